Context: an optimization exercise on an open-source flow, tuned for small area, a short achievable clock period and few clock cycles. The choices shown serve that exercise and are no tape-out recipe.
Where RTL was checked, it was by simulation tests only, not by an equivalence proof against the original.
Runs are listed by start time; runs that overlapped did not see each other's results, and the first one shown may already differ from the original design.
The series may have gaps, and a smaller design here may also do less where the tests do not look.
No functional check of the RTL was part of run 2.
No activity file was given, so power comes from the tool's default toggle rates.

## design/flow/design.v

```verilog
module singleCycle
(
	input 			clk_i ,
	input 			rst_ni,
	input  [16:0]	io_sw_i  ,
	output [31:0]	imem_addr_o,
	input  [31:0]	imem_data_i,
	output [8:0]	dmem_addr_o,
	output 			dmem_we_o,
	output [31:0]	dmem_wdata_o,
	input  [31:0]	dmem_rdata_i,
	output [31:0]	io_lcd_o ,
	output [7:0]	io_ledg_o,
	output [16:0]	io_ledr_o,
	output [6:0]  	io_hex7_o, io_hex6_o, io_hex5_o, io_hex4_o, io_hex3_o, io_hex2_o, io_hex1_o, io_hex0_o
);
logic [12:2] pc;                  
logic [31:0] e_a, e_b;
logic [11:0] e_imm;               
logic [12:2] e_alt;               
logic [4:0]  e_rd;
logic        e_wen, e_load, e_store, e_br, e_jalr;
logic        e_pred, e_beq, e_bltu;
logic        e_sub, e_s_sum, e_s_slt, e_s_sltu, e_s_xor, e_s_or, e_s_and;
logic        e_s_sll, e_s_srl, e_s_sra, e_s_b, e_m8, e_m16;
logic [2:0]  e_f3;
logic [31:0] m_res;
logic [10:2] m_addr;
logic [4:0]  m_rd;
logic        m_wen, m_load, m_we, m_iost;
logic        m_ld_mem, m_ld_sw, m_ld_io;
logic [2:0]  m_f3;
logic [31:0] rf [1:31];
logic [31:0] r_lcd;
logic [16:0] r_ledr;
logic [7:0]  r_ledg;
logic [6:0]  r_hex0, r_hex1, r_hex2, r_hex3, r_hex4, r_hex5, r_hex6, r_hex7;
wire [31:0] ir = imem_data_i;
assign imem_addr_o = {19'd0, pc, 2'b00};
wire [4:0] op  = ir[6:2];
wire [2:0] f3  = ir[14:12];
wire       b30 = ir[30];
wire [4:0] rs1 = ir[19:15];
wire [4:0] rs2 = ir[24:20];
wire [4:0] rd  = ir[11:7];
wire op_r     = (op == 5'b01100);
wire op_i     = (op == 5'b00100);
wire op_load  = (op == 5'b00000);
wire op_store = (op == 5'b01000);
wire op_br    = (op == 5'b11000);
wire op_jalr  = (op == 5'b11001);
wire op_jal   = (op == 5'b11011);
wire op_auipc = (op == 5'b00101);
wire r_ok    = op_r & ((f3 == 3'b000) | (f3 == 3'b101) | ~b30);
wire i_ok    = op_i & ((f3 != 3'b001) | ~b30);
wire ld_ok   = op_load & ((f3 == 3'b000) | (f3 == 3'b001) | (f3 == 3'b010) | (f3 == 3'b100) | (f3 == 3'b101));
wire st_ok   = op_store & ((f3 == 3'b000) | (f3 == 3'b001) | (f3 == 3'b010));
wire br_ok   = op_br & ((f3 == 3'b000) | (f3 == 3'b100) | (f3 == 3'b110));
wire jalr_ok = op_jalr & (f3 == 3'b000);
wire alu_ok  = r_ok | i_ok;
wire writes  = (alu_ok | ld_ok | jalr_ok | op_jal | op_auipc) & (rd != 5'd0);
wire [31:0] rv1 = (rs1 == 5'd0) ? 32'd0 : rf[rs1];
wire [31:0] rv2 = (rs2 == 5'd0) ? 32'd0 : rf[rs2];
wire use1 = ~(op_jal | op_auipc);
wire use2 = op_r | op_store | op_br;
wire haz  = (use1 & ((e_wen & (e_rd == rs1)) | (m_wen & (m_rd == rs1)))) |
            (use2 & ((e_wen & (e_rd == rs2)) | (m_wen & (m_rd == rs2))));
wire [31:0] imm_i = {{20{ir[31]}}, ir[31:20]};
wire [31:0] imm_u = {ir[31:12], 12'd0};
wire [12:2] imm_b = {ir[31], ir[7], ir[30:25], ir[11:9]};
wire [12:2] imm_j = {ir[12], ir[20], ir[30:22]};
wire [12:2] pc_1  = pc + 11'd1;
wire [12:2] pc_4  = pc + 11'd4;
wire [12:2] pc_b  = pc + imm_b;
wire [12:2] pc_j  = pc + imm_j;
wire        pred  = ir[31];       
logic        redirect;
logic [12:2] redirect_pc;
wire         stall = haz & ~redirect;
wire         issue = ~haz & ~redirect;
logic [12:2] pc_nxt;
always_comb begin
	if (redirect)            pc_nxt = redirect_pc;
	else if (haz)            pc_nxt = pc;
	else if (op_jal)         pc_nxt = pc_j;
	else if (br_ok)          pc_nxt = pred ? pc_b : pc_4;
	else                     pc_nxt = pc_1;
end
always_ff @(posedge clk_i, negedge rst_ni) begin
	if (!rst_ni) pc <= 11'd0;
	else         pc <= pc_nxt;
end
wire [31:0] link  = {19'd0, pc_1, 2'b00};
wire [31:0] a_nxt = op_auipc ? {19'd0, pc, 2'b00} : rv1;
logic [31:0] b_nxt;
always_comb begin
	if (op_r | op_store | op_br) b_nxt = rv2;
	else if (op_jal | op_jalr)   b_nxt = link;
	else if (op_auipc)           b_nxt = imm_u;
	else                         b_nxt = imm_i;
end
always_ff @(posedge clk_i, negedge rst_ni) begin
	if (!rst_ni) begin
		e_wen <= 1'b0; e_load <= 1'b0; e_store <= 1'b0; e_br <= 1'b0; e_jalr <= 1'b0;
	end else begin
		e_wen   <= issue & writes;
		e_load  <= issue & ld_ok;
		e_store <= issue & st_ok;
		e_br    <= issue & br_ok;
		e_jalr  <= issue & jalr_ok;
	end
end
always_ff @(posedge clk_i) begin
	e_a    <= a_nxt;
	e_b    <= b_nxt;
	e_imm  <= op_store ? {ir[31:25], ir[11:7]} : ir[31:20];
	e_alt  <= pred ? pc_4 : pc_b;
	e_rd   <= rd;
	e_f3   <= f3;
	e_pred <= pred;
	e_beq  <= ~f3[2];
	e_bltu <= f3[1];
	e_sub    <= (op_r & b30 & (f3 == 3'b000)) | ((op_r | op_i) & (f3[2:1] == 2'b01)) | op_br;
	e_s_sum  <= ((op_r | op_i) & (f3 == 3'b000)) | op_auipc;
	e_s_slt  <= (op_r | op_i) & (f3 == 3'b010);
	e_s_sltu <= (op_r | op_i) & (f3 == 3'b011);
	e_s_xor  <= (op_r | op_i) & (f3 == 3'b100);
	e_s_or   <= (op_r | op_i) & (f3 == 3'b110);
	e_s_and  <= (op_r | op_i) & (f3 == 3'b111);
	e_s_sll  <= (op_r | op_i) & (f3 == 3'b001);
	e_s_srl  <= (op_r | op_i) & (f3 == 3'b101) & ~b30;
	e_s_sra  <= (op_r | op_i) & (f3 == 3'b101) & b30;
	e_s_b    <= op_jal | op_jalr | op_store;
	e_m8     <= op_store & (f3[1:0] == 2'b00);
	e_m16    <= op_store & (f3[1:0] != 2'b10);
end
wire [31:0] bx  = e_b ^ {32{e_sub}};
wire [32:0] sum = {1'b0, e_a} + {1'b0, bx} + {32'd0, e_sub};
wire        lt_u = ~sum[32];
wire        lt_s = (e_a[31] ^ e_b[31]) ? e_a[31] : sum[31];
wire        eq   = (e_a == e_b);
wire [31:0] sll = e_a << e_b[4:0];
wire [31:0] srl = e_a >> e_b[4:0];
wire [31:0] sra = $signed(e_a) >>> e_b[4:0];
wire [31:0] bmask = {{16{~e_m16}}, {8{~e_m8}}, 8'hFF};
wire [31:0] res =
	({32{e_s_sum}}  & sum[31:0]) |
	({32{e_s_slt}}  & {31'd0, lt_s}) |
	({32{e_s_sltu}} & {31'd0, lt_u}) |
	({32{e_s_xor}}  & (e_a ^ e_b)) |
	({32{e_s_or}}   & (e_a | e_b)) |
	({32{e_s_and}}  & (e_a & e_b)) |
	({32{e_s_sll}}  & sll) |
	({32{e_s_srl}}  & srl) |
	({32{e_s_sra}}  & sra) |
	({32{e_s_b}}    & (e_b & bmask));
wire [12:0] ea = e_a[12:0] + {e_imm[11], e_imm};
wire taken = e_beq ? eq : (e_bltu ? lt_u : lt_s);
assign redirect    = e_jalr | (e_br & (taken ^ e_pred));
assign redirect_pc = e_jalr ? ea[12:2] : e_alt;
wire ea_io  = ea[11];
wire io_out = ea[11] & (ea[10:8] == 3'b000) & (ea[3:0] == 4'd0) & (ea[7:4] <= 4'hA);
wire io_sw  = (ea[11:0] == 12'h900);
always_ff @(posedge clk_i, negedge rst_ni) begin
	if (!rst_ni) begin
		m_wen <= 1'b0; m_load <= 1'b0; m_we <= 1'b0; m_iost <= 1'b0;
	end else begin
		m_wen  <= e_wen;
		m_load <= e_load;
		m_we   <= e_store & ~ea_io;
		m_iost <= e_store & io_out;
	end
end
always_ff @(posedge clk_i) begin
	m_res    <= res;
	m_addr   <= ea[10:2];
	m_rd     <= e_rd;
	m_f3     <= e_f3;
	m_ld_mem <= ~ea_io;
	m_ld_sw  <= io_sw;
	m_ld_io  <= io_out;
end
assign dmem_addr_o  = m_addr;
assign dmem_we_o    = m_we;
assign dmem_wdata_o = m_res;
logic [31:0] io_rd;
always_comb begin
	case (m_addr[7:4])
		4'h0: io_rd = {25'd0, r_hex0};
		4'h1: io_rd = {25'd0, r_hex1};
		4'h2: io_rd = {25'd0, r_hex2};
		4'h3: io_rd = {25'd0, r_hex3};
		4'h4: io_rd = {25'd0, r_hex4};
		4'h5: io_rd = {25'd0, r_hex5};
		4'h6: io_rd = {25'd0, r_hex6};
		4'h7: io_rd = {25'd0, r_hex7};
		4'h8: io_rd = {15'd0, r_ledr};
		4'h9: io_rd = {24'd0, r_ledg};
		4'hA: io_rd = r_lcd;
		default: io_rd = 32'd0;
	endcase
end
wire [31:0] ld_raw = ({32{m_ld_mem}} & dmem_rdata_i) |
                     ({32{m_ld_sw}}  & {15'd0, io_sw_i}) |
                     ({32{m_ld_io}}  & io_rd);
logic [31:0] ld_val;
always_comb begin
	case (m_f3)
		3'b000:  ld_val = {{24{ld_raw[7]}},  ld_raw[7:0]};
		3'b001:  ld_val = {{16{ld_raw[15]}}, ld_raw[15:0]};
		3'b100:  ld_val = {24'd0, ld_raw[7:0]};
		3'b101:  ld_val = {16'd0, ld_raw[15:0]};
		default: ld_val = ld_raw;
	endcase
end
wire [31:0] wb = m_load ? ld_val : m_res;
always_ff @(posedge clk_i) begin
	for (int i = 1; i < 32; i++)
		if (m_wen && m_rd == i[4:0]) rf[i] <= wb;
end
always_ff @(posedge clk_i, negedge rst_ni) begin
	if (!rst_ni) begin
		r_lcd  <= 32'd0;
		r_ledr <= 17'd0;
		r_ledg <= 8'd0;
		r_hex0 <= 7'd0; r_hex1 <= 7'd0; r_hex2 <= 7'd0; r_hex3 <= 7'd0;
		r_hex4 <= 7'd0; r_hex5 <= 7'd0; r_hex6 <= 7'd0; r_hex7 <= 7'd0;
	end else if (m_iost) begin
		case (m_addr[7:4])
			4'h8: r_ledr <= m_res[16:0];
			4'h9: r_ledg <= m_res[7:0];
			4'hA: r_lcd  <= m_res;
			4'h0: r_hex0 <= m_res[6:0];
			4'h1: r_hex1 <= m_res[6:0];
			4'h2: r_hex2 <= m_res[6:0];
			4'h3: r_hex3 <= m_res[6:0];
			4'h4: r_hex4 <= m_res[6:0];
			4'h5: r_hex5 <= m_res[6:0];
			4'h6: r_hex6 <= m_res[6:0];
			4'h7: r_hex7 <= m_res[6:0];
			default: ;
		endcase
	end
end
assign io_lcd_o  = r_lcd;
assign io_ledr_o = r_ledr;
assign io_ledg_o = r_ledg;
assign io_hex0_o = r_hex0;
assign io_hex1_o = r_hex1;
assign io_hex2_o = r_hex2;
assign io_hex3_o = r_hex3;
assign io_hex4_o = r_hex4;
assign io_hex5_o = r_hex5;
assign io_hex6_o = r_hex6;
assign io_hex7_o = r_hex7;
endmodule
```

## design/flow/run.sh

```bash
#!/bin/bash
# synth_recipe.tcl (not shown) runs the flow's synth.tcl, then flattens the netlist and writes it again
# the make line also repeats each setting of config.mk as NAME=value (left out here)
make -C /OpenROAD-flow-scripts/flow DESIGN_CONFIG=/design/flow/config.mk WORK_HOME=/design/flow/orfs CLKGATE_MAP_FILE= SYNTH_SCRIPT=/design/flow/synth_recipe.tcl finish
```

## design/flow/config.mk

```make
export PLATFORM = sky130hd
export DESIGN_NAME = singleCycle
export DESIGN_NICKNAME = singleCycle
export VERILOG_FILES = /design/flow/design.v
export SDC_FILE = /design/flow/constraint.sdc
export NUM_CORES = 4
export LEC_CHECK = 0
export CAP_MARGIN = 20
export CORE_MARGIN = 2
export CORE_UTILIZATION = 30
export PLACE_DENSITY = 0.5
export SLEW_MARGIN = 20
```

## design/flow/constraint.sdc

```tcl
create_clock -name core_clock -period 7.0 [get_ports {clk_i}]
set_input_delay 1.4000 -clock core_clock [delete_from_list [all_inputs] [get_ports {clk_i}]]
set_output_delay 1.4000 -clock core_clock [all_outputs]
set_load 0.01 [all_outputs]
```

==> results of run 1 <==
[synthesized netlist by cell type (29+ instances only)]
library cell,instances
edfxtp_1,992
a22oi_1,410
clkbuf_1,313
nor2_1,311
o21ai_0,290
nand2_1,263
a22o_1,246
a221oi_1,244
a21oi_1,230
dfxtp_1,161
nand4_1,138
dfrtp_1,133
nand3_1,131
ha_1,127
mux2_2,121
mux2i_1,119
inv_1,99
nor3_1,83
a222oi_1,82
xor2_1,70
buf_1,52
xnor2_1,49
a21o_1,29
o211ai_1,29
[per-layer routing]
| metal | share of wire (%) | GRT usage (%) |
|---|---|---|
| met2 | 43 | 43.7 |
| met3 | 15 | 10.8 |
| met5 | 0.017 | 0.0918 |
| met1 | 37 | 37.2 |
| met4 | 5.8 | 13.7 |
[logic make-up after synthesis]
family                   count (synthesis)  share of synthesized area, %
XOR/XNOR                               119                          1.69
other                                    1                       0.00610
multiplexers                           246                          4.37
buffers and inverters                  498                          3.20
adder cells (fa/ha/maj)                131                          2.71
AO/OA/AOI/OAI                         1734                          20.6
AND/OR/NAND/NOR                       1081                          8.38
flip-flops                            1286                          59.1
[power groups by stage]
| stage | logic (mW) | registers, mW | clock network (mW) |
|---|---|---|---|
| floorplan | 2.20 | 8.85 | 0 |
| global placement | 3.70 | 9.02 | 0 |
| detailed placement | 3.70 | 9.02 | 0 |
| CTS | 3.71 | 8.86 | 7.77 |
| global route | 4.06 | 8.89 | 8.08 |
| finish | 3.83 | 8.87 | 7.73 |
[registers in the layout (all words and copies together), names as in the netlist, 5 cells and up]
| signal | count |
|---|---|
| e_a | 32 |
| r_hex6 | 7 |
| m_res | 32 |
| e_b | 32 |
| r_hex2 | 7 |
| r_hex1 | 7 |
| pc | 11 |
| r_hex7 | 7 |
| r_hex0 | 7 |
| r_ledg | 8 |
| e_rd | 5 |
| r_hex3 | 7 |
| r_hex4 | 7 |
| e_imm | 12 |
| m_addr | 9 |
| r_lcd | 32 |
| rf | 992 |
| e_alt | 11 |
| m_rd | 5 |
| r_ledr | 17 |
| r_hex5 | 7 |
[worst max path at each step]
stage / end
6_report: e_b[16]
5_1_grt: e_load
4_1_cts: e_load
3_5_place_dp: e_b[16]
3_3_place_gp: e_b[16]
2_1_floorplan: pc[12]
[through the flow]
stage | hold WS [ns] | setup slack [ns] | power (mW) | cells | cell area [sq um]
CTS | 0.327 | 1.94 | 20.3 | 8151 | 73500
detailed placement | 0.312 | 1.43 | 12.7 | 7896 | 68700
global placement | 0.312 | 1.46 | 12.7 | 7893 | 68600
global route | 0.352 | 1.67 | 21.0 | 8154 | 73600
floorplan | 0.310 | 2.88 | 11.0 | 5116 | 61600
finish | 0.326 | 1.91 | 20.4 | 8163 | 73600
[critical path: cells and delay by family]
family	cells	cell delay, ns
simple gates	4	2.07
buf+inv	5	1.56
compound gates	2	0.63
[cell type report]
type | count | area (sq um)
Inverter | 103 | 387
Clock buffer | 172 | 3630
Sequential cell | 1286 | 36300
Tap cell | 2688 | 3360
Fill cell | 19856 | 131000
Clock inverter | 83 | 1110
Timing Repair Buffer | 489 | 4560
Antenna cell | 10 | 25.0
Multi-Input combinational cell | 3332 | 24200
==> flow_metrics.env, run 1 <==
export IMPL_run_status="timing/DRC/antenna clean"
export IMPL_via_count=53925
export IMPL_nets=5564
export IMPL_cp_arrival_ns=5.72
export IMPL_crit_top_cell="buf_4"
export IMPL_end_kind="flop"
export IMPL_portBuffers=246
export IMPL_die_w_microns=457
export IMPL_fmax_mhz=196
export IMPL_post_route_min_period_ns=5.09
export IMPL_gp_congestion=0.969
export IMPL_cts_setup_buffers=0
export IMPL_firstDrtPassIters=9
export IMPL_cts_root_buffer="clkbuf_16"
export IMPL_hold_class="flop to flop"
export IMPL_final_util_pct=36.0
export IMPL_dieArea_sq_um=209000
export IMPL_p_sw_mw=6.33
export IMPL_clock_sinks=1286
export IMPL_finClkSkew_ns=0.0731
export IMPL_wl_per_cell_microns=38.8
export IMPL_clk_pin_slew_ns=0.06
export IMPL_synth_seq_cells=1286
export IMPL_p_seq_share_pct=43.4
export IMPL_r2r_start="e_sub"
export IMPL_grt_pass1_vias=50595
export IMPL_cts_resized=0
export IMPL_slew_headroom_pct=9.41
export IMPL_final_common_cell="edfxtp_1"
export IMPL_yosysWarnings=34
export IMPL_crit_path_start_kind="input port"
export IMPL_netlist_area_sq_um=61500
export IMPL_grt_max_degree=92
export IMPL_drc=0
export IMPL_worstHoldStart="e_f3[2]"
export IMPL_setup_viol=0
export IMPL_post_dp_hpwl_mm=199
export IMPL_syn_area_per_cell_sq_um=12.1
export IMPL_finalHoldViolations=0
export IMPL_clkLatencyLatePin_ns=0.85
export IMPL_startpoint="imem_data_i[23]"
export IMPL_wirelength_mm=317
export IMPL_yosysSeqAreaShare_pct=59.1
export IMPL_area_growth_syn_to_layout_pct=19.6
export IMPL_layout_drive_gt1_share_pct=13.7
export IMPL_pwr_share_clk_pct=37.8
export IMPL_ir_worst_vdd_mv=0.279
export IMPL_start_util_pct=30.1
export IMPL_worst_ep_required_time_ns=7.63
export IMPL_cts_buffers_inserted=138
export IMPL_synth_area_leader_cell="edfxtp_1"
export IMPL_die_h_microns=457
export IMPL_grt_pass1_wl_mm=426
export IMPL_swShare_pct=31.0
export IMPL_final_cell_mix="edfxtp_1, a22oi_1, o21ai_0"
export IMPL_r2r_cells=13
export IMPL_synth_edf_count=992
export IMPL_cts_tree="done"
export IMPL_synth_area_leaders="edfxtp_1, dfrtp_1, dfxtp_1"
export IMPL_slowest_stage="nor3_1"
export IMPL_hold_path_depth=0
export IMPL_clockBufferDepth=3
export IMPL_p_comb_share_pct=18.8
export IMPL_track_usage_pct=29.2
export IMPL_via_per_inst=6.61
export IMPL_holdBufCountCts=0
export IMPL_crit_path_max_incr_delay_ns=0.91
export IMPL_tightest_slew_ns=1.36
export IMPL_pin_count=270
export IMPL_rsz0062_at_grt="no"
export IMPL_h_tree_depth=4
export IMPL_synth_cells=5096
export IMPL_grt_overflow=0
export IMPL_async_reset_ff_share_pct=10.3
export IMPL_coreArea_sq_um=204000
export IMPL_worstSetupPathType="input port to flop"
export IMPL_tns_ns=0
export IMPL_crit_fanout=12
export IMPL_cap_viol_max_count=0
export IMPL_r2r_end="e_load"
export IMPL_drt_iter0_drc=11570
export IMPL_power_internal_mw=14.1
export IMPL_slew_violations=0
export IMPL_worst_r2r_setup_slack_ns=1.94
export IMPL_synth_cell_types=84
export IMPL_p_leak_nw=25.7
export IMPL_p_per_area_nw_per_um2=278
export IMPL_path_cells="clkdlybuf4s50_1 > buf_4 > inv_1 > nand2_1 > nor2_4 > buf_16 > buf_4 > a222oi_1 > nand4_1 > nor3_1 > o21ai_0"
export IMPL_antenna_left=0
export IMPL_yosysTopAreaCellShare_pct=48.4
export IMPL_hold_path_endpoint="m_f3[2]"
export IMPL_synth_main_ff_cell="edfxtp_1"
export IMPL_period_share_pct=72.7
export IMPL_antenna_found_initial=19
export IMPL_fp_row_count=166
Testbench counts, summed over its fixed seeds: cycles 61,608.
==> inputs of run 2 (changes only) <==
--- a/design/flow/design.v
+++ b/design/flow/design.v
@@ -21,4 +21,5 @@
 logic [4:0]  e_rd;
 logic        e_wen, e_load, e_store, e_br, e_jalr;
+logic        e_kill;              
 logic        e_pred, e_beq, e_bltu;
 logic        e_sub, e_s_sum, e_s_slt, e_s_sltu, e_s_xor, e_s_or, e_s_and;
@@ -64,6 +65,7 @@
 wire use1 = ~(op_jal | op_auipc);
 wire use2 = op_r | op_store | op_br;
-wire haz  = (use1 & ((e_wen & (e_rd == rs1)) | (m_wen & (m_rd == rs1)))) |
-            (use2 & ((e_wen & (e_rd == rs2)) | (m_wen & (m_rd == rs2))));
+wire ew   = e_wen & ~e_kill;
+wire haz  = (use1 & ((ew & (e_rd == rs1)) | (m_wen & (m_rd == rs1)))) |
+            (use2 & ((ew & (e_rd == rs2)) | (m_wen & (m_rd == rs2))));
 wire [31:0] imm_i = {{20{ir[31]}}, ir[31:20]};
 wire [31:0] imm_u = {ir[31:12], 12'd0};
@@ -74,9 +76,8 @@
 wire [12:2] pc_b  = pc + imm_b;
 wire [12:2] pc_j  = pc + imm_j;
-wire        pred  = ir[31];       
+wire        same  = (rs1 == rs2);
+wire        pred  = same ? ~f3[2] : (ir[31] | ((f3 == 3'b110) & (rs1 == 5'd0)));
 logic        redirect;
 logic [12:2] redirect_pc;
-wire         stall = haz & ~redirect;
-wire         issue = ~haz & ~redirect;
 logic [12:2] pc_nxt;
 always_comb begin
@@ -103,10 +104,12 @@
 	if (!rst_ni) begin
 		e_wen <= 1'b0; e_load <= 1'b0; e_store <= 1'b0; e_br <= 1'b0; e_jalr <= 1'b0;
+		e_kill <= 1'b0;
 	end else begin
-		e_wen   <= issue & writes;
-		e_load  <= issue & ld_ok;
-		e_store <= issue & st_ok;
-		e_br    <= issue & br_ok;
-		e_jalr  <= issue & jalr_ok;
+		e_wen   <= ~haz & writes;
+		e_load  <= ~haz & ld_ok;
+		e_store <= ~haz & st_ok;
+		e_br    <= ~haz & br_ok;
+		e_jalr  <= ~haz & jalr_ok;
+		e_kill  <= redirect;
 	end
 end
@@ -121,5 +124,5 @@
 	e_beq  <= ~f3[2];
 	e_bltu <= f3[1];
-	e_sub    <= (op_r & b30 & (f3 == 3'b000)) | ((op_r | op_i) & (f3[2:1] == 2'b01)) | op_br;
+	e_sub    <= op_r & b30 & (f3 == 3'b000);
 	e_s_sum  <= ((op_r | op_i) & (f3 == 3'b000)) | op_auipc;
 	e_s_slt  <= (op_r | op_i) & (f3 == 3'b010);
@@ -136,7 +139,7 @@
 end
 wire [31:0] bx  = e_b ^ {32{e_sub}};
-wire [32:0] sum = {1'b0, e_a} + {1'b0, bx} + {32'd0, e_sub};
-wire        lt_u = ~sum[32];
-wire        lt_s = (e_a[31] ^ e_b[31]) ? e_a[31] : sum[31];
+wire [31:0] sum = e_a + bx + {31'd0, e_sub};
+wire        lt_u = e_a < e_b;
+wire        lt_s = $signed(e_a) < $signed(e_b);
 wire        eq   = (e_a == e_b);
 wire [31:0] sll = e_a << e_b[4:0];
@@ -157,5 +160,5 @@
 wire [12:0] ea = e_a[12:0] + {e_imm[11], e_imm};
 wire taken = e_beq ? eq : (e_bltu ? lt_u : lt_s);
-assign redirect    = e_jalr | (e_br & (taken ^ e_pred));
+assign redirect    = ~e_kill & (e_jalr | (e_br & (taken ^ e_pred)));
 assign redirect_pc = e_jalr ? ea[12:2] : e_alt;
 wire ea_io  = ea[11];
@@ -166,8 +169,8 @@
 		m_wen <= 1'b0; m_load <= 1'b0; m_we <= 1'b0; m_iost <= 1'b0;
 	end else begin
-		m_wen  <= e_wen;
+		m_wen  <= ew;
 		m_load <= e_load;
-		m_we   <= e_store & ~ea_io;
-		m_iost <= e_store & io_out;
+		m_we   <= e_store & ~e_kill & ~ea_io;
+		m_iost <= e_store & ~e_kill & io_out;
 	end
 end
--- a/design/flow/config.mk
+++ b/design/flow/config.mk
@@ -6,7 +6,9 @@
 export NUM_CORES = 4
 export LEC_CHECK = 0
+export ABC_CLOCK_PERIOD_IN_PS = 3000
 export CAP_MARGIN = 20
 export CORE_MARGIN = 2
-export CORE_UTILIZATION = 30
-export PLACE_DENSITY = 0.5
+export CORE_UTILIZATION = 35
+export PLACE_DENSITY = 0.55
+export SETUP_SLACK_MARGIN = 4.0
 export SLEW_MARGIN = 20
==> run 2 against run 1 <==
Compared with the run above:
- critical path depth is 1 higher
- sequential cell count up 2
- setup slack better by 1.7 ns
- first-iteration DRC count grew 7.8%
- synthesized cell count increased by 2.6%
- synthesized area up 2.7%
- non-clock buffer count is 463 higher
- largest cell class unchanged
- highest routed layer unchanged
==> flow_metrics.env, run 2 <==
export IMPL_grt_overflow=0
export IMPL_gp_congestion=0.971
export IMPL_fp_row_count=155
export IMPL_rsz0062_at_grt="yes"
export IMPL_fmax_mhz=298
export IMPL_worstHoldStart="e_f3[2]"
export IMPL_via_per_inst=6.96
export IMPL_r2r_start="e_sub"
export IMPL_clockBufferDepth=3
export IMPL_start_util_pct=35.3
export IMPL_synth_area_leaders="edfxtp_1, a22oi_1, dfrtp_1"
export IMPL_finalHoldViolations=0
export IMPL_synth_edf_count=992
export IMPL_hold_path_depth=0
export IMPL_antenna_found_initial=25
export IMPL_synth_cell_types=97
export IMPL_synth_area_leader_cell="edfxtp_1"
export IMPL_stdcell_area_sq_um=82200
export IMPL_ir_worst_vdd_mv=0.194
export IMPL_grt_max_degree=93
export IMPL_synth_cells=5227
export IMPL_die_h_microns=429
export IMPL_cts_buffers_inserted=144
export IMPL_finClkSkew_ns=0.0485
export IMPL_yosysSeqAreaShare_pct=57.6
export IMPL_clock_sinks=1288
export IMPL_cp_arrival_ns=4.01
export IMPL_crit_path_start_kind="flop"
export IMPL_firstDrtPassIters=11
export IMPL_async_reset_ff_share_pct=10.4
export IMPL_clk_pin_slew_ns=0.06
export IMPL_nets=6195
export IMPL_setup_viol=0
export IMPL_final_cell_mix="edfxtp_1, a22oi_1, buf_4"
export IMPL_top_register="rf"
export IMPL_crit_fanout=5
export IMPL_cap_viol_max_count=0
export IMPL_grt_pass1_wl_mm=451
export IMPL_post_dp_hpwl_mm=192
export IMPL_finalNonFillerCells=8434
export IMPL_yosys_top_cells_count="edfxtp_1, a22oi_1, nor2_1"
export IMPL_tns_ns=0
export IMPL_cts_root_buffer="clkbuf_16"
export IMPL_drt_iter0_drc=12468
export IMPL_r2r_cells=12
export IMPL_coreArea_sq_um=179000
export IMPL_syn_area_per_cell_sq_um=12.1
export IMPL_period_share_pct=48.0
export IMPL_tightest_slew_ns=1.17
export IMPL_via_count=58727
export IMPL_cts_tree="done"
export IMPL_worstSetupPathType="flop to flop"
export IMPL_largest_register_ffs=992
export IMPL_wl_per_cell_microns=40.2
export IMPL_post_synth_top_count_cell="edfxtp_1"
export IMPL_drc=0
export IMPL_dp_cells=7696
export IMPL_synth_main_ff_cell="edfxtp_1"
export IMPL_p_leak_nw=30.5
export IMPL_h_tree_depth=4
export IMPL_worst_ep_required_time_ns=7.66
export IMPL_track_usage_pct=35.0
export IMPL_wirelength_mm=339
export IMPL_worst_r2r_setup_slack_ns=3.64
export IMPL_netlist_area_sq_um=63200
export IMPL_synth_seq_cells=1288
export IMPL_run_status="timing/DRC/antenna clean"
export IMPL_clkLatencyLatePin_ns=0.83
export IMPL_post_route_min_period_ns=3.36
export IMPL_layout_drive_gt1_share_pct=27.4
export IMPL_pin_count=270
export IMPL_slew_violations=0
export IMPL_final_common_cell="edfxtp_1"
export IMPL_r2r_end="m_res[19]"
export IMPL_hold_class="flop to flop"
export IMPL_portBuffers=246
export IMPL_die_w_microns=429
export IMPL_dieArea_sq_um=184000
export IMPL_yosysWarnings=34
export IMPL_slew_headroom_pct=21.7
export IMPL_p_per_area_nw_per_um2=264
export IMPL_grt_pass1_vias=55032
export IMPL_antenna_left=0
export IMPL_area_growth_syn_to_layout_pct=30.2
export IMPL_dpl_cell_area_sq_um=70000
export IMPL_hold_path_endpoint="m_f3[2]"
export IMPL_end_kind="flop"
export IMPL_totalPowerFinal_mw=21.7
export IMPL_yosysTopAreaCellShare_pct=47.1
## run 2: per-stage QoR
stage | worst slack (ns) | util [%] | hold WS, ns
4_1_cts | 3.74 | 44.8 | 0.328
3_3_place_gp | 1.59 | 39.1 | 0.312
5_1_grt | 3.63 | 45.9 | 0.338
6_report | 3.64 | 45.9 | 0.328
3_5_place_dp | 1.44 | 39.1 | 0.315
2_1_floorplan | 3.49 | - | 0.310
## run 2: kinds of logic after synthesis
logic type / synth area share, %
AO/OA/AOI/OAI: 19.5
flip-flops: 57.6
AND/OR/NAND/NOR: 9.09
buffers and inverters: 3.41
multiplexers: 5.53
adder cells (fa/ha/maj): 3.20
XOR/XNOR: 1.68
other: 0.00594
## run 2: worst max-delay path by stage
stage | start | endpoint | slack, ns | depth (start not counted)
2_1_floorplan | imem_data_i[28] | pc[12] | 3.49 | 10
5_1_grt | e_sub | m_res[19] | 3.63 | 12
4_1_cts | e_sub | m_res[30] | 3.74 | 12
6_report | e_sub | m_res[19] | 3.64 | 12
3_3_place_gp | imem_data_i[16] | e_a[24] | 1.59 | 9
3_5_place_dp | imem_data_i[16] | e_a[24] | 1.44 | 9
## run 2: final cells by class
| cell class | instances | area [sq um] |
|---|---|---|
| tap | 2355 | 2950 |
| sequential | 1288 | 36600 |
| clock inverter | 75 | 746 |
| antenna | 13 | 32.5 |
| clock buffer | 184 | 3930 |
| fill | 15933 | 96800 |
| timing repair buffer | 952 | 9650 |
| multi-input combinational | 3455 | 27900 |
| timing repair inverter | 1 | 6.26 |
| inverter | 111 | 458 |
## run 2: per-layer routing
| layer | up-vias | global-route usage [%] | share of wire [%] |
|---|---|---|---|
| li1 | 22318 | - | - |
| met1 | 28486 | 41.9 | 34 |
| met2 | 6109 | 51.9 | 42 |
| met3 | 1784 | 14.5 | 16 |
| met4 | 30 | 22.4 | 8.3 |
| met5 | - | 0.833 | 0.16 |
## run 2: worst max-delay path, cell delays in order, from the launching register on
cell	delay, ns
dfxtp_4	0.39
buf_12	0.15
xor2_1	0.14
ha_1	0.31
a211o_1	0.33
or4_4	0.44
nor3_4	0.30
buf_6	0.15
nor4_4	0.05
a21boi_2	0.22
o21ai_2	0.10
xor2_2	0.23
a211o_1	0.40
## run 2: report_power, final
part / switching [mW] / internal [mW] / leakage (nW)
Clock: 3.32 / 4.37 / 2.27
Combinational: 3.12 / 2.09 / 15.9
Sequential: 0.278 / 8.53 / 12.4
## run 2: timing repair
item | CTS | global route
gates cloned | 26 | 6
pin swaps | 175 | 133
gates resized for setup | 773 | 252
hold buffers | 0 | 0
hold endpoints to repair | 0 | 0
endpoints found under the setup margin | 1263 | 511
setup buffers | 318 | 116
==> inputs of run 3 (changes only) <==
--- a/design/flow/design.v
+++ b/design/flow/design.v
@@ -26,5 +26,6 @@
 logic        e_s_sll, e_s_srl, e_s_sra, e_s_b, e_m8, e_m16;
 logic [2:0]  e_f3;
-logic [31:0] m_res;
+logic [31:0] m_res, m_sum;
+logic        m_is_sum;
 logic [10:2] m_addr;
 logic [4:0]  m_rd;
@@ -148,5 +149,4 @@
 wire [31:0] bmask = {{16{~e_m16}}, {8{~e_m8}}, 8'hFF};
 wire [31:0] res =
-	({32{e_s_sum}}  & sum[31:0]) |
 	({32{e_s_slt}}  & {31'd0, lt_s}) |
 	({32{e_s_sltu}} & {31'd0, lt_u}) |
@@ -177,4 +177,6 @@
 always_ff @(posedge clk_i) begin
 	m_res    <= res;
+	m_sum    <= sum;
+	m_is_sum <= e_s_sum;
 	m_addr   <= ea[10:2];
 	m_rd     <= e_rd;
@@ -217,5 +219,5 @@
 	endcase
 end
-wire [31:0] wb = m_load ? ld_val : m_res;
+wire [31:0] wb = m_load ? ld_val : (m_is_sum ? m_sum : m_res);
 always_ff @(posedge clk_i) begin
 	for (int i = 1; i < 32; i++)
--- a/design/flow/config.mk
+++ b/design/flow/config.mk
@@ -10,5 +10,8 @@
 export CORE_MARGIN = 2
 export CORE_UTILIZATION = 35
+export CTS_CLUSTER_DIAMETER = 80
+export CTS_CLUSTER_SIZE = 22
 export PLACE_DENSITY = 0.55
 export SETUP_SLACK_MARGIN = 4.0
 export SLEW_MARGIN = 20
+export TNS_END_PERCENT = 20
==> run 3 against run 2 <==
Compared with the run above:
- setup slack lost 0.0095 ns
- combinational power is 12% lower
- via count decreased by 4.0%
- synthesized cell count down 0.80%
- power is 13% lower
- clock skew increased by 0.0069 ns
- sequential power grew 3.1%
- synthesized area rose by 0.23%
- die area up 0.23%
- critical path type unchanged
==> flow_metrics.env, run 3 <==
export IMPL_post_dp_hpwl_mm=187
export IMPL_worstSetupPathType="flop to flop"
export IMPL_top_register="rf"
export IMPL_gp_congestion=0.974
export IMPL_final_cell_mix="edfxtp_1, buf_4, a22oi_1"
export IMPL_tns_ns=0
export IMPL_grt_max_degree=89
export IMPL_yosysTopAreaCellShare_pct=47.0
export IMPL_wl_per_cell_microns=39.3
export IMPL_cp_top_family="simple AND/OR/NAND/NOR gates"
export IMPL_run_status="timing/DRC/antenna clean"
export IMPL_yosys_top_cells_count="edfxtp_1, a22oi_1, nor2_1"
export IMPL_hold_class="flop to flop"
export IMPL_antenna_found_initial=20
export IMPL_final_util_pct=43.0
export IMPL_post_synth_top_count_cell="edfxtp_1"
export IMPL_fp_row_count=156
export IMPL_finalHoldViolations=0
export IMPL_layout_drive_gt1_share_pct=21.2
export IMPL_cp_arrival_ns=3.99
export IMPL_worst_ep_required_time_ns=7.62
export IMPL_slew_headroom_pct=18.0
export IMPL_via_count=56386
export IMPL_synth_area_leader_cell="edfxtp_1"
export IMPL_drc=0
export IMPL_track_usage_pct=32.8
export IMPL_pin_count=270
export IMPL_synth_area_leaders="edfxtp_1, dfxtp_1, dfrtp_1"
export IMPL_dieArea_sq_um=184000
export IMPL_h_tree_depth=3
export IMPL_cp_num_buf_inv=5
export IMPL_start_util_pct=35.1
export IMPL_tightest_slew_ns=1.23
export IMPL_via_per_inst=6.97
export IMPL_synth_cells=5185
export IMPL_clockBufferDepth=3
export IMPL_area_growth_syn_to_layout_pct=22.5
export IMPL_slew_violations=0
export IMPL_clkLatencyLatePin_ns=0.77
export IMPL_antenna_left=0
export IMPL_crit_path_start_kind="flop"
export IMPL_cts_root_buffer="clkbuf_16"
export IMPL_clock_sinks=1321
export IMPL_period_share_pct=48.1
export IMPL_worst_r2r_setup_slack_ns=3.63
export IMPL_largest_register_ffs=992
export IMPL_firstDrtPassIters=17
export IMPL_stdcell_area_sq_um=77500
export IMPL_dp_cells=7652
export IMPL_setup_viol=0
export IMPL_syn_area_per_cell_sq_um=12.2
export IMPL_rsz0062_at_grt="yes"
export IMPL_synth_main_ff_cell="edfxtp_1"
export IMPL_final_common_cell="edfxtp_1"
export IMPL_dpl_cell_area_sq_um=70100
export IMPL_cts_tree="done"
export IMPL_cts_buffers_inserted=80
export IMPL_p_per_area_nw_per_um2=244
export IMPL_grt_pass1_wl_mm=425
export IMPL_p_leak_nw=27.6
export IMPL_synth_seq_cells=1321
export IMPL_clk_pin_slew_ns=0.10
export IMPL_synth_edf_count=992
export IMPL_die_w_microns=429
export IMPL_die_h_microns=429
export IMPL_nets=5910
export IMPL_post_route_min_period_ns=3.37
export IMPL_netlist_area_sq_um=63300
export IMPL_ir_worst_vdd_mv=0.203
export IMPL_crit_path_max_incr_delay_ns=0.57
export IMPL_finClkSkew_ns=0.0554
export IMPL_async_reset_ff_share_pct=10.1
export IMPL_end_kind="flop"
export IMPL_slowest_stage="or4b_4"
export IMPL_yosysWarnings=34
export IMPL_cap_viol_max_count=0
export IMPL_grt_overflow=0
export IMPL_portBuffers=246
export IMPL_drt_iter0_drc=12014
export IMPL_path_cells="buf_12 > clkinvlp_4 > ha_4 > nor4_4 > nand4_1 > buf_6 > a21oi_4 > nor4_4 > buf_6 > or4b_4 > a21o_1 > o2111ai_4 > buf_6 > mux2i_2 > a21oi_1"
export IMPL_crit_top_cell="buf_6"
export IMPL_finalNonFillerCells=8093
export IMPL_coreArea_sq_um=180000
export IMPL_wirelength_mm=318
export IMPL_grt_pass1_vias=51701
export IMPL_synth_cell_types=89
export IMPL_fmax_mhz=297
export IMPL_yosysSeqAreaShare_pct=58.5
export IMPL_crit_fanout=7
[run 3: report_power, final]
group	switching [mW]	internal (mW)	leakage, nW
clock network	2.92	2.28	1.21
registers	0.300	8.78	12.7
logic	2.80	1.80	13.7
total	6.02	12.9	27.6
[run 3: repair_timing]
action                     in CTS  in global routing
hold buffers                    0                  0
setup endpoints to repair    1251                969
gates cloned                   15                  8
buffers inserted              207                 72
pin swaps                      87                 38
resized for setup             346                141
[run 3: cells by family after synthesis]
kind of cell | share of synthesized area (%)
other | 0.00592
adder cells (fa/ha/maj) | 3.19
flip-flops | 58.5
multiplexers | 4.72
buffers and inverters | 3.22
AND/OR/NAND/NOR | 8.08
XOR/XNOR | 1.85
AO/OA/AOI/OAI | 20.4
[run 3: final timing paths]
kind                         start         to  depth (start not counted)
min reg2reg                e_f3[2]    m_f3[2]                          0
max                        e_a[31]      pc[6]                         15
max reg2reg                e_a[31]      pc[6]                         15
max in group asynchronous   rst_ni  r_lcd[27]                          2
min in group asynchronous   rst_ni   r_lcd[1]                          1
min                        e_f3[2]    m_f3[2]                          0
[run 3: through the flow]
stage | hold WS (ns) | setup slack, ns | total power [mW]
floorplan | 0.310 | 3.59 | 11.5
detailed placement | 0.315 | 1.47 | 12.9
finish | 0.330 | 3.63 | 18.9
global route | 0.342 | 3.55 | 19.4
global placement | 0.313 | 1.50 | 12.9
CTS | 0.326 | 3.70 | 18.4
[run 3: worst register-to-register path, stage by stage, from the launching register on]
cell and delay (ns):
dfxtp_2 0.36, buf_12 0.12, clkinvlp_4 0.12, ha_4 0.26
nor4_4 0.30, nand4_1 0.15, buf_6 0.16, a21oi_4 0.18
nor4_4 0.05, buf_6 0.15, or4b_4 0.57, a21o_1 0.22
o2111ai_4 0.10, buf_6 0.19, mux2i_2 0.24, a21oi_1 0.06
[run 3: layout make-up]
type                       instances  area [sq um]
clock buffer                      92          2070
antenna                           14          35.0
fill                           16638        103000
inverter                         103           398
sequential                      1321         37200
clock inverter                    31           440
timing repair buffer             774          7790
multi-input combinational       3388         26700
tap                             2370          2970
[run 3: per-layer routing]
layer / track usage [%] / share of wire [%] / up-vias
met5: 0 / 0.098 / -
met4: 17.6 / 7.5 / 14
met3: 14.8 / 17 / 1533
met2: 47.1 / 41 / 5630
met1: 40.9 / 35 / 27572
li1: - / - / 21637
Testbench counts for the RTL of run 3, summed over its fixed seeds: cycles 61,333.
==> inputs of run 4 (changes only) <==
--- a/design/flow/design.v
+++ b/design/flow/design.v
@@ -18,13 +18,16 @@
 logic [31:0] e_a, e_b;
 logic [11:0] e_imm;               
+logic [4:0]  e_shl, e_shr;        
 logic [12:2] e_alt;               
 logic [4:0]  e_rd;
 logic        e_wen, e_load, e_store, e_br, e_jalr;
 logic        e_kill;              
-logic        e_pred, e_beq, e_bltu;
-logic        e_sub, e_s_sum, e_s_slt, e_s_sltu, e_s_xor, e_s_or, e_s_and;
-logic        e_s_sll, e_s_srl, e_s_sra, e_s_b, e_m8, e_m16;
+logic        e_pred, e_beq, e_uns;
+logic        e_sub, e_s_sum, e_s_slt, e_s_xor, e_s_or, e_s_and;
+logic        e_s_sll, e_s_sr, e_s_sra, e_s_b, e_m8, e_m16;
 logic [2:0]  e_f3;
-logic [31:0] m_res, m_sum;
+logic [31:0] m_res;
+logic [15:0] m_sum_lo;
+logic        m_c16;
 logic        m_is_sum;
 logic [10:2] m_addr;
@@ -118,4 +121,6 @@
 	e_a    <= a_nxt;
 	e_b    <= b_nxt;
+	e_shl  <= b_nxt[4:0];
+	e_shr  <= b_nxt[4:0];
 	e_imm  <= op_store ? {ir[31:25], ir[11:7]} : ir[31:20];
 	e_alt  <= pred ? pc_4 : pc_b;
@@ -124,14 +129,13 @@
 	e_pred <= pred;
 	e_beq  <= ~f3[2];
-	e_bltu <= f3[1];
+	e_uns  <= op_br ? f3[1] : f3[0];
 	e_sub    <= op_r & b30 & (f3 == 3'b000);
 	e_s_sum  <= ((op_r | op_i) & (f3 == 3'b000)) | op_auipc;
-	e_s_slt  <= (op_r | op_i) & (f3 == 3'b010);
-	e_s_sltu <= (op_r | op_i) & (f3 == 3'b011);
+	e_s_slt  <= (op_r | op_i) & (f3[2:1] == 2'b01);
 	e_s_xor  <= (op_r | op_i) & (f3 == 3'b100);
 	e_s_or   <= (op_r | op_i) & (f3 == 3'b110);
 	e_s_and  <= (op_r | op_i) & (f3 == 3'b111);
 	e_s_sll  <= (op_r | op_i) & (f3 == 3'b001);
-	e_s_srl  <= (op_r | op_i) & (f3 == 3'b101) & ~b30;
+	e_s_sr   <= (op_r | op_i) & (f3 == 3'b101);
 	e_s_sra  <= (op_r | op_i) & (f3 == 3'b101) & b30;
 	e_s_b    <= op_jal | op_jalr | op_store;
@@ -140,24 +144,22 @@
 end
 wire [31:0] bx  = e_b ^ {32{e_sub}};
-wire [31:0] sum = e_a + bx + {31'd0, e_sub};
-wire        lt_u = e_a < e_b;
-wire        lt_s = $signed(e_a) < $signed(e_b);
+wire [16:0] sum_lo = {1'b0, e_a[15:0]} + {1'b0, bx[15:0]} + {16'd0, e_sub};
+wire        lt   = {e_a[31] ^ ~e_uns, e_a[30:0]} < {e_b[31] ^ ~e_uns, e_b[30:0]};
 wire        eq   = (e_a == e_b);
-wire [31:0] sll = e_a << e_b[4:0];
-wire [31:0] srl = e_a >> e_b[4:0];
-wire [31:0] sra = $signed(e_a) >>> e_b[4:0];
+wire [31:0] sll  = e_a << e_shl;
+wire [32:0] sh_x = {e_s_sra & e_a[31], e_a};
+wire [32:0] sh_r = $signed(sh_x) >>> e_shr;
 wire [31:0] bmask = {{16{~e_m16}}, {8{~e_m8}}, 8'hFF};
 wire [31:0] res =
-	({32{e_s_slt}}  & {31'd0, lt_s}) |
-	({32{e_s_sltu}} & {31'd0, lt_u}) |
+	({32{e_s_sum}}  & {e_a[31:16] ^ bx[31:16], e_a[31:16] & bx[31:16]}) |
+	({32{e_s_slt}}  & {31'd0, lt}) |
 	({32{e_s_xor}}  & (e_a ^ e_b)) |
 	({32{e_s_or}}   & (e_a | e_b)) |
 	({32{e_s_and}}  & (e_a & e_b)) |
 	({32{e_s_sll}}  & sll) |
-	({32{e_s_srl}}  & srl) |
-	({32{e_s_sra}}  & sra) |
+	({32{e_s_sr}}   & sh_r[31:0]) |
 	({32{e_s_b}}    & (e_b & bmask));
 wire [12:0] ea = e_a[12:0] + {e_imm[11], e_imm};
-wire taken = e_beq ? eq : (e_bltu ? lt_u : lt_s);
+wire taken = e_beq ? eq : lt;
 assign redirect    = ~e_kill & (e_jalr | (e_br & (taken ^ e_pred)));
 assign redirect_pc = e_jalr ? ea[12:2] : e_alt;
@@ -177,5 +179,6 @@
 always_ff @(posedge clk_i) begin
 	m_res    <= res;
-	m_sum    <= sum;
+	m_sum_lo <= sum_lo[15:0];
+	m_c16    <= sum_lo[16];
 	m_is_sum <= e_s_sum;
 	m_addr   <= ea[10:2];
@@ -219,5 +222,22 @@
 	endcase
 end
-wire [31:0] wb = m_load ? ld_val : (m_is_sum ? m_sum : m_res);
+logic [15:0] kg [0:4];
+logic [15:0] kp [0:4];
+always_comb begin
+	kp[0] = m_res[31:16];
+	kg[0] = m_res[15:0];
+	kg[0][0] = m_res[0] | (m_res[16] & m_c16);
+	for (int l = 0; l < 4; l++)
+		for (int i = 0; i < 16; i++)
+			if (i >= (1 << l)) begin
+				kg[l+1][i] = kg[l][i] | (kp[l][i] & kg[l][i - (1 << l)]);
+				kp[l+1][i] = kp[l][i] & kp[l][i - (1 << l)];
+			end else begin
+				kg[l+1][i] = kg[l][i];
+				kp[l+1][i] = kp[l][i];
+			end
+end
+wire [15:0] sum_hi = m_res[31:16] ^ {kg[4][14:0], m_c16};
+wire [31:0] wb = m_load ? ld_val : (m_is_sum ? {sum_hi, m_sum_lo} : m_res);
 always_ff @(posedge clk_i) begin
 	for (int i = 1; i < 32; i++)
==> design/flow/flow/run.sh (new file) <==
#!/bin/bash
# The standard layout (standard.sh) with one change: the buffers that
# global placement puts on every input and output port are
# sky130_fd_sc_hd__buf_2 instead of ORFS's default pick
# (sky130_fd_sc_hd__clkdlybuf4s50_1, a slow delay cell). Synthesis is the
# standard one, unchanged. Each step's full output goes to its own log here.
set -euo pipefail
bash standard.sh synth > synth.log 2>&1
bash standard.sh "BUFFER_PORTS_ARGS=-buffer_cell sky130_fd_sc_hd__buf_2" finish > layout.log 2>&1
==> design/flow/standard.sh (new file) <==
#!/bin/bash
# synth_recipe.tcl (not shown) runs the flow's synth.tcl, then flattens the netlist and writes it again
# the make line also repeats each setting of config.mk as NAME=value (left out here)
make -C /OpenROAD-flow-scripts/flow DESIGN_CONFIG=/design/flow/config.mk WORK_HOME=/design/flow/orfs CLKGATE_MAP_FILE= SYNTH_SCRIPT=/design/flow/synth_recipe.tcl "${@:-finish}"
--- a/design/flow/config.mk
+++ b/design/flow/config.mk
@@ -6,5 +6,4 @@
 export NUM_CORES = 4
 export LEC_CHECK = 0
-export ABC_CLOCK_PERIOD_IN_PS = 3000
 export CAP_MARGIN = 20
 export CORE_MARGIN = 2
@@ -15,3 +14,3 @@
 export SETUP_SLACK_MARGIN = 4.0
 export SLEW_MARGIN = 20
-export TNS_END_PERCENT = 20
+export TNS_END_PERCENT = 100
removed: design/flow/run.sh
==> run 4 against run 3 <==
Compared with the run above:
- hold slack better by 0.0017 ns
- first-iteration DRC count is 2.4% higher
- die area is 0.98% lower
- sequential power hardly changed
- synthesized cell count is 1.4% lower
==> flow_metrics.env, run 4 <==
export IMPL_run_status="timing/DRC/antenna clean"
export IMPL_ir_worst_vdd_mv=0.155
export IMPL_synth_cell_types=84
export IMPL_syn_area_per_cell_sq_um=12.3
export IMPL_worstSetupPathType="flop to flop"
export IMPL_start_util_pct=35.2
export IMPL_drc=0
export IMPL_via_per_inst=7.02
export IMPL_crit_fanout=12
export IMPL_grt_busiest_layer="met2"
export IMPL_nets=5755
export IMPL_track_usage_pct=33.4
export IMPL_rsz0062_at_grt="yes"
export IMPL_yosysWarnings=36
export IMPL_worst_ep_required_time_ns=7.63
export IMPL_antenna_found_initial=22
export IMPL_grt_max_degree=90
export IMPL_area_growth_syn_to_layout_pct=20.1
export IMPL_cts_buffers_inserted=78
export IMPL_p_sw_mw=5.80
export IMPL_hold_class="flop to flop"
export IMPL_power_internal_mw=12.4
export IMPL_firstDrtPassIters=12
export IMPL_portBuffers=246
export IMPL_synth_cells=5112
export IMPL_synth_area_leader_cell="edfxtp_1"
export IMPL_finClkSkew_ns=0.0627
export IMPL_p_leak_nw=26.9
export IMPL_die_w_microns=427
export IMPL_h_tree_depth=3
export IMPL_yosysSeqAreaShare_pct=58.6
export IMPL_tns_ns=0
export IMPL_die_h_microns=427
export IMPL_stdcell_area_sq_um=75300
export IMPL_holdBufCountCts=0
export IMPL_slew_violations=0
export IMPL_tightest_slew_ns=1.44
export IMPL_use_met3_pct=15.3
export IMPL_synth_seq_cells=1306
export IMPL_top_register="rf"
export IMPL_pin_count=270
export IMPL_yosys_top_cells_count="edfxtp_1, a22oi_1, clkbuf_1"
export IMPL_final_cell_mix="edfxtp_1, a22oi_1, buf_4"
export IMPL_layout_drive_gt1_share_pct=24.6
export IMPL_wl_per_cell_microns=40.3
export IMPL_dpl_cell_area_sq_um=68200
export IMPL_p_comb_share_pct=22.1
export IMPL_synth_area_leaders="edfxtp_1, a22oi_1, dfxtp_1"
export IMPL_antenna_left=0
export IMPL_post_synth_top_count_cell="edfxtp_1"
export IMPL_period_share_pct=47.9
export IMPL_grt_util_met2_pct=47.5
export IMPL_yosysTopAreaCellShare_pct=47.5
export IMPL_post_dp_hpwl_mm=177
export IMPL_dieArea_sq_um=183000
export IMPL_synth_edf_count=992
export IMPL_coreArea_sq_um=178000
export IMPL_fp_row_count=155
export IMPL_setup_viol=0
export IMPL_cts_tree="done"
export IMPL_slew_headroom_pct=2.12
export IMPL_seq_area_sq_um=36900
export IMPL_via_count=55495
export IMPL_cap_viol_max_count=0
export IMPL_swShare_pct=31.9
export IMPL_end_kind="flop"
export IMPL_async_reset_ff_share_pct=10.3
export IMPL_final_common_cell="edfxtp_1"
export IMPL_grt_pass1_wl_mm=422
export IMPL_largest_register_ffs=992
export IMPL_fill_cells=16348
export IMPL_grt_pass1_vias=50490
export IMPL_synth_main_ff_cell="edfxtp_1"
export IMPL_netlist_area_sq_um=62700
export IMPL_fmax_mhz=298
export IMPL_cp_arrival_ns=3.98
export IMPL_p_per_area_nw_per_um2=241
export IMPL_grt_overflow=0
export IMPL_p_seq_share_pct=49.8
export IMPL_grtUsageMet1_pct=41.6
export IMPL_wirelength_mm=319
export IMPL_finalHoldViolations=0
export IMPL_multi_input_area_sq_um=26500
export IMPL_clockBufferDepth=3
export IMPL_cts_root_buffer="clkbuf_16"
export IMPL_pwr_share_clk_pct=28.1
export IMPL_crit_path_start_kind="flop"
export IMPL_post_route_min_period_ns=3.35
export IMPL_clock_sinks=1306
export IMPL_gp_congestion=0.961
export IMPL_clkLatencyLatePin_ns=0.78
export IMPL_clk_pin_slew_ns=0.09
export IMPL_drt_iter0_drc=12298
[run 4: cell types whose count changed in the layout (fill, tap and decap cells not counted), moves of 22 or more]
cell | before | now
nand2_1 | 203 | 235
a22oi_1 | 381 | 651
a221oi_1 | 261 | 135
clkdlybuf4s50_1 | 213 | 0
buf_2 | 0 | 236
a22o_1 | 271 | 124
buf_4 | 417 | 299
mux4_2 | 16 | 47
a21oi_1 | 202 | 152
buf_6 | 29 | 51
nand3_1 | 140 | 97
[run 4: critical path, cell delays in order (launching register included)]
cell      delay (ns)
dfxtp_4         0.38
buf_4           0.14
buf_4           0.21
ha_1            0.23
a221oi_1        0.31
o21bai_2        0.16
o41ai_2         0.40
nand4b_2        0.25
and3_4          0.25
o41ai_4         0.36
buf_6           0.20
mux2_2          0.33
[run 4: cell families after synthesis]
group | Yosys count | share of synthesized area (%)
AND/OR/NAND/NOR | 1077 | 8.51
XOR/XNOR | 127 | 1.77
buffers and inverters | 507 | 3.19
multiplexers | 268 | 5.47
AO/OA/AOI/OAI | 1665 | 19.2
other | 1 | 0.00598
adder cells (fa/ha/maj) | 161 | 3.26
flip-flops | 1306 | 58.6
[run 4: final timing paths]
check,startpoint,cells after the start,end,slack [ns]
setup / recovery,e_a[12],11,pc[10],3.65
hold / removal,e_f3[1],0,m_f3[1],0.33
setup reg to reg,e_a[12],11,pc[10],3.65
hold reg to reg,e_f3[1],0,m_f3[1],0.33
max in group asynchronous,rst_ni,2,r_hex1[2],5.06
min in group asynchronous,rst_ni,1,r_lcd[28],0.72
[run 4: what timing repair did]
item,in CTS,in global routing
gates resized for setup,317,123
pin swaps,72,59
hold endpoints to repair,0,0
endpoints found under the setup margin,1086,692
buffers inserted,186,46
gates cloned,16,8
[run 4: routing by layer]
| metal | share of wire [%] | vias to the layer above |
|---|---|---|
| li1 | - | 21172 |
| met1 | 35 | 27173 |
| met2 | 40 | 5690 |
| met3 | 17 | 1442 |
| met4 | 7.6 | 18 |
| met5 | 0.13 | - |
[run 4: area by class of cell]
class                           count  share of cell area (%)
Inverter                          102                   0.525
Sequential cell                  1306                    49.0
Timing Repair Buffer              688                    8.08
Clock buffer                       89                    2.72
Multi-Input combinational cell   3335                    35.2
Clock inverter                     26                   0.480
Antenna cell                        9                  0.0299
Tap cell                         2355                    3.91
[run 4: stage by stage]
| step | setup WS [ns] | power [mW] | hold WS [ns] | cells | utilization, % |
|---|---|---|---|---|---|
| floorplan | 3.45 | 11.2 | 0.310 | 5132 | - |
| detailed placement | 2.03 | 12.5 | 0.313 | 7529 | 38.2 |
| CTS | 3.68 | 17.8 | 0.334 | 7846 | 41.6 |
| global route | 3.63 | 18.7 | 0.338 | 7905 | 42.2 |
| finish | 3.65 | 18.2 | 0.331 | 7910 | 42.2 |
| global placement | 2.05 | 12.5 | 0.313 | 7527 | 38.2 |
[run 4: power by group through the flow]
stage	registers (mW)	clock network (mW)	logic, mW
6_report	9.05	5.10	4.01
5_1_grt	9.07	5.37	4.21
4_1_cts	9.03	5.09	3.73
3_5_place_dp	9.22	0	3.26
3_3_place_gp	9.22	0	3.24
2_1_floorplan	8.99	0	2.16
Testbench counts for the RTL of run 4, summed over its fixed seeds: cycles 61,333.
==> inputs of run 5 (changes only) <==
--- a/design/flow/design.v
+++ b/design/flow/design.v
@@ -78,6 +78,27 @@
 wire [12:2] pc_1  = pc + 11'd1;
 wire [12:2] pc_4  = pc + 11'd4;
-wire [12:2] pc_b  = pc + imm_b;
-wire [12:2] pc_j  = pc + imm_j;
+logic [10:0] bg [0:4];
+logic [10:0] bp [0:4];
+logic [10:0] jg [0:4];
+logic [10:0] jp [0:4];
+always_comb begin
+	bg[0] = pc & imm_b;  bp[0] = pc ^ imm_b;
+	jg[0] = pc & imm_j;  jp[0] = pc ^ imm_j;
+	for (int l = 0; l < 4; l++)
+		for (int i = 0; i < 11; i++)
+			if (i >= (1 << l)) begin
+				bg[l+1][i] = bg[l][i] | (bp[l][i] & bg[l][i - (1 << l)]);
+				bp[l+1][i] = bp[l][i] & bp[l][i - (1 << l)];
+				jg[l+1][i] = jg[l][i] | (jp[l][i] & jg[l][i - (1 << l)]);
+				jp[l+1][i] = jp[l][i] & jp[l][i - (1 << l)];
+			end else begin
+				bg[l+1][i] = bg[l][i];
+				bp[l+1][i] = bp[l][i];
+				jg[l+1][i] = jg[l][i];
+				jp[l+1][i] = jp[l][i];
+			end
+end
+wire [12:2] pc_b  = bp[0] ^ {bg[4][9:0], 1'b0};
+wire [12:2] pc_j  = jp[0] ^ {jg[4][9:0], 1'b0};
 wire        same  = (rs1 == rs2);
 wire        pred  = same ? ~f3[2] : (ir[31] | ((f3 == 3'b110) & (rs1 == 5'd0)));
@@ -121,6 +142,6 @@
 	e_a    <= a_nxt;
 	e_b    <= b_nxt;
-	e_shl  <= b_nxt[4:0];
-	e_shr  <= b_nxt[4:0];
+	e_shl  <= b_nxt[4:0] & {5{(op_r | op_i) & (f3 == 3'b001)}};
+	e_shr  <= b_nxt[4:0] & {5{(op_r | op_i) & (f3 == 3'b101)}};
 	e_imm  <= op_store ? {ir[31:25], ir[11:7]} : ir[31:20];
 	e_alt  <= pred ? pc_4 : pc_b;
@@ -145,6 +166,22 @@
 wire [31:0] bx  = e_b ^ {32{e_sub}};
 wire [16:0] sum_lo = {1'b0, e_a[15:0]} + {1'b0, bx[15:0]} + {16'd0, e_sub};
-wire        lt   = {e_a[31] ^ ~e_uns, e_a[30:0]} < {e_b[31] ^ ~e_uns, e_b[30:0]};
-wire        eq   = (e_a == e_b);
+wire [31:0] ca = {e_a[31] ^ ~e_uns, e_a[30:0]};
+wire [31:0] cb = {e_b[31] ^ ~e_uns, e_b[30:0]};
+logic [31:0] clt [0:5];
+logic [31:0] ceq [0:5];
+always_comb begin
+	clt[0] = ~ca & cb;
+	ceq[0] = ~(ca ^ cb);
+	for (int l = 1; l <= 5; l++) begin
+		clt[l] = 32'd0;
+		ceq[l] = 32'd0;
+		for (int i = 0; i < (32 >> l); i++) begin
+			clt[l][i] = clt[l-1][2*i+1] | (ceq[l-1][2*i+1] & clt[l-1][2*i]);
+			ceq[l][i] = ceq[l-1][2*i+1] & ceq[l-1][2*i];
+		end
+	end
+end
+wire        lt   = clt[5][0];
+wire        eq   = ceq[5][0];
 wire [31:0] sll  = e_a << e_shl;
 wire [32:0] sh_x = {e_s_sra & e_a[31], e_a};
==> run 5 against run 4 <==
Compared with the run above:
- maximum frequency is 4.0% higher
- largest cell class unchanged
- non-clock buffer count grew 61
- first-iteration DRC count is 1.1% higher
- synthesized area grew 1.2%
- utilization increased by 0.23 points
- clock-buffer cell count increased by 5
- hold slack hardly changed
- largest power group unchanged
- register-to-register slack improved by 0.31 ns
- design area grew 1.8%
- still clean
==> flow_metrics.env, run 5 <==
export IMPL_slowest_stage="buf_6"
export IMPL_cp_num_buf_inv=2
export IMPL_nets=5972
export IMPL_cp_top_family="simple AND/OR/NAND/NOR gates"
export IMPL_startpoint="imem_data_i[21]"
export IMPL_timing_final_ws_setup_ns=3.78
export IMPL_yosysSeqAreaShare_pct=58.2
export IMPL_slew_violations=0
export IMPL_start_util_pct=35.2
export IMPL_dieArea_sq_um=185000
export IMPL_grt_overflow=0
export IMPL_clockBufferDepth=3
export IMPL_grt_util_met2_pct=48.2
export IMPL_path_cells="buf_16 > nand3b_4 > nor2_4 > buf_6 > a22oi_1 > nand4_1 > nor3_4 > o21ai_0"
export IMPL_coreArea_sq_um=181000
export IMPL_via_per_inst=7.02
export IMPL_tightest_slew_ns=1.25
export IMPL_grt_pass1_wl_mm=433
export IMPL_crit_fanout=25
export IMPL_cap_viol_max_count=0
export IMPL_post_synth_top_count_cell="edfxtp_1"
export IMPL_die_h_microns=430
export IMPL_fmax_mhz=310
export IMPL_grt_busiest_layer="met2"
export IMPL_crit_path_start_kind="input port"
export IMPL_syn_area_per_cell_sq_um=12.0
export IMPL_die_w_microns=430
export IMPL_largest_register_ffs=992
export IMPL_synth_area_leaders="edfxtp_1, a22oi_1, dfxtp_1"
export IMPL_hold_class="flop to flop"
export IMPL_timing_hold_ws_ns=0.331
export IMPL_via_count=57294
export IMPL_final_cell_mix="edfxtp_1, a22oi_1, buf_4"
export IMPL_clkLatencyLatePin_ns=0.77
export IMPL_cts_tree="done"
export IMPL_final_common_cell="edfxtp_1"
export IMPL_layout_drive_gt1_share_pct=25.4
export IMPL_use_met3_pct=16.4
export IMPL_yosysTopAreaCellShare_pct=46.9
export IMPL_synth_cell_types=101
export IMPL_netlist_area_sq_um=63500
export IMPL_holdBufCountCts=0
export IMPL_track_usage_pct=33.6
export IMPL_async_reset_ff_share_pct=10.2
export IMPL_h_tree_depth=3
export IMPL_top_register="rf"
export IMPL_synth_edf_count=992
export IMPL_area_growth_syn_to_layout_pct=20.8
export IMPL_synth_seq_cells=1316
export IMPL_synth_main_ff_cell="edfxtp_1"
export IMPL_antenna_found_initial=28
export IMPL_cts_buffers_inserted=79
export IMPL_end_kind="flop"
export IMPL_post_dp_hpwl_mm=184
export IMPL_r2r_start="m_c16"
export IMPL_p_leak_nw=27.5
export IMPL_ir_worst_vdd_mv=0.186
export IMPL_post_route_min_period_ns=3.22
export IMPL_run_status="timing/DRC/antenna clean"
export IMPL_worst_ep_required_time_ns=7.56
export IMPL_totalPowerFinal_mw=18.0
export IMPL_grt_max_degree=75
export IMPL_crit_path_max_incr_delay_ns=0.53
export IMPL_dpl_cell_area_sq_um=68600
export IMPL_synth_cells=5273
export IMPL_slew_headroom_pct=16.6
export IMPL_clk_pin_slew_ns=0.09
export IMPL_firstDrtPassIters=15
export IMPL_wirelength_mm=327
export IMPL_yosysWarnings=42
export IMPL_drc=0
export IMPL_yosys_top_cells_count="edfxtp_1, a22oi_1, nand2_1"
export IMPL_worstHoldStart="e_f3[1]"
export IMPL_finalHoldViolations=0
export IMPL_worstSetupPathType="input port to flop"
export IMPL_tns_ns=0
export IMPL_rsz0062_at_grt="yes"
export IMPL_antenna_left=0
export IMPL_cp_arrival_ns=3.79
export IMPL_setup_viol=0
export IMPL_finClkSkew_ns=0.0763
export IMPL_wl_per_cell_microns=40.1
export IMPL_cts_root_buffer="clkbuf_16"
export IMPL_period_share_pct=46.1
export IMPL_synth_area_leader_cell="edfxtp_1"
export IMPL_stdcell_area_sq_um=76700
export IMPL_clock_sinks=1316
export IMPL_worst_r2r_setup_slack_ns=3.96
export IMPL_dp_slack_ns=1.84
export IMPL_p_per_area_nw_per_um2=235
export IMPL_pin_count=270
export IMPL_portBuffers=246
export IMPL_drt_iter0_drc=12435
export IMPL_grt_pass1_vias=52058
export IMPL_grtUsageMet1_pct=40.4
export IMPL_fp_row_count=156
export IMPL_gp_congestion=0.957
## run 5: cell types whose count changed in the layout (fill, tap and decap cells not counted), sizes merged, moves of 13 or more
cell    previous run  this run
buf              681       736
or3               20         5
o221ai            15         2
nor2             303       245
a21oi            195       234
a221oi           142        43
a22oi            654       849
inv              118       143
o21ai            274       250
a22o             124        33
nor3              58       113
nand2            238       353
mux2             125       140
## run 5: final timing paths
kind                              to  cells past startpoint
max                          e_b[20]                      8
min                          m_f3[1]                      0
max reg2reg                rf[1][26]                     13
min reg2reg                  m_f3[1]                      0
max in group asynchronous  r_hex0[4]                      2
min in group asynchronous  r_lcd[20]                      1
## run 5: kinds of logic after synthesis
logic type / Yosys count / synth area share, %
mux: 281 / 5.50
compound gates: 1710 / 19.0
simple gates: 1140 / 8.78
other cells: 1 / 0.00591
buf+inv: 540 / 3.56
fa+ha+maj: 160 / 3.20
flops: 1316 / 58.2
xor+xnor: 125 / 1.73
## run 5: per-layer routing
layer | vias up | share of wire, % | wire, microns
met1 | 27856 | 34 | 110000
met5 | - | 0.26 | 852
met2 | 6009 | 41 | 133000
met3 | 1679 | 17 | 56600
met4 | 38 | 8.3 | 27100
li1 | 21712 | - | -
## run 5: layout make-up
class / count / area [sq um]
inverter: 130 / 503
fill: 16700 / 104000
clock inverter: 31 / 413
timing repair buffer: 749 / 6770
multi-input combinational: 3453 / 26800
antenna: 14 / 35.0
sequential: 1316 / 37100
clock buffer: 94 / 2050
tap: 2370 / 2970
## run 5: where the power goes
group | total, mW | leakage [nW] | switching (mW) | internal (mW)
clock | 5.14 | 1.19 | 2.88 | 2.26
sequential | 9.07 | 12.6 | 0.390 | 8.68
combinational | 3.79 | 13.7 | 2.34 | 1.45
total | 18.0 | 27.5 | 5.61 | 12.4
## run 5: through the flow
stage               std cells  util, %
floorplan                5293        -
global placement         7684     38.0
detailed placement       7688     38.0
CTS                      8047     41.5
global route             8148     42.5
finish                   8157     42.5
## run 5: timing repair
item                                    4_1_cts  5_1_grt
endpoints found under the setup margin      971      510
setup buffers                               214       84
gates resized for setup                     363      191
pin swaps                                    88       62
cloned                                       20       10
## run 5: worst register-to-register path: stages (launching register included)
cell and delay (ns):
dfxtp_4 0.38, ha_4 0.16, or2_4 0.23, ha_4 0.16
o211ai_1 0.24, a21oi_1 0.14, o21ai_1 0.19, a21oi_2 0.10
o21a_1 0.19, o21ai_2 0.28, xor2_2 0.24, mux2i_4 0.10
buf_12 0.21, clkbuf_16 0.23
Testbench counts for the RTL of run 5, summed over its fixed seeds: cycles 61,333.
==> inputs of run 6 (changes only) <==
==> design/flow/run.sh (new file) <==
#!/bin/bash
# synth_recipe.tcl (not shown) runs the flow's synth.tcl, then flattens the netlist and writes it again
# the make line also repeats each setting of config.mk as NAME=value (left out here)
make -C /OpenROAD-flow-scripts/flow DESIGN_CONFIG=/design/flow/config.mk WORK_HOME=/design/flow/orfs CLKGATE_MAP_FILE= SYNTH_SCRIPT=/design/flow/synth_recipe.tcl finish
removed: design/flow/flow/run.sh
removed: design/flow/standard.sh
==> run 6 against run 5 <==
Compared with the run above:
- still clean
- global-route usage rose by 1.1 points
- maximum frequency rose by 2.2%
- design area rose by 4.0%
- cell count rose by 2.0%
- synthesized area did not move
- combinational power rose by 8.2%
- clock-buffer cell count fell by 4
- critical path depth rose by 2
- synthesized cell count did not move
- critical path type unchanged
- critical endpoint is now e_a[19]
- largest power group unchanged
- highest routed layer unchanged
==> flow_metrics.env, run 6 <==
export IMPL_clk_pin_slew_ns=0.09
export IMPL_synth_edf_count=992
export IMPL_h_tree_depth=3
export IMPL_track_usage_pct=34.7
export IMPL_pin_count=270
export IMPL_worstSetupPathType="input port to flop"
export IMPL_swShare_pct=31.2
export IMPL_yosysWarnings=42
export IMPL_netlist_area_sq_um=63500
export IMPL_die_h_microns=430
export IMPL_top_register="rf"
export IMPL_rsz0062_at_grt="yes"
export IMPL_fmax_mhz=317
export IMPL_yosysSeqAreaShare_pct=58.2
export IMPL_crit_fanout=31
export IMPL_run_status="timing/DRC/antenna clean"
export IMPL_portBuffers=246
export IMPL_firstDrtPassIters=14
export IMPL_grtUsageMet1_pct=41.1
export IMPL_async_reset_ff_share_pct=10.2
export IMPL_dp_slack_ns=1.54
export IMPL_cts_buffers_inserted=79
export IMPL_layout_drive_gt1_share_pct=24.6
export IMPL_synth_area_leader_cell="edfxtp_1"
export IMPL_via_per_inst=7.00
export IMPL_clockBufferDepth=3
export IMPL_clock_sinks=1316
export IMPL_power_internal_mw=12.6
export IMPL_finalHoldViolations=0
export IMPL_ir_worst_vdd_mv=0.181
export IMPL_timing_final_ws_setup_ns=3.84
export IMPL_slew_headroom_pct=17.5
export IMPL_clkLatencyLatePin_ns=0.78
export IMPL_p_per_area_nw_per_um2=229
export IMPL_cp_arrival_ns=3.72
export IMPL_wl_per_cell_microns=40.3
export IMPL_drt_iter0_drc=13024
export IMPL_cap_viol_max_count=0
export IMPL_grt_busiest_layer="met2"
export IMPL_tns_ns=0
export IMPL_gp_congestion=0.972
export IMPL_r2r_start="e_a[31]"
export IMPL_drc=0
export IMPL_synth_seq_cells=1316
export IMPL_synth_cells=5273
export IMPL_setup_viol=0
export IMPL_worstHoldStart="e_f3[1]"
export IMPL_yosysTopAreaCellShare_pct=46.9
export IMPL_via_count=58233
export IMPL_p_comb_share_pct=22.5
export IMPL_tightest_slew_ns=1.24
export IMPL_final_cell_mix="edfxtp_1, a22oi_1, buf_4"
export IMPL_worst_ep_required_time_ns=7.56
export IMPL_p_leak_nw=29.0
export IMPL_cts_root_buffer="clkbuf_16"
export IMPL_p_sw_mw=5.70
export IMPL_synth_area_leaders="edfxtp_1, a22oi_1, dfxtp_1"
export IMPL_die_w_microns=430
export IMPL_hold_path_endpoint="m_f3[1]"
export IMPL_worst_r2r_setup_slack_ns=3.94
export IMPL_period_share_pct=45.1
export IMPL_hold_class="flop to flop"
export IMPL_finClkSkew_ns=0.0740
export IMPL_hold_path_depth=0
export IMPL_post_route_min_period_ns=3.16
export IMPL_final_common_cell="edfxtp_1"
export IMPL_fp_row_count=156
export IMPL_crit_path_start_kind="input port"
export IMPL_coreArea_sq_um=181000
export IMPL_grt_pass1_vias=53459
export IMPL_post_synth_top_count_cell="edfxtp_1"
export IMPL_end_kind="flop"
export IMPL_p_seq_share_pct=49.1
export IMPL_start_util_pct=35.2
export IMPL_grt_util_met2_pct=49.7
export IMPL_syn_area_per_cell_sq_um=12.0
export IMPL_antenna_left=0
export IMPL_slew_violations=0
export IMPL_grt_max_degree=75
export IMPL_area_growth_syn_to_layout_pct=25.6
export IMPL_synth_cell_types=101
export IMPL_post_dp_hpwl_mm=191
export IMPL_yosys_top_cells_count="edfxtp_1, a22oi_1, nand2_1"
export IMPL_totalPowerFinal_mw=18.3
export IMPL_grt_pass1_wl_mm=446
export IMPL_timing_hold_ws_ns=0.331
export IMPL_wirelength_mm=336
export IMPL_grt_overflow=0
export IMPL_r2r_end="pc[10]"
export IMPL_largest_register_ffs=992
export IMPL_pwr_share_clk_pct=28.4
export IMPL_nets=6133
export IMPL_synth_main_ff_cell="edfxtp_1"
export IMPL_dieArea_sq_um=185000
export IMPL_r2r_cells=11
export IMPL_cts_tree="done"
export IMPL_antenna_found_initial=21
export IMPL_use_met3_pct=17.1
export IMPL_startpoint="imem_data_i[17]"
run 6: per-layer routing:
| metal | share of wire (%) | up-vias |
|---|---|---|
| met1 | 33 | 28403 |
| met4 | 8.7 | 18 |
| met5 | 0.085 | - |
| met2 | 41 | 5964 |
| li1 | - | 22081 |
| met3 | 17 | 1767 |
run 6: power groups by stage:
stage | clock (mW) | combinational, mW | sequential, mW
after floorplan | 0 | 1.88 | 9.03
after global placement | 0 | 3.00 | 9.22
after detailed placement | 0 | 3.02 | 9.23
after CTS | 5.19 | 3.76 | 8.96
after global routing | 5.44 | 4.26 | 8.98
final | 5.19 | 4.10 | 8.96
run 6: cell families after synthesis:
family | share of synthesized area, %
AOI/OAI and AO/OA | 19.0
xor gates and xnor gates | 1.73
adders and majority gates | 3.20
buffers and inverters | 3.56
DFF | 58.2
muxes | 5.50
other | 0.00591
and+or+nand+nor | 8.78
run 6: final cells by class:
| cell class | count | area (sq um) |
|---|---|---|
| Antenna cell | 18 | 45.0 |
| Tap cell | 2370 | 2970 |
| Sequential cell | 1316 | 37200 |
| Fill cell | 16384 | 101000 |
| Clock inverter | 35 | 459 |
| Clock buffer | 90 | 2080 |
| Multi-Input combinational cell | 3457 | 27100 |
| Timing Repair Buffer | 906 | 9340 |
| Inverter | 130 | 498 |
run 6: through the flow:
| step | utilization [%] | instance area [sq um] | cells |
|---|---|---|---|
| 2_1_floorplan | - | 64200 | 5293 |
| 3_3_place_gp | 38.8 | 70100 | 7724 |
| 3_5_place_dp | 38.9 | 70200 | 7727 |
| 4_1_cts | 43.3 | 78200 | 8227 |
| 5_1_grt | 44.1 | 79700 | 8305 |
| 6_report | 44.1 | 79700 | 8322 |
run 6: worst max-delay path: stages:
cell      delay, ns
buf_6          0.12
buf_8          0.14
nand3b_1       0.30
buf_4          0.23
nor2_4         0.08
buf_6          0.54
a22oi_1        0.20
nand2_1        0.11
nor3_1         0.07
a21oi_2        0.45
run 6: how the worst max path moves through the flow:
stage / endpoint / slack [ns] / cells past startpoint
3_5_place_dp: e_a[12] / 1.54 / 10
5_1_grt: pc[10] / 3.91 / 11
6_report: e_a[19] / 3.84 / 10
3_3_place_gp: e_a[20] / 1.54 / 9
4_1_cts: dmem_wdata_o[25] / 3.85 / 1
2_1_floorplan: e_shl[0] / 3.72 / 10
run 6: repair_timing:
action                     in CTS  in global routing
pin swaps                      98                 60
hold buffers                    0                  0
gates cloned                   25                  4
setup endpoints to repair    1126                671
buffers inserted              350                 70
resized for setup             704                165
==> inputs of run 7 (changes only) <==
==> design/flow/flow/run.sh (new file) <==
#!/bin/bash
# The standard layout (standard.sh) with one change: the buffers that
# global placement puts on every input and output port are
# sky130_fd_sc_hd__buf_2 instead of ORFS's default pick
# (sky130_fd_sc_hd__clkdlybuf4s50_1, a slow delay cell). Synthesis is the
# standard one, unchanged. Each step's full output goes to its own log here.
set -euo pipefail
bash standard.sh synth > synth.log 2>&1
bash standard.sh "BUFFER_PORTS_ARGS=-buffer_cell sky130_fd_sc_hd__buf_2" finish > layout.log 2>&1
==> design/flow/standard.sh (new file) <==
#!/bin/bash
# synth_recipe.tcl (not shown) runs the flow's synth.tcl, then flattens the netlist and writes it again
# the make line also repeats each setting of config.mk as NAME=value (left out here)
make -C /OpenROAD-flow-scripts/flow DESIGN_CONFIG=/design/flow/config.mk WORK_HOME=/design/flow/orfs CLKGATE_MAP_FILE= SYNTH_SCRIPT=/design/flow/synth_recipe.tcl "${@:-finish}"
--- a/design/flow/config.mk
+++ b/design/flow/config.mk
@@ -8,8 +8,8 @@
 export CAP_MARGIN = 20
 export CORE_MARGIN = 2
-export CORE_UTILIZATION = 35
+export CORE_UTILIZATION = 40
 export CTS_CLUSTER_DIAMETER = 80
 export CTS_CLUSTER_SIZE = 22
-export PLACE_DENSITY = 0.55
+export PLACE_DENSITY = 0.6
 export SETUP_SLACK_MARGIN = 4.0
 export SLEW_MARGIN = 20
removed: design/flow/run.sh
==> run 7 against run 6 <==
Compared with the run above:
- synthesized cell count unchanged
- utilization up 3.9 points
- clock skew up 0.0011 ns
- highest routed layer unchanged
- critical endpoint is now e_a[25]
- maximum frequency down 5.6%
- sequential power up 1%
- power down 2.4%
- still clean
==> flow_metrics.env, run 7 <==
export IMPL_synth_cell_types=101
export IMPL_crit_path_start_kind="input port"
export IMPL_clockBufferDepth=3
export IMPL_pwr_share_clk_pct=28.7
export IMPL_post_dp_hpwl_mm=177
export IMPL_cts_buffers_inserted=78
export IMPL_antenna_left=0
export IMPL_period_share_pct=47.7
export IMPL_setup_viol=0
export IMPL_via_count=57117
export IMPL_multi_input_area_sq_um=26600
export IMPL_finalHoldViolations=0
export IMPL_worst_ep_required_time_ns=7.54
export IMPL_dieArea_sq_um=162000
export IMPL_p_per_area_nw_per_um2=235
export IMPL_stdcell_area_sq_um=75900
export IMPL_largest_register_ffs=992
export IMPL_die_h_microns=402
export IMPL_power_internal_mw=12.3
export IMPL_hold_class="flop to flop"
export IMPL_clk_pin_slew_ns=0.09
export IMPL_dpl_cell_area_sq_um=68300
export IMPL_yosysTopAreaCellShare_pct=46.9
export IMPL_drt_iter0_drc=13858
export IMPL_nets=5956
export IMPL_yosys_top_cells_count="edfxtp_1, a22oi_1, nand2_1"
export IMPL_holdBufCountCts=0
export IMPL_drc=0
export IMPL_wl_met2_mm=125
export IMPL_final_cell_mix="edfxtp_1, a22oi_1, nand2_1"
export IMPL_async_reset_ff_share_pct=10.2
export IMPL_die_w_microns=402
export IMPL_area_growth_syn_to_layout_pct=19.6
export IMPL_portBuffers=246
export IMPL_swShare_pct=30.9
export IMPL_cts_root_buffer="clkbuf_16"
export IMPL_slew_headroom_pct=10.2
export IMPL_synth_edf_count=992
export IMPL_synth_seq_cells=1316
export IMPL_pin_count=270
export IMPL_firstDrtPassIters=14
export IMPL_layout_drive_gt1_share_pct=25.0
export IMPL_grt_max_degree=82
export IMPL_worst_r2r_setup_slack_ns=4.00
export IMPL_crit_fanout=14
export IMPL_synth_area_leaders="edfxtp_1, a22oi_1, dfxtp_1"
export IMPL_gp_congestion=0.973
export IMPL_antenna_found_initial=29
export IMPL_p_comb_share_pct=20.3
export IMPL_post_route_min_period_ns=3.34
export IMPL_end_kind="flop"
export IMPL_wl_met1_mm=103
export IMPL_ir_worst_vdd_mv=0.207
export IMPL_p_leak_nw=27.4
export IMPL_track_usage_pct=37.1
export IMPL_p_sw_mw=5.50
export IMPL_rsz0062_at_grt="yes"
export IMPL_post_synth_top_count_cell="edfxtp_1"
export IMPL_worstSetupPathType="input port to flop"
export IMPL_tns_ns=0
export IMPL_synth_cells=5273
export IMPL_slew_violations=0
export IMPL_netlist_area_sq_um=63500
export IMPL_dp_cells=7395
export IMPL_grt_overflow=0
export IMPL_wl_per_cell_microns=39.9
export IMPL_p_seq_share_pct=50.9
export IMPL_clkLatencyLatePin_ns=0.78
export IMPL_grt_pass1_vias=52385
export IMPL_tightest_slew_ns=1.33
export IMPL_synth_area_leader_cell="edfxtp_1"
export IMPL_fill_cells=13781
export IMPL_coreArea_sq_um=158000
export IMPL_syn_area_per_cell_sq_um=12.0
export IMPL_fmax_mhz=299
export IMPL_run_status="timing/DRC/antenna clean"
export IMPL_wl_met3_mm=56.6
export IMPL_seq_area_sq_um=37100
export IMPL_yosysWarnings=42
export IMPL_synth_main_ff_cell="edfxtp_1"
export IMPL_finClkSkew_ns=0.0752
export IMPL_h_tree_depth=3
export IMPL_cp_arrival_ns=3.88
export IMPL_maxUsedRoutingLayer="met5"
export IMPL_finalNonFillerCells=7847
export IMPL_wirelength_mm=313
export IMPL_grt_pass1_wl_mm=421
export IMPL_clock_sinks=1316
export IMPL_via_per_inst=7.28
export IMPL_cap_viol_max_count=0
export IMPL_top_register="rf"
export IMPL_cts_tree="done"
export IMPL_start_util_pct=40.2
export IMPL_fp_row_count=146
export IMPL_yosysSeqAreaShare_pct=58.2
export IMPL_final_common_cell="edfxtp_1"
run 7: cell counts after synthesis:
No cell type changed its count.
run 7: cells by family (layout without fill, tap and decap cells):
logic type      count (synthesis)  in the layout  synth area share [%]
compound gates               1710           1720                  19.0
xor+xnor                      125            125                  1.73
fa+ha+maj                     160            160                  3.20
buf+inv                       540            995                  3.56
flops                        1316           1316                  58.2
mux                           281            283                  5.50
other cells                     1             36               0.00591
simple gates                 1140           1140                  8.78
run 7: final timing paths:
check / cells past startpoint / startpoint / end
min in group asynchronous: 1 / rst_ni / r_lcd[31]
hold reg to reg: 0 / e_f3[1] / m_f3[1]
hold / removal: 0 / e_f3[1] / m_f3[1]
max in group asynchronous: 2 / rst_ni / r_hex0[1]
setup reg to reg: 4 / e_shl[2] / m_res[20]
setup / recovery: 6 / imem_data_i[18] / e_a[25]
run 7: final cells by class:
| type | count | share of cell area (%) |
|---|---|---|
| Sequential cell | 1316 | 48.9 |
| Multi-Input combinational cell | 3449 | 35.0 |
| Timing Repair Buffer | 738 | 8.67 |
| Tap cell | 2072 | 3.42 |
| Clock buffer | 96 | 2.70 |
| Inverter | 130 | 0.653 |
| Clock inverter | 31 | 0.559 |
| Antenna cell | 15 | 0.0494 |
run 7: worst max-delay path: stages:
cell and delay, ns:
buf_4 0.21, or2_4 0.29, buf_12 0.16, or3_4 0.46
o21ai_0 1.06, a21oi_2 0.27
run 7: power by group through the flow:
stage	registers, mW	logic, mW	clock network, mW
floorplan	9.03	1.88	0
global placement	9.22	2.83	0
detailed placement	9.22	2.85	0
CTS	9.06	3.34	5.11
global route	9.09	3.79	5.36
finish	9.08	3.62	5.12
run 7: metal layers:
metal	vias to the layer above	GRT usage (%)
met5	-	0.743
met4	30	24.1
met3	1838	18.8
met2	6087	52.1
met1	27502	44.5
li1	21660	-
run 7: per-stage QoR:
| step | setup slack, ns | util, % | power [mW] | hold slack [ns] |
|---|---|---|---|---|
| after floorplan | 3.72 | - | 10.9 | 0.310 |
| after global placement | 1.99 | 43.2 | 12.1 | 0.311 |
| after detailed placement | 1.91 | 43.2 | 12.1 | 0.312 |
| after CTS | 4.00 | 47.2 | 17.5 | 0.291 |
| after global routing | 3.92 | 48.0 | 18.2 | 0.288 |
| final | 3.66 | 48.0 | 17.8 | 0.286 |
run 7: repair_timing:
| action | in CTS | in global routing |
|---|---|---|
| pin swaps | 89 | 59 |
| gates cloned | 21 | 4 |
| gates resized for setup | 335 | 143 |
| setup buffers | 210 | 75 |
| endpoints found under the setup margin | 901 | 521 |
| endpoints found under the hold margin | 0 | 0 |
==> inputs of run 8 (changes only) <==
--- a/design/flow/design.v
+++ b/design/flow/design.v
@@ -142,6 +142,6 @@
 	e_a    <= a_nxt;
 	e_b    <= b_nxt;
-	e_shl  <= b_nxt[4:0] & {5{(op_r | op_i) & (f3 == 3'b001)}};
-	e_shr  <= b_nxt[4:0] & {5{(op_r | op_i) & (f3 == 3'b101)}};
+	e_shl  <= op_r ? rv2[4:0] : ir[24:20];
+	e_shr  <= op_r ? rv2[4:0] : (ir[24:20] & {5{op_i}});
 	e_imm  <= op_store ? {ir[31:25], ir[11:7]} : ir[31:20];
 	e_alt  <= pred ? pc_4 : pc_b;
--- a/design/flow/config.mk
+++ b/design/flow/config.mk
@@ -8,8 +8,8 @@
 export CAP_MARGIN = 20
 export CORE_MARGIN = 2
-export CORE_UTILIZATION = 40
+export CORE_UTILIZATION = 35
 export CTS_CLUSTER_DIAMETER = 80
 export CTS_CLUSTER_SIZE = 22
-export PLACE_DENSITY = 0.6
+export PLACE_DENSITY = 0.55
 export SETUP_SLACK_MARGIN = 4.0
 export SLEW_MARGIN = 20
==> run 8 against run 7 <==
Compared with the run above:
- still clean
- synthesized cell count fell by 0.82%
- sequential cell count stayed put
- sequential power hardly changed
- cell count grew 4.5%
- maximum frequency grew 7.3%
- critical endpoint is now e_b[19]
- largest power group unchanged
- highest routed layer unchanged
==> flow_metrics.env, run 8 <==
export IMPL_run_status="timing/DRC/antenna clean"
export IMPL_layout_drive_gt1_share_pct=27.6
export IMPL_die_h_microns=430
export IMPL_track_usage_pct=33.8
export IMPL_worstSetupPathType="input port to flop"
export IMPL_finClkSkew_ns=0.0531
export IMPL_start_util_pct=35.2
export IMPL_coreArea_sq_um=180000
export IMPL_clock_sinks=1316
export IMPL_synth_cells=5230
export IMPL_syn_area_per_cell_sq_um=12.1
export IMPL_netlist_area_sq_um=63400
export IMPL_synth_seq_cells=1316
export IMPL_clockBufferDepth=3
export IMPL_dieArea_sq_um=185000
export IMPL_worst_ep_required_time_ns=7.58
export IMPL_grt_max_degree=74
export IMPL_via_per_inst=7.05
export IMPL_synth_main_ff_cell="edfxtp_1"
export IMPL_post_synth_top_count_cell="edfxtp_1"
export IMPL_pin_count=270
export IMPL_yosysWarnings=42
export IMPL_rsz0062_at_grt="yes"
export IMPL_final_common_cell="edfxtp_1"
export IMPL_top_register="rf"
export IMPL_via_count=57809
export IMPL_grt_pass1_wl_mm=436
export IMPL_cap_viol_max_count=0
export IMPL_cp_arrival_ns=3.69
export IMPL_cts_tree="done"
export IMPL_synth_edf_count=992
export IMPL_firstDrtPassIters=13
export IMPL_fp_row_count=156
export IMPL_end_kind="flop"
export IMPL_largest_register_ffs=992
export IMPL_nets=6021
export IMPL_cts_buffers_inserted=78
export IMPL_hold_class="flop to flop"
export IMPL_grt_pass1_vias=52356
export IMPL_slew_headroom_pct=20.6
export IMPL_clkLatencyLatePin_ns=0.76
export IMPL_finalHoldViolations=0
export IMPL_yosysSeqAreaShare_pct=58.3
export IMPL_p_per_area_nw_per_um2=238
export IMPL_crit_fanout=16
export IMPL_post_route_min_period_ns=3.11
export IMPL_yosys_top_cells_count="edfxtp_1, a22oi_1, nand2_1"
export IMPL_die_w_microns=430
export IMPL_p_leak_nw=28.5
export IMPL_drc=0
export IMPL_yosysTopAreaCellShare_pct=47.0
export IMPL_wirelength_mm=333
export IMPL_totalPowerFinal_mw=18.7
export IMPL_synth_cell_types=97
export IMPL_area_growth_syn_to_layout_pct=23.6
export IMPL_clk_pin_slew_ns=0.08
export IMPL_slew_violations=0
export IMPL_antenna_left=0
export IMPL_final_cell_mix="edfxtp_1, a22oi_1, buf_4"
export IMPL_grt_overflow=0
export IMPL_post_dp_hpwl_mm=185
export IMPL_ir_worst_vdd_mv=0.161
export IMPL_synth_area_leaders="edfxtp_1, a22oi_1, dfxtp_1"
export IMPL_gp_congestion=0.980
export IMPL_crit_path_start_kind="input port"
export IMPL_portBuffers=246
export IMPL_setup_viol=0
export IMPL_antenna_found_initial=23
export IMPL_timing_hold_ws_ns=0.335
export IMPL_tightest_slew_ns=1.19
export IMPL_synth_area_leader_cell="edfxtp_1"
export IMPL_period_share_pct=44.5
export IMPL_cts_root_buffer="clkbuf_16"
export IMPL_h_tree_depth=3
export IMPL_drt_iter0_drc=12987
export IMPL_fmax_mhz=321
export IMPL_wl_per_cell_microns=40.6
export IMPL_async_reset_ff_share_pct=10.2
export IMPL_tns_ns=0
-- run 8: power breakdown --
group	switching, mW	internal [mW]	leakage [nW]
registers	0.401	8.70	12.6
logic	2.73	1.77	14.7
clock network	2.82	2.23	1.16
total	5.96	12.7	28.5
-- run 8: worst paths after layout --
| check | startpoint | end | slack, ns | cells past startpoint |
|---|---|---|---|---|
| worst max-delay path | imem_data_i[21] | e_b[19] | 3.89 | 12 |
| worst min-delay path | e_f3[1] | m_f3[1] | 0.33 | 0 |
| worst max register to register | m_rd[1] | rf[10][1] | 3.96 | 3 |
| worst min register to register | e_f3[1] | m_f3[1] | 0.33 | 0 |
| max in group asynchronous | rst_ni | r_hex0[2] | 4.93 | 2 |
| min in group asynchronous | rst_ni | r_ledr[12] | 0.70 | 1 |
-- run 8: cell type report --
cell class | instances | area (sq um)
Timing Repair Buffer | 832 | 7570
Multi-Input combinational cell | 3435 | 27800
Sequential cell | 1316 | 37200
Clock buffer | 89 | 2020
Fill cell | 16484 | 102000
Inverter | 115 | 459
Tap cell | 2370 | 2970
Clock inverter | 28 | 362
Antenna cell | 12 | 30.0
-- run 8: critical path, stage by stage --
cell and delay (ns):
buf_16 0.14, nand3b_1 0.18, buf_4 0.13, buf_4 0.13, nor2_4 0.06, buf_4 0.24, a22oi_1 0.21, nand2_1 0.09
nor2_1 0.10, nand4_1 0.14, nor4_2 0.69, o21ai_1 0.14
-- run 8: cells by family (layout without fill, tap and decap cells) --
family / Yosys count / in the layout / synth area share (%)
adder cells (fa/ha/maj): 160 / 160 / 3.20
flip-flops: 1316 / 1316 / 58.3
XOR/XNOR: 127 / 127 / 1.75
AND/OR/NAND/NOR: 1118 / 1122 / 8.44
multiplexers: 290 / 293 / 5.67
AO/OA/AOI/OAI: 1699 / 1712 / 19.4
other: 1 / 33 / 0.00591
buffers and inverters: 519 / 1064 / 3.25
-- run 8: per-layer routing --
metal  routed length (microns)  vias to the layer above  part of all wire, %  track usage [%]
met3                     60400                     1688                   18             17.4
met4                     26300                       24                  7.9             18.6
met5                      1120                        -                 0.34                0
met2                    134000                     6141                   40             48.3
met1                    111000                    28118                   33             41.1
li1                          -                    21838                    -                -
-- run 8: what timing repair did --
item	in CTS	in global routing
gates cloned	25	19
setup endpoints to repair	1135	649
setup buffers	232	136
hold buffers	0	0
resized for setup	411	241
pin swaps	114	115
-- run 8: through the flow --
| stage | cell area [sq um] | utilization [%] | std cells | worst slack, ns |
|---|---|---|---|---|
| detailed placement | 68900 | 38.2 | 7655 | 1.78 |
| global route | 78400 | 43.5 | 8187 | 3.89 |
| finish | 78400 | 43.5 | 8197 | 3.89 |
| CTS | 75700 | 42.0 | 8029 | 3.98 |
| floorplan | 64100 | - | 5250 | 3.64 |
| global placement | 68800 | 38.2 | 7653 | 1.70 |
Testbench counts for the RTL of run 8, summed over its fixed seeds: cycles 61,333.

==> port drivers added, routing unchanged <==
The flow's constraints put no driver on any port. The routed layouts listed below were extracted and timed again, unchanged, in two steps.
Step 1 (the two cells are an assumption about what drives the block):
set clk [get_ports {clk_i}]
set_driving_cell -lib_cell sky130_fd_sc_hd__clkbuf_16 $clk
set_driving_cell -lib_cell sky130_fd_sc_hd__buf_2 [delete_from_list [all_inputs] $clk]
Step 2 also shifts input and output timing later by t, the mid clock arrival at the registers, as if the neighbouring blocks saw the same clock.
Slacks: ideal / step 1 / step 2; pairs: ideal / step 1.
| run | t, ns | setup WS [ns] | clock arrival spread, ns |
|---|---|---|---|
| run 1 | 0.905 | 1.910 / 1.938 / 1.064 | 0.077 / 0.076 |
| run 2 | 0.895 | 3.642 / 3.642 / 2.987 | 0.049 / 0.049 |
| run 3 | 0.833 | 3.632 / 3.632 / 2.909 | 0.060 / 0.060 |
| run 4 | 0.835 | 3.647 / 3.645 / 2.810 | 0.065 / 0.065 |
| run 5 | 0.814 | 3.776 / 3.780 / 2.966 | 0.076 / 0.076 |
| run 6 | 0.830 | 3.845 / 3.816 / 2.986 | 0.077 / 0.077 |
| run 7 | 0.827 | 3.658 / 3.663 / 2.836 | 0.078 / 0.078 |
| run 8 | 0.826 | 3.886 / 3.816 / 2.990 | 0.058 / 0.059 |
After both steps every run listed still meets setup and hold. For run 8, which loses most, drivers alone change the setup slack by -0.070 ns; drivers and shift together by -0.896 ns.
